This is an optimization exercise on Yosys and OpenROAD, whose aim is small area, not a production implementation. Function was checked by simulation only, so behaviour that the tests miss may differ from the original. Order is by start time. A run may have started before the one above it ended, and the first run may already hold edits. Some runs may be left out. An edit can pass the tests and still lose a function that they never use. In runs 8 to 13 the design's own scripts or RTL, not TritonCTS, make the clock network. No driver is modelled on the clock port, so clock power and skew are understated where the tree is cut down; a real chip needs a root buffer or a tree. Power is estimated from default activity; no workload was simulated.

==> flow/design.v <==
module clock_generate(
	input clk,
	input rst_n,
	output reg clk_5_MHz,
	output ce_5_MHz
);
	reg [3:0] cnt;
	always @(posedge clk)
	begin
		if(!rst_n) begin
			cnt <= 4'b0;
			clk_5_MHz <= 1'b0;
		end
		else if(cnt > 3) begin
			cnt <= 0;
			clk_5_MHz <= ~clk_5_MHz;
		end
		else 
			cnt <= cnt + 4'b1;
	end
	assign ce_5_MHz = (cnt > 3) & ~clk_5_MHz;
endmodule 
module counter_mod
#(	parameter width_cnt = 9,
	parameter mod_cnt   = 10)(
	input clk,
	input en,
	input rst_n,
	output cout,
	output cout_rise
);
	reg [width_cnt-1:0] out;
	always @(posedge clk)
	begin
		if(!rst_n) 
			out <= 'd0;
		else if(en) begin
			if(out == (mod_cnt-1)) 
				out <= 'd0;
			else
				out <= out + 1'd1;
		end
	end
	assign cout = (out == (mod_cnt - 1));
	assign cout_rise = en & (out == (mod_cnt - 2));
endmodule
module fix_and_clear_ivi(
	input clk,
	input ce,
	input rst_n,
	input en,
	output reg fix,
	output fix_rise,
	output reg clrn
);
	reg en_delay;
	reg delay;
	reg clrn_reg;
	wire cout;
	wire tick;
	defparam cnt_mod_50.width_cnt = 9;
	defparam cnt_mod_50.mod_cnt   = 50;
	counter_mod cnt_mod_50(
		.clk(clk),
		.en(ce),
		.rst_n(rst_n),
		.cout(cout),
		.cout_rise(tick)
	);
	always @(posedge clk)
	begin
		if(!rst_n)
			en_delay <= 1'b0;
		else if(!clrn)
			en_delay <= 1'b0;
		else if(tick)
			en_delay <= en;  
	end
	always @(posedge clk)
	begin
		if(!rst_n) begin
			delay    <= 1'b0;
			fix      <= 1'b0;
			clrn_reg <= 1'b0;
			clrn     <= 1'b1;
		end
		else if(tick) begin
			delay    <= en_delay;
			fix      <= delay;
			clrn_reg <= fix;
			clrn     <= ~clrn_reg;
		end
	end
	assign fix_rise = tick & delay & ~fix;
endmodule
module jkff_trig( 
	input j,
	input k,
	input clk,
	input clrn,
	output reg q,
	output reg q_n
);
	always @ (posedge clk)
	begin
		if(!clrn) 
		begin
			q   <= 1'b0;
			q_n <= 1'b1;
		end
		else
		begin
			case({j,k})
				{1'b0, 1'b0}: begin q <= q;    q_n <= q_n;  end
				{1'b0, 1'b1}: begin q <= 1'b0; q_n <= 1'b1; end
				{1'b1, 1'b0}: begin q <= 1'b1; q_n <= 1'b0; end
				{1'b1, 1'b1}: begin q <= ~q;   q_n <= ~q_n; end
			endcase
		end
	end
endmodule
module async_counter
#(parameter width_cnt = 26)(
	input clk,
	input clrn,
	input cnt_en,
	input cnt_frw,
	output [width_cnt - 1:0] out
);
	reg [width_cnt - 1:0] q;
	always @(posedge clk)
	begin
		if(!clrn)
			q <= {width_cnt{1'b0}};
		else if(cnt_en)
			q <= q - 1'b1;
	end
	assign out = cnt_frw ? q : (1 + ~q);
endmodule
module lock_and_count(
   input in_a,
   input in_b,
   input clk,
   input rst_n,
   input clrn,
   output wire signed [25:0] result,
   output reg overflow,
   output reg stop,
   output reg cnt_en
);
	wire a;
	wire b;
	reg start;
	reg sign;
	wire q_sign;
	reg cnt_frw;
	wire signed [25:0] cnt;
	reg en;
	wire clr_n = clrn & rst_n;
	jkff_trig input_a (.j(in_a), .k(1'b0), .clk(clk), .clrn(clr_n), .q(a), .q_n());
	jkff_trig input_b (.j(in_b), .k(1'b0), .clk(clk), .clrn(clr_n), .q(b), .q_n());
	jkff_trig forward (.j(sign), .k(1'b0), .clk(clk), .clrn(clr_n), .q(q_sign), .q_n());
	always @(posedge clk)
	begin
		if(!rst_n) begin
			start    <= 1'b0;
			stop     <= 1'b0;
			sign     <= 1'b0;
			cnt_frw  <= 1'b0;
			en       <= 1'b0;
			overflow <= 1'b0;
			cnt_en   <= 1'b0;
		end
		else begin
			start <= a | b;
			stop  <= a & b;
			sign  <= a & ~b;
			cnt_frw <= ~q_sign;
			en <= (start & ~stop);
			overflow <= cnt_frw  ? (cnt < -24_999_999) : (cnt >  24_999_999);
			cnt_en <= (en & ~overflow);
		end
	end
	defparam acnt.width_cnt = 26;
	async_counter acnt(
		.clk(clk),
		.clrn(clr_n),
		.cnt_en(cnt_en),
		.cnt_frw(cnt_frw),
		.out(cnt)
	);
	assign result = cnt;
endmodule
module intervalometer(
   input clk,
   input ce_5,
   input rst_n,
   input in_a,
   input in_b,
   input [3:0] read_byte,
   output [7:0] out
);
	reg signed [31:0] interval;
	wire signed [25:0] cnt_1;
	wire overflow;
	wire ready;
	wire cnt_en;
	reg ready_all;
	reg overflow_all;
	reg count_stop;
	wire en_wr;
	wire fix_rise;
	wire clrn;
	lock_and_count lac_1(
		.in_a(in_a),
		.in_b(in_b),
		.clk(clk),
		.rst_n(rst_n),
		.clrn(clrn),
		.result(cnt_1),
		.overflow(overflow),
		.stop(ready),
		.cnt_en(cnt_en)
	);
	always @(posedge clk)
	begin
		if(!rst_n) begin
			overflow_all <= 1'b0;
			ready_all    <= 1'b0;
			count_stop   <= 1'b0;
		end
		else begin
			overflow_all <= overflow;
			ready_all    <= ready;  
			count_stop   <= ready_all | overflow_all;
		end
	end
	wire signed [31:0] summa = cnt_1;
	wire signed [31:0] result = overflow_all ? 32'h7FFFFFFF : summa;
	fix_and_clear_ivi f_n_clrn_ivi(
		.clk(clk),
		.ce(ce_5),
		.rst_n(rst_n),
		.en(count_stop),
		.fix(en_wr),
		.fix_rise(fix_rise),
		.clrn(clrn)
	);
	always @(posedge clk)
	begin
		if(!rst_n)
			interval <= 32'h00000000;
		else if(fix_rise)
			interval <= result;
	end
	assign out = ({8{read_byte[0]}} & interval[7:0])   |
	             ({8{read_byte[1]}} & interval[15:8])  |
	             ({8{read_byte[2]}} & interval[23:16]) |
	             ({8{read_byte[3]}} & interval[31:24]);
endmodule
module ivi_top(
	input        clk,
	input        rst_n,
	input        in_a,
	input        in_b,
	input  [3:0] read_byte,
	output [7:0] out
);
	wire clk_5;
	wire ce_5;
	clock_generate clk_5_MHz(
		.clk(clk),
		.rst_n(rst_n),
		.clk_5_MHz(clk_5),
		.ce_5_MHz(ce_5)
	);
	intervalometer ivi(
		.clk(clk),
		.ce_5(ce_5),
		.rst_n(rst_n),
		.in_a(in_a),
		.in_b(in_b),
		.read_byte(read_byte),
		.out(out)
	);
endmodule
==> flow/run.sh <==
#!/bin/bash
# synth_recipe.tcl (not shown) runs the flow's synth.tcl, then flattens the netlist and writes it again
# the make line also repeats each setting of config.mk as NAME=value (left out here)
make -C /OpenROAD-flow-scripts/flow DESIGN_CONFIG=/design/flow/config.mk WORK_HOME=/design/flow/orfs CLKGATE_MAP_FILE= SYNTH_SCRIPT=/design/flow/synth_recipe.tcl finish
==> flow/config.mk <==
export PLATFORM = sky130hd
export DESIGN_NAME = ivi_top
export DESIGN_NICKNAME = ivi_top
export VERILOG_FILES = /design/flow/design.v
export SDC_FILE = /design/flow/constraint.sdc
export NUM_CORES = 4
export LEC_CHECK = 0
export CAP_MARGIN = 20
export CORE_MARGIN = 2
export CORE_UTILIZATION = 40
export SLEW_MARGIN = 20
==> flow/constraint.sdc <==
create_clock -name core_clock -period 10.0 [get_ports {clk}]
set_input_delay 2.0000 -clock core_clock [delete_from_list [all_inputs] [get_ports {clk}]]
set_output_delay 2.0000 -clock core_clock [all_outputs]
set_load 0.01 [all_outputs]
==> metrics.md, run 1 <==
| Metric | Value |
|---|---|
| Cts repair resizes | 0 |
| CTS H-tree lvls | 3 |
| Slew headroom | 31.9% |
| Reg2Reg Setup Slack | 7.06 ns |
| Max-slew violation count | 0 |
| Die Y | 106 um |
| Most frequent cells in the layout | dfxtp_1, nor2_1, nand2_1 |
| Total gr overflow | 0 |
| Pwr dens | 166 mW/mm^2 |
| Internal power | 521 uW |
| I/O pin count | 16 |
| Clk slew on worst S/H paths | 0.08 ns |
| Final core occ | 44.3% |
| Status | finished clean |
| Cell count after synthesis | 499 |
| Crit-path most repeated cell | clkdlybuf4s50_1 |
| First-pass GRT wire length | 15.3 mm |
| Area taken by flip-flops and latches | 0.00170 mm^2 |
| FP Rows | 37 |
| Via count | 3,389 |
| Number of detailed-route iterations in the first pass | 4 |
| Die Width | 106 um |
| Worst-Margin Slew | 1.02 ns |
| Count of cell types in the netlist | 53 |
| CTS max path bufs | 2 |
| ANT nets after route | 0 |
| Area of the multi-input gates | 0.00228 mm^2 |
| Root Driver | clkbuf_8 |
| Post-CTS setup buffer count | 0 |
| Min Tclk post-route | 5.41 ns |
| RSZ-0062 raised after global routing | no |
| Worst Path Required | 8.00 ns |
| Share of cells above drive strength 1 | 5.85% |
| Synth-to-Final Area Change | 8.83% |
| Initial antenna violation count | 0 |
| Vias in the first global route | 3,097 |
| TritonCTS clock tree | built |
| Clk network pwr share | 32.4% |
| Cts bufs inserted | 9 |
| Remaining DRCs | 0 |
| Ant diodes | 0 |
| Max reg flops | 27 |
| Clk Latency, worst-skew pair | 0.36 ns |
| Vias per inst | 5.36 |
| Largest net degree at the start of global routing | 49 |
| CP peak stage delay | 0.63 ns |
| Core area | 0.0102 mm^2 |
| Setup violators final | 0 |
| Syn avg cell area | 8.35 um^2 |
| Met1 wire length | 4.40 mm |
| Sequential power share | 48.4% |
| Max-Cap Viols | 0 |
| Max IR drop VDD | 0.0607 mV |
| Initial core utilization | 40.7% |
| Metal3 WL | 444 um |
| Final Skew | 0.0103 ns |
| Fill cell count | 1,040 |
| GPL Wtd Cong | 0.826 |
| Worst Hold Class | reg2reg |
| Critical Path End Type | primary output |
| Post-synthesis sequential area ratio | 40.8% |
| Synthesized cell area | 0.00417 mm^2 |
| R2R Path End | ivi.lac_1.overflow |
| Switching fraction of total power | 30.8% |
| Top Metal Used | met4 |
| Final period util | 54.1% |
| Commonest register cell after synthesis | dfxtp_1 |
| Combinational power share | 19.2% |
| Worst-path cell chain | clkdlybuf4s50_1 -> a22oi_1 -> nand2_1 -> clkdlybuf4s50_1 |
| Fraction of registers with async set or reset after synthesis | 0% |
| Hold EP | ivi.lac_1.en |
| Crit Path Category | in2out |
| Worst reg2reg path depth | 7 |
| Worst path slowest cell | clkdlybuf4s50_1 |
| Hold depth | 1 |
| HP Start | ivi.lac_1.stop |
| Switching power of the nets | 232 uW |
| Port Buffers | 15 |
| Syn nets | 512 |
| Total track usage | 16.9% |
| Synth Warn # | 7 |
| Largest regs | ivi.interval (27), ivi.lac_1.acnt.q (26), ivi.f_n_clrn_ivi.cnt_mod_50.out (9) |
| Routed Wire Length | 8.93 mm |
| Met2 routed WL | 3.92 mm |
| Startpoint types | input pin |
| Post-DP HPWL | 6.23 mm |
| Flops & latches, synth | 85 |
| Fin nets | 504 |
| Worst flop-to-flop path startpoint | ivi.lac_1.cnt_frw |
| DR iter-0 viols | 204 |
| Fmax | 185 MHz |
| Wirelength per Cell | 14.1 um |
| Setup TNS | 0 ns |
| Clk sink count | 85 |
| Commonest non-fill, non-tap cell in the layout | dfxtp_1 |
| Die area | 0.0112 mm^2 |
| Final Hold Violating Endpoints | 0 |
| CP max FO | 8 |
| Hold buffers post-CTS | 0 |
| Leakage | 1.76 nW |
| Post-synth EDFFs | 0 |
| Top reg by flops | ivi.interval |
| Worst endpoint data arrival time | 3.41 ns |
## kinds of logic (layout without fill, tap and decap cells)
| group | Yosys count | in the layout | share of synthesized area, % |
|---|---|---|---|
| adders and majority gates | 5 | 5 | 1.50 |
| AOI/OAI and AO/OA | 96 | 96 | 14.8 |
| other | 1 | 1 | 0.0900 |
| DFF | 85 | 85 | 40.8 |
| muxes | 5 | 5 | 1.20 |
| xor gates and xnor gates | 56 | 56 | 11.8 |
| buffers and inverters | 43 | 40 | 4.59 |
| and+or+nand+nor | 208 | 208 | 25.2 |
## layout make-up
type / count / share of cell area (%)
Inverter: 7 / 0.579
Tap cell: 136 / 3.75
Clock inverter: 7 / 1.57
Sequential cell: 85 / 37.5
Timing Repair Buffer: 17 / 3.64
Clock buffer: 9 / 2.73
Multi-Input combinational cell: 371 / 50.2
## power groups by stage
stage	combinational, mW	sequential, mW	clock [mW]
detailed placement	0.143	0.373	0
finish	0.145	0.365	0.244
global placement	0.143	0.373	0
global route	0.163	0.367	0.265
CTS	0.144	0.365	0.251
floorplan	0.128	0.361	0
## synth_stat cells (all sizes together), types with 2 or more instances
library cell  instances  area [um^2]
mux2i                 5         50.1
nand2b                2         12.5
o211a                 4         40.0
and2                  5         31.3
nand3                21          105
a31oi                10         62.6
or3                   5         31.3
o41ai                 3         26.3
buf                  12         75.1
a22oi                10         75.1
or4                   5         41.3
o21ai                26          130
clkinv                2         7.51
ha                    5         62.6
nand4b                4         35.0
o211ai                5         37.5
inv                   5         18.8
nor2b                 4         25.0
nor2                 69          259
xnor2                26          228
xor2                 30          263
nor4                 12         96.3
a21boi                2         15.0
o21a                  2         15.0
dfxtp                85         1700
o31ai                 3         22.5
nand2                40          150
a21oi                23          115
clkbuf               24         90.1
nand4                 7         43.8
nor3                 18         90.1
and3                  6         37.5
nor3b                 5         42.5
or2                   2         12.5
## metrics by stage
step,hold WS (ns),cell area [um^2],power [mW],setup WS (ns),instances
floorplan,0.383,4170,0.490,5.53,499
global placement,0.389,4340,0.515,4.65,616
detailed placement,0.392,4340,0.516,4.60,616
CTS,0.405,4530,0.760,4.60,632
global route,0.420,4530,0.795,4.52,632
finish,0.402,4530,0.753,4.59,632
## routing by layer
layer | up-vias | global-route usage [%]
li1 | 1732 | -
met1 | 1578 | 23.9
met2 | 67 | 25.3
met3 | 12 | 3.37
met4 | 0 | 6.77
met5 | - | 0
## worst max-delay path, delay by kind of cell
family / cells / cell delay [ns]
buffers and inverters: 2 / 1.17
AOI/OAI and AO/OA: 1 / 0.14
and+or+nand+nor: 1 / 0.10
## how the worst max path moves through the flow
stage / start / endpoint / cells past startpoint
after CTS: read_byte[0] / out[1] / 4
after global routing: read_byte[0] / out[7] / 4
after floorplan: read_byte[0] / out[1] / 3
after global placement: read_byte[0] / out[1] / 4
after detailed placement: read_byte[2] / out[7] / 4
final: read_byte[2] / out[7] / 4
==> run 2, diff against run 1 <==
==> flow/design.v (replaced) <==
module ivi_top(
	input        clk,
	input        rst_n,
	input        in_a,
	input        in_b,
	input  [3:0] read_byte,
	output [7:0] out
);
	reg  [8:0] tb;
	wire       tb_top = &tb[8:4];             
	wire       tick   = tb_top &  tb[1] &  tb[0];    
	wire       etick  = tb_top & ~tb[1] & ~tb[0];    
	always @(posedge clk)
		if (!rst_n)
			tb <= 9'd15;
		else if (tick)
			tb <= 9'd0;
		else
			tb <= tb + 9'd1;
	reg  [3:0] st;
	wire       clr_st = st[3] | (st[2] & st[1]);    
	wire       cap    = tick & (st == 4'd3);
	wire       cs;
	always @(posedge clk)
		if (!rst_n)
			st <= 4'd0;
		else if (st == 4'd0) begin
			if (etick & cs)
				st <= 4'd1;
		end
		else if (tick)
			st <= (st == 4'd9) ? 4'd0 : st + 4'd1;
	reg        a, b, sb;
	reg [24:0] n;
	wire       clr = ~rst_n | clr_st;
	always @(posedge clk) begin
		a  <= ~clr & (a | in_a);
		b  <= ~clr & (b | in_b);
		sb <= b & (sb | ~a);
	end
	wire hi  = &{n[24], n[22], n[21], n[20], n[19], n[18], n[16],
	             n[14], n[13], n[12], n[11]};
	wire ov  = hi & (n[6] | (sb & (&n[5:0])));
	wire dn  = hi & n[6] & (sb ? (n[1] & n[0]) : n[2]);
	assign cs = (a & b) | dn;
	wire cnt_en = (a ^ b) & ~(b & in_a) & ~dn;
	always @(posedge clk)
		if (~a & ~b)
			n <= 25'd0;
		else if (cnt_en)
			n <= n + 25'd1;
	reg [24:0] m;
	reg        f, x;
	always @(posedge clk)
		if (cap)
			m <= n;
	always @(posedge clk)
		if (!rst_n) begin
			f <= 1'b1;
			x <= 1'b0;
		end
		else if (cap) begin
			f <= ov;
			x <= sb | ov;
		end
	wire [7:0] sel = ({8{read_byte[0]}} & m[7:0])   |
	                 ({8{read_byte[1]}} & m[15:8])  |
	                 ({8{read_byte[2]}} & m[23:16]) |
	                 ({8{read_byte[3]}} & {7'b0, m[24]});
	wire       rd_lo = read_byte[0] | read_byte[1] | read_byte[2];
	wire       inv   = x & (rd_lo | read_byte[3]);
	assign out[6:0] = (sel[6:0] & {7{~f}}) ^ {7{inv}};
	assign out[7]   = ((sel[7] & ~f) ^ (x & rd_lo)) | (read_byte[3] & x & ~f);
endmodule
==> run 2 against run 1 <==
  * Clock skew is essentially flat
  * Non-clock buffer count shrank 2
  * Wire length shrank 29%
  * Total power shrank 25%
  * Setup slack lost 0.78 ns
  * Final cell count shrank 32%
  * Sequential share of layout area grew 7.1 points
==> metrics.md, run 2 <==
| Metric | Value |
|---|---|
| Top cell type's share of synthesized area | 27.1% |
| Count of cell types in the netlist | 52 |
| Routed Wire Length | 6.33 mm |
| CTS max path bufs | 2 |
| Syn nets | 324 |
| Initial core utilization | 41.2% |
| Die area | 0.00868 mm^2 |
| Fin nets | 336 |
| I/O pin count | 16 |
| Yosys top cell by area | dfxtp_1 |
| First-pass GRT wire length | 10.8 mm |
| Setup TNS | 0 ns |
| CP max FO | 10 |
| Port Buffers | 15 |
| Dpl ws | 3.81 ns |
| Wirelength per Cell | 14.8 um |
| Post-synthesis sequential area ratio | 50.7% |
| Worst Path Required | 8.00 ns |
| Core area | 0.00773 mm^2 |
| Share of cells above drive strength 1 | 8.59% |
| Number of detailed-route iterations in the first pass | 6 |
| DR iter-0 viols | 148 |
| Max IR drop VDD | 0.0747 mV |
| Fraction of registers with async set or reset after synthesis | 0% |
| Status | finished clean |
| Top post-synthesis cells by area | dfxtp_1, edfxtp_1, xnor2_1 |
| Largest net degree at the start of global routing | 26 |
| Setup slack after layout | 3.81 ns |
| Syn avg cell area | 10.3 um^2 |
| R2R Path End | st[3] |
| Crit Path Category | in2out |
| HP Start | tb[0] |
| Clk Latency, worst-skew pair | 0.34 ns |
| Largest regs | m (25), n (25), tb (9) |
| Worst-Margin Slew | 1.02 ns |
| Hold buffers post-CTS | 0 |
| Ant diodes | 0 |
| Worst flop-to-flop path startpoint | n[0] |
| Pwr dens | 156 mW/mm^2 |
| Slew headroom | 31.6% |
| FP Rows | 32 |
| Min Tclk post-route | 6.19 ns |
| Cts repair resizes | 0 |
| Startpoint types | input pin |
| Flops & latches, synth | 68 |
| Max-slew violation count | 0 |
| Final period util | 61.9% |
| Critical Path End Type | primary output |
| Root Driver | clkbuf_8 |
| Initial antenna violation count | 0 |
| Hold depth | 1 |
| Post-DP HPWL | 4.43 mm |
| Commonest register cell after synthesis | dfxtp_1 |
| Reg2Reg Setup Slack | 7.44 ns |
| Synth-to-Final Area Change | 13.4% |
| Vias in the first global route | 2,137 |
| Total track usage | 16.0% |
| Cts bufs inserted | 9 |
| Final Hold Violating Endpoints | 0 |
| Setup violators final | 0 |
| Die Y | 93.2 um |
| GPL Wtd Cong | 0.804 |
| Post-synth EDFFs | 25 |
| Commonest non-fill, non-tap cell in the layout | nor2_1 |
| Fill cell count | 725 |
| Total gr overflow | 0 |
| Post-synth top cells | nor2_1, dfxtp_1, xnor2_1 |
| Final Skew | 0.0105 ns |
| ANT nets after route | 0 |
| TritonCTS clock tree | built |
| Remaining DRCs | 0 |
| Worst endpoint data arrival time | 4.19 ns |
| Via count | 2,266 |
| Die Width | 93.2 um |
| Synth Warn # | 1 |
| Worst Hold Class | reg2reg |
| Cell count after synthesis | 309 |
| Most numerous cell in the Yosys netlist | nor2_1 |
| Worst reg2reg path depth | 6 |
| Synthesized cell area | 0.00318 mm^2 |
| CTS H-tree lvls | 3 |
| Max-Cap Viols | 0 |
| Vias per inst | 5.29 |
| Leakage | 1.19 nW |
| Clk slew on worst S/H paths | 0.08 ns |
| Post-CTS setup buffer count | 0 |
| Hold EP | tb[0] |
| Most frequent cells in the layout | nor2_1, dfxtp_1, xnor2_1 |
| Fmax | 162 MHz |
| Final core occ | 46.7% |
| RSZ-0062 raised after global routing | no |
| Clk sink count | 68 |
==> run 2: cell count changes after synthesis, moves of 15 or more <==
| cell | delta |
|---|---|
| dfxtp_1 | -42 |
| xor2_1 | -27 |
| edfxtp_1 | +25 |
| o21ai_0 | -22 |
| nor2_1 | -20 |
| nand2_1 | -17 |
| a21oi_1 | -16 |
| clkbuf_1 | -15 |
==> run 2: worst max-delay path, cell delays in order <==
cell and delay [ns]:
clkdlybuf4s50_1 0.63, o41ai_4 0.79, xnor2_1 0.19, clkdlybuf4s50_1 0.57
==> run 2: metrics by stage <==
step	instances	instance area (um^2)	hold slack (ns)	power (mW)
after floorplan	309	3180	0.395	0.327
after global placement	412	3390	0.414	0.336
after detailed placement	412	3390	0.420	0.337
after CTS	428	3610	0.439	0.569
after global routing	428	3610	0.463	0.588
final	428	3610	0.438	0.564
==> run 2: worst max path at each step <==
stage | slack (ns) | to | cells past startpoint | from
floorplan | 4.95 | out[0] | 3 | read_byte[0]
global placement | 3.88 | out[2] | 4 | read_byte[0]
detailed placement | 3.81 | out[6] | 4 | read_byte[0]
CTS | 3.81 | out[6] | 4 | read_byte[0]
global route | 3.68 | out[6] | 4 | read_byte[0]
finish | 3.81 | out[6] | 4 | read_byte[0]
==> run 2: per-layer routing <==
layer	share of wire (%)	vias up	GRT usage, %
li1	-	1143	-
met1	50	1059	23.5
met2	44	52	22.8
met3	3.9	12	3.14
met4	1.9	0	6.99
met5	0	-	0
==> run 2: area by class of cell <==
type,instances,area (um^2),area share [%]
multi-input cells,217,1470,40.7
well taps,102,128,3.54
repair buffers,15,150,4.16
clock buffers,12,188,5.20
flip-flops and latches,68,1610,44.7
clock inverters,4,25.0,0.694
inverters,10,37.5,1.04
==> run 2: logic make-up (layout without fill, tap and decap cells) <==
| group | Yosys count | in the layout | share of synthesized area (%) |
|---|---|---|---|
| buffers and inverters | 24 | 41 | 3.19 |
| adders and majority gates | 7 | 7 | 2.75 |
| xor gates and xnor gates | 34 | 34 | 9.36 |
| DFF | 68 | 68 | 50.7 |
| and+or+nand+nor | 136 | 136 | 23.6 |
| AOI/OAI and AO/OA | 37 | 37 | 9.44 |
| muxes | 3 | 3 | 0.983 |
==> run 2: where the power goes <==
group          switching (mW)  internal [mW]
logic                  0.0176         0.0131
clock network           0.106          0.127
registers             0.00784          0.292
==> run 3, diff against run 2 <==
--- a/flow/design.v
+++ b/flow/design.v
@@ -8,14 +8,12 @@
 );
 	reg  [8:0] tb;
-	wire       tb_top = &tb[8:4];             
-	wire       tick   = tb_top &  tb[1] &  tb[0];    
-	wire       etick  = tb_top & ~tb[1] & ~tb[0];    
+	wire       tick  = (tb == 9'd434);
+	wire       etick = (tb == 9'd118);
+	wire [8:0] tb_sh = {tb[7:0], tb[8] ^ tb[3]};
 	always @(posedge clk)
 		if (!rst_n)
-			tb <= 9'd15;
-		else if (tick)
-			tb <= 9'd0;
+			tb <= 9'd313;
 		else
-			tb <= tb + 9'd1;
+			tb <= {tb_sh[8:3], tb_sh[2] & ~tick, tb_sh[1:0]};
 	reg  [3:0] st;
 	wire       clr_st = st[3] | (st[2] & st[1]);    
@@ -42,12 +40,17 @@
 	             n[14], n[13], n[12], n[11]};
 	wire ov  = hi & (n[6] | (sb & (&n[5:0])));
-	wire dn  = hi & n[6] & (sb ? (n[1] & n[0]) : n[2]);
+	wire dn  = hi & n[6] & n[1] & n[0];
 	assign cs = (a & b) | dn;
 	wire cnt_en = (a ^ b) & ~(b & in_a) & ~dn;
-	always @(posedge clk)
-		if (~a & ~b)
-			n <= 25'd0;
-		else if (cnt_en)
-			n <= n + 25'd1;
+	wire [25:0] nc;
+	assign nc[0] = cnt_en;
+	genvar i;
+	generate
+		for (i = 0; i < 25; i = i + 1) begin : g_cnt
+			assign nc[i+1] = nc[i] & n[i];
+			always @(posedge clk)
+				n[i] <= (a | b) & (n[i] ^ nc[i]);
+		end
+	endgenerate
 	reg [24:0] m;
 	reg        f, x;
==> run 3 against run 2 <==
  * Still clean on timing, DRC and antenna
  * Setup slack lost 0.84 ns
  * Utilization increased by 0.93 points
  * Sequential power about the same
  * Count of clock-buffer cells in the layout stayed put
  * Fmax down 12%
  * First-iteration DRC count rose by 20%
  * Non-clock buffer count rose by 1
  * Combinational power down 31%
  * Critical path depth increased by 25
==> metrics.md, run 3 <==
| Metric | Value |
|---|---|
| Largest regs | m (25), n (25), tb (9) |
| GPL Wtd Cong | 0.722 |
| Ant diodes | 0 |
| Share of cells above drive strength 1 | 9.43% |
| Crit Path Category | in2reg |
| Die Y | 88.0 um |
| Setup violators final | 0 |
| Placed cells | 324 |
| Vias per inst | 4.84 |
| Max-Cap Viols | 0 |
| Routed Wire Length | 4.83 mm |
| Top cell type's share of synthesized area | 30.5% |
| CP max FO | 2 |
| Slew headroom | 40.3% |
| Worst flop-to-flop path startpoint | n[14] |
| CP peak stage delay | 0.48 ns |
| Fin nets | 273 |
| Cell count after synthesis | 220 |
| Clk sink count | 68 |
| First-pass GRT wire length | 8.02 mm |
| Setup TNS | 0 ns |
| Leakage | 1.22 nW |
| Worst Hold Class | reg2reg |
| Largest net degree at the start of global routing | 30 |
| Initial antenna violation count | 0 |
| Total track usage | 14.1% |
| Clk slew on worst S/H paths | 0.07 ns |
| Most numerous cell in the Yosys netlist | dfxtp_1 |
| Post-synth top cells | dfxtp_1, ha_1, edfxtp_1, nor2b_1, nor2_1 |
| Total power | 532 uW |
| HP Start | n[8] |
| TritonCTS clock tree | built |
| Synthesized cell area | 0.00282 mm^2 |
| Worst path slowest cell | clkdlybuf4s50_1 |
| Initial core utilization | 41.5% |
| GR Util met1 | 20.9% |
| Total gr overflow | 0 |
| Final period util | 70.3% |
| Top post-synthesis cells by area | dfxtp_1, edfxtp_1, ha_1 |
| Post-DP HPWL | 3.43 mm |
| Hold WS | 0.449 ns |
| Syn nets | 254 |
| RSZ-0062 raised after global routing | no |
| Worst-Margin Slew | 0.895 ns |
| Fmax | 142 MHz |
| Fraction of registers with async set or reset after synthesis | 0% |
| Port Buffers | 15 |
| Flops & latches, synth | 68 |
| FP Rows | 30 |
| Synth Warn # | 1 |
| Root Driver | clkbuf_8 |
| Min Tclk post-route | 7.03 ns |
| Synth-to-Final Area Change | 14.7% |
| CTS H-tree lvls | 3 |
| CTS max path bufs | 2 |
| Cts bufs inserted | 9 |
| Count of cell types in the netlist | 42 |
| Vias in the first global route | 1,596 |
| Die area | 0.00774 mm^2 |
| Remaining DRCs | 0 |
| Die Width | 88.0 um |
| Setup crit start | in_a |
| GRT met3 Usage | 5.00% |
| Worst Path Required | 10.19 ns |
| DR iter-0 viols | 178 |
| Post-synth EDFFs | 25 |
| Post-synthesis sequential area ratio | 57.2% |
| Cell Count, Final, Fillers Out | 340 |
| Met2 usage in global routing | 17.9% |
| Commonest non-fill, non-tap cell in the layout | dfxtp_1 |
| Worst endpoint data arrival time | 7.22 ns |
| Critical Path End Type | flop |
| Commonest register cell after synthesis | dfxtp_1 |
| Yosys top cell by area | dfxtp_1 |
| Number of detailed-route iterations in the first pass | 4 |
| Status | finished clean |
| Hold buffers post-CTS | 0 |
| Core area | 0.00679 mm^2 |
| Startpoint types | input pin |
| Max-slew violation count | 0 |
| Wirelength per Cell | 14.2 um |
| GRT Max-Usage Layer | met1 |
| Final Hold Violating Endpoints | 0 |
| Max IR drop VDD | 0.0616 mV |
| ANT nets after route | 0 |
| Final Skew | 0.0103 ns |
| Crit-path most repeated cell | ha_1 |
| Post-CTS setup buffer count | 0 |
| I/O pin count | 16 |
| Clk Latency, worst-skew pair | 0.33 ns |
| Cts repair resizes | 0 |
| Syn avg cell area | 12.8 um^2 |
| Setup slack after layout | 2.97 ns |
| Dpl ws | 2.59 ns |
| Most frequent cells in the layout | dfxtp_1, ha_1, nor2b_1, edfxtp_1, clkdlybuf4s50_1 |
| Pwr dens | 165 mW/mm^2 |
| Via count | 1,645 |
run 3: area by class of cell:
type / count / area, um^2
timing repair buffer: 16 / 158
fill: 623 / 3560
sequential: 68 / 1610
multi-input combinational: 138 / 1140
clock inverter: 4 / 50.0
inverter: 6 / 22.5
clock buffer: 12 / 135
tap: 96 / 120
run 3: metrics by stage:
stage	cell area (um^2)	util [%]
2_1_floorplan	2820	-
3_3_place_gp	3050	44.9
3_5_place_dp	3050	44.9
4_1_cts	3230	47.6
5_1_grt	3230	47.6
6_report	3230	47.6
run 3: cells by family (layout without fill, tap and decap cells):
family          count (synthesis)  after routing  synth area share, %
xor+xnor                       10             10                 3.11
fa+ha+maj                      26             26                 11.5
buf+inv                        14             38                 2.49
flops                          68             68                 57.2
compound gates                 27             27                 7.86
mux                             2              2                0.710
simple gates                   73             73                 17.1
run 3: worst max-delay path: cells and delay by family:
family | cells | cell delay [ns]
AO/OA/AOI/OAI | 1 | 0.04
adder cells (fa/ha/maj) | 24 | 4.46
buffers and inverters | 1 | 0.48
AND/OR/NAND/NOR | 3 | 0.25
run 3: path summary, 6_finish.rpt:
check / end / slack, ns / depth (start not counted)
setup / recovery: n[23] / 2.97 / 29
hold / removal: m[8] / 0.45 / 0
setup reg to reg: n[23] / 4.12 / 28
hold reg to reg: m[8] / 0.45 / 0
run 3: metal layers:
metal / share of wire [%] / routed length (um)
met4: 1.1 / 53
met1: 52 / 2510
met2: 42 / 2050
met5: 0 / 0
met3: 4.3 / 210
run 3: power breakdown:
group          leakage (nW)  switching [mW]  internal [mW]
sequential            0.528         0.00642          0.291
combinational         0.606          0.0108         0.0104
clock                0.0866          0.0988          0.115
total                  1.22           0.116          0.416
==> run 4, diff against run 3 <==
==> flow/flow/run.sh (new file) <==
#!/bin/bash
# Standard layout with two changes: ports buffered with buf_1, and no CTS
# dummy loads. Each step's output goes to its own log here.
set -e
cp standard.sh standard_copy.sh.txt
export BUFFER_PORTS_ARGS="-buffer_cell sky130_fd_sc_hd__buf_1"
export CTS_ARGS="-sink_clustering_enable -repair_clock_nets -dont_use_dummy_load"
bash standard.sh synth > synth.log 2>&1
bash standard.sh finish > layout.log 2>&1
==> flow/standard.sh (new file) <==
#!/bin/bash
# synth_recipe.tcl (not shown) runs the flow's synth.tcl, then flattens the netlist and writes it again
# the make line also repeats each setting of config.mk as NAME=value (left out here)
make -C /OpenROAD-flow-scripts/flow DESIGN_CONFIG=/design/flow/config.mk WORK_HOME=/design/flow/orfs CLKGATE_MAP_FILE= SYNTH_SCRIPT=/design/flow/synth_recipe.tcl "${@:-finish}"
removed: flow/run.sh
==> run 4 against run 3 <==
  * Non-clock buffer count did not move
  * Clock skew rose by 0.023 ns
  * Setup slack improved by 0.42 ns
  * Critical endpoint is now n[24]
  * Still clean
==> metrics.md, run 4 <==
| Metric | Value |
|---|---|
| Cts repair resizes | 0 |
| I/O pin count | 16 |
| Final period util | 66.1% |
| Count of cell types in the netlist | 42 |
| Design area | 0.00308 mm^2 |
| Critical Path End Type | flop |
| Setup TNS | 0 ns |
| FP Rows | 30 |
| Fill cell count | 623 |
| Syn avg cell area | 12.8 um^2 |
| Share of cells above drive strength 1 | 8.02% |
| Cts bufs inserted | 9 |
| Hold buffers post-CTS | 0 |
| Worst path slowest cell | ha_1 |
| Slew headroom | 38.1% |
| Synth Warn # | 1 |
| Most numerous cell in the Yosys netlist | dfxtp_1 |
| Worst flop-to-flop path startpoint | n[14] |
| Max-slew violation count | 0 |
| Number of detailed-route iterations in the first pass | 4 |
| Largest net degree at the start of global routing | 30 |
| Synthesized cell area | 0.00282 mm^2 |
| Worst Path Required | 10.18 ns |
| TritonCTS clock tree | built |
| Delay-heaviest family, CP | adder cells |
| Final Hold Violating Endpoints | 0 |
| Syn nets | 254 |
| Area of the multi-input gates | 0.00114 mm^2 |
| HP Start | n[10] |
| Max IR drop VDD | 0.0692 mV |
| Remaining DRCs | 0 |
| CP max FO | 2 |
| Crit Path Category | in2reg |
| CTS max path bufs | 2 |
| Leakage | 1.16 nW |
| Status | finished clean |
| Routed Wire Length | 4.69 mm |
| Crit-path most repeated cell | ha_1 |
| Top post-synthesis cells by area | dfxtp_1, edfxtp_1, ha_1 |
| CP peak stage delay | 0.22 ns |
| Hold depth | 0 |
| DR iter-0 viols | 68 |
| Placed cell areas | 0.00296 mm^2 |
| Clk Latency, worst-skew pair | 0.33 ns |
| Startpoint types | input pin |
| Via count | 1,652 |
| Die Y | 88.0 um |
| Die Width | 88.0 um |
| Fin nets | 273 |
| Ant diodes | 0 |
| Yosys top cell by area | dfxtp_1 |
| Final Skew | 0.0329 ns |
| Fmax | 151 MHz |
| Pwr dens | 157 mW/mm^2 |
| Initial core utilization | 41.5% |
| Core area | 0.00679 mm^2 |
| Hold EP | m[10] |
| Cell count after synthesis | 220 |
| Post-CTS setup buffer count | 0 |
| Max-Cap Viols | 0 |
| Wirelength per Cell | 14.1 um |
| Top cell type's share of synthesized area | 30.5% |
| Commonest non-fill, non-tap cell in the layout | dfxtp_1 |
| Worst Hold Class | reg2reg |
| Min Tclk post-route | 6.61 ns |
| Fraction of registers with async set or reset after synthesis | 0% |
| First-pass GRT wire length | 7.82 mm |
| Worst-Margin Slew | 0.929 ns |
| Setup violators final | 0 |
| Commonest register cell after synthesis | dfxtp_1 |
| Most frequent cells in the layout | dfxtp_1, ha_1, nor2b_1, edfxtp_1, buf_1 |
| RSZ-0062 raised after global routing | no |
| Post-synth EDFFs | 25 |
| Post-synthesis sequential area ratio | 57.2% |
| ANT nets after route | 0 |
| Total gr overflow | 0 |
| Area taken by flip-flops and latches | 0.00161 mm^2 |
| Root Driver | clkbuf_8 |
| Clk sink count | 68 |
| Largest regs | m (25), n (25), tb (9) |
| Synth-to-Final Area Change | 9.23% |
| R2R Path End | n[24] |
| GPL Wtd Cong | 0.727 |
| Initial antenna violation count | 0 |
| Hold WS | 0.439 ns |
| Flops & latches, synth | 68 |
| Vias in the first global route | 1,562 |
| Die area | 0.00774 mm^2 |
| CTS H-tree lvls | 3 |
| Clk slew on worst S/H paths | 0.07 ns |
| Worst endpoint data arrival time | 6.78 ns |
| Vias per inst | 4.96 |
| Final core occ | 45.3% |
| Crit path buffers/inverters | 1 |
| Total track usage | 13.5% |
| Worst reg2reg path depth | 29 |
| Port Buffers | 15 |
| Reg2Reg Setup Slack | 4.15 ns |
| Post-DP HPWL | 3.36 mm |
| Post-synth top cells | dfxtp_1, ha_1, edfxtp_1, nor2b_1, nor2_1 |
-- run 4: kinds of logic (layout without fill, tap and decap cells) --
kind of cell / count (synthesis) / count (layout) / share of synthesized area (%)
AND/OR/NAND/NOR: 73 / 73 / 17.1
flip-flops: 68 / 68 / 57.2
AO/OA/AOI/OAI: 27 / 27 / 7.86
adder cells (fa/ha/maj): 26 / 26 / 11.5
buffers and inverters: 14 / 31 / 2.49
XOR/XNOR: 10 / 10 / 3.11
multiplexers: 2 / 2 / 0.710
-- run 4: area by class of cell --
class                      count  share of cell area (%)
multi-input combinational    138                    36.9
tap                           96                    3.90
inverter                       6                   0.731
timing repair buffer          16                    2.07
sequential                    68                    52.3
clock buffer                   9                    4.02
-- run 4: worst max-delay path by stage --
| stage | startpoint | to | slack [ns] | depth (start not counted) |
|---|---|---|---|---|
| finish | in_a | n[24] | 3.39 | 30 |
| global route | in_a | n[24] | 3.06 | 30 |
| CTS | in_a | n[24] | 3.35 | 30 |
| detailed placement | in_a | n[23] | 3.00 | 29 |
| global placement | in_a | n[23] | 3.05 | 29 |
| floorplan | in_a | n[23] | 3.41 | 28 |
-- run 4: report_power, final --
part	total (mW)	switching, mW	internal, mW
registers	0.297	0.00630	0.291
clock network	0.167	0.0868	0.0801
logic	0.0189	0.0105	0.00839
total	0.483	0.104	0.380
-- run 4: metrics by stage --
stage          std cells  setup slack [ns]  total power [mW]
2_1_floorplan        220              3.41             0.317
3_3_place_gp         324              3.05             0.322
3_5_place_dp         324              3.00             0.323
4_1_cts              333              3.35             0.490
5_1_grt              333              3.06             0.504
6_report             333              3.39             0.483
-- run 4: layer usage --
layer / vias to the layer above / share of wire [%] / track usage, % / routed length, um
li1: 830 / - / - / -
met3: 5 / 3.9 / 4.52 / 185
met5: - / 0 / 0 / 0
met4: 0 / 0.66 / 4.20 / 31
met1: 789 / 51 / 19.1 / 2390
met2: 28 / 45 / 19.4 / 2090
==> run 5, diff against run 4 <==
==> flow/flow/run.sh (replaced) <==
#!/bin/bash
# Layout flow: the standard flow (standard.sh) with
#  - synthesis: the standard flow's synthesis script, but yosys's abc call runs
#    flow/abc_area.script (area-oriented mapping, no up-sizing) in place of
#    ORFS's speed script; everything else (synth -nofsm -noshare, flatten,
#    renaming) is the same, so the registers are the standard ones
#  - ports buffered with buf_1
#  - CTS options: 
# Each step writes its full output to its own log in this folder.
set -euo pipefail
W=$(pwd)
export MY_ABC_SCRIPT=$W/flow/abc_area.script
export BUFFER_PORTS_ARGS="-buffer_cell sky130_fd_sc_hd__buf_1"
export CTS_ARGS="-sink_clustering_enable -repair_clock_nets -dont_use_dummy_load "
bash standard.sh SYNTH_SCRIPT=$W/flow/synth.tcl synth > synth.log 2>&1
bash standard.sh floorplan > floorplan.log 2>&1
bash standard.sh place > place.log 2>&1
bash standard.sh cts > cts.log 2>&1
bash standard.sh finish > finish.log 2>&1
==> flow/flow/abc_area.script (new file) <==
&get -n
&st
&dc2
&syn2
&dch -f
&nf -a -R 1000
&put
topo
dnsize -c
==> flow/flow/synth.tcl (new file) <==
proc synth {args} { yosys synth -nofsm -noshare {*}$args }
proc abc {args} {
  set i [lsearch -exact $args -script]
  if { $i >= 0 && [info exists ::env(MY_ABC_SCRIPT)] } { lset args [expr {$i+1}] $::env(MY_ABC_SCRIPT) }
  yosys abc {*}$args
}
source $::env(SCRIPTS_DIR)/synth.tcl
# left out here: clear keep_hierarchy, flatten, clean up, hide names made inside functions, write 1_2_yosys.v
==> run 5 against run 4 <==
  * Count of clock-buffer cells in the layout unchanged
  * Total power fell by 2.0%
  * Fmax rose by 0.39%
  * Largest cell class unchanged
  * Global-route usage grew 0.68 points
  * Area after synthesis down 5.3%
  * Critical endpoint is now n[23]
  * Die area fell by 5.1%
  * Synthesized cell count down 1.8%
==> metrics.md, run 5 <==
| Metric | Value |
|---|---|
| Port Buffers | 15 |
| I/O pin count | 16 |
| ANT nets after route | 0 |
| Crit Path Category | in2reg |
| Top post-synthesis cells by area | dfxtp_1, edfxtp_1, ha_1 |
| Crit path buffers/inverters | 1 |
| Ant diodes | 0 |
| Syn avg cell area | 12.4 um^2 |
| Syn nets | 250 |
| Largest regs | m (25), n (25), tb (9) |
| Dpl ws | 3.03 ns |
| CTS H-tree lvls | 3 |
| GPL Wtd Cong | 0.787 |
| Clk sink count | 68 |
| CP peak stage delay | 0.26 ns |
| FP Rows | 29 |
| Pwr dens | 160 mW/mm^2 |
| Flops & latches, synth | 68 |
| Setup slack after layout | 3.42 ns |
| Die area | 0.00734 mm^2 |
| Fmax | 152 MHz |
| Clk Latency, worst-skew pair | 0.32 ns |
| Vias in the first global route | 1,562 |
| Remaining DRCs | 0 |
| Delay-heaviest family, CP | adder cells |
| Setup TNS | 0 ns |
| Min Tclk post-route | 6.58 ns |
| Die Y | 85.7 um |
| Count of cell types in the netlist | 28 |
| Commonest register cell after synthesis | dfxtp_1 |
| Cts repair resizes | 0 |
| Worst reg2reg path depth | 29 |
| Vias per inst | 5.12 |
| Synth Warn # | 1 |
| Max-Cap Viols | 0 |
| Synthesized cell area | 0.00267 mm^2 |
| RSZ-0062 raised after global routing | no |
| CTS max path bufs | 2 |
| Most numerous cell in the Yosys netlist | dfxtp_1 |
| Top cell type's share of synthesized area | 32.2% |
| Post-synth top cells | dfxtp_1, ha_1, edfxtp_1 |
| Total gr overflow | 0 |
| Startpoint types | input pin |
| Hold depth | 0 |
| Worst path slowest cell | ha_1 |
| Cts bufs inserted | 9 |
| Largest net degree at the start of global routing | 30 |
| Initial antenna violation count | 0 |
| Critical Path End Type | flop |
| Wirelength per Cell | 14.0 um |
| Cell count after synthesis | 216 |
| Setup violators final | 0 |
| Worst flop-to-flop path startpoint | n[24] |
| Max IR drop VDD | 0.0802 mV |
| Slew headroom | 44.6% |
| Initial core utilization | 41.8% |
| Fin nets | 277 |
| Hold buffers post-CTS | 0 |
| Yosys top cell by area | dfxtp_1 |
| CP max FO | 2 |
| Root Driver | clkbuf_8 |
| Reg2Reg Setup Slack | 4.23 ns |
| Commonest non-fill, non-tap cell in the layout | dfxtp_1 |
| DR iter-0 viols | 164 |
| Max-slew violation count | 0 |
| Hold EP | m[8] |
| Status | finished clean |
| Worst-Margin Slew | 0.831 ns |
| Leakage | 1.15 nW |
| First-pass GRT wire length | 7.85 mm |
| TritonCTS clock tree | built |
| Number of detailed-route iterations in the first pass | 4 |
| Routed Wire Length | 4.47 mm |
| Post-CTS setup buffer count | 0 |
| Die Width | 85.7 um |
| Post-synthesis sequential area ratio | 60.4% |
| Share of cells above drive strength 1 | 4.56% |
| Total track usage | 14.1% |
| Synth-to-Final Area Change | 10.9% |
| Clk slew on worst S/H paths | 0.07 ns |
| Final period util | 65.8% |
| Crit-path most repeated cell | ha_1 |
| Via count | 1,628 |
| Worst Hold Class | reg2reg |
| Final Hold Violating Endpoints | 0 |
| Core area | 0.00639 mm^2 |
| Final Skew | 0.0194 ns |
| Post-synth EDFFs | 25 |
| HP Start | n[8] |
| Worst endpoint data arrival time | 6.77 ns |
| Post-DP HPWL | 3.24 mm |
| R2R Path End | n[23] |
| Fill cell count | 596 |
| Worst Path Required | 10.19 ns |
| Fraction of registers with async set or reset after synthesis | 0% |
| Most frequent cells in the layout | dfxtp_1, ha_1, edfxtp_1 |
==> run 5: changes by cell type after synthesis, sizes merged, moves of 4 or more <==
cell,delta
nand2,+4
inv,-6
buf,-4
clkinv,+5
clkbuf,-4
==> run 5: through the flow <==
stage | hold slack (ns) | total power, mW | cell area [um^2] | util [%] | cells
finish | 0.442 | 0.474 | 2960 | 46.4 | 318
detailed placement | 0.427 | 0.318 | 2840 | 44.4 | 309
floorplan | 0.410 | 0.310 | 2670 | - | 216
CTS | 0.443 | 0.481 | 2960 | 46.4 | 318
global placement | 0.426 | 0.318 | 2840 | 44.4 | 309
global route | 0.460 | 0.498 | 2960 | 46.4 | 318
==> run 5: per-layer routing <==
metal,part of all wire (%),GRT usage (%),vias to the layer above
met5,0,0,-
met4,1.8,8.66,0
met3,4.2,3.46,6
met2,45,19.5,32
met1,49,19.9,756
li1,-,-,834
==> run 5: final cells by class <==
type                       instances  area, um^2  share of cell area (%)
multi-input combinational        143        1050                    35.3
tap                               77        96.3                    3.25
inverter                           5        18.8                   0.634
timing repair buffer              16        63.8                    2.16
sequential                        68        1610                    54.4
clock buffer                       9         124                    4.18
==> run 5: where the power goes <==
| group | switching [mW] | internal (mW) |
|---|---|---|
| logic | 0.00938 | 0.00677 |
| clock network | 0.0821 | 0.0800 |
| registers | 0.00435 | 0.291 |
| total | 0.0958 | 0.378 |
==> run 5: kinds of logic after synthesis <==
| group | after synthesis | synth area share (%) |
|---|---|---|
| AND/OR/NAND/NOR | 78 | 15.7 |
| flip-flops | 68 | 60.4 |
| AO/OA/AOI/OAI | 28 | 7.45 |
| buffers and inverters | 5 | 0.703 |
| XOR/XNOR | 11 | 3.61 |
| adder cells (fa/ha/maj) | 26 | 12.2 |
==> run 5: worst max path at each step <==
stage	from	endpoint	slack, ns	cells past startpoint
after floorplan	in_a	n[23]	3.42	28
after global routing	in_a	n[23]	3.03	29
after CTS	in_a	n[23]	3.38	29
after detailed placement	in_a	n[23]	3.03	29
final	in_a	n[23]	3.42	29
after global placement	in_a	n[23]	3.08	29
==> run 6, diff against run 5 <==
--- a/flow/flow/run.sh
+++ b/flow/flow/run.sh
@@ -6,5 +6,5 @@
 #    renaming) is the same, so the registers are the standard ones
 #  - ports buffered with buf_1
-#  - CTS options: 
+#  - CTS options: -buf_list sky130_fd_sc_hd__clkbuf_4 -root_buf sky130_fd_sc_hd__clkbuf_4 -sink_clustering_size 25 -sink_clustering_max_diameter 200
 # Each step writes its full output to its own log in this folder.
 set -euo pipefail
@@ -12,5 +12,5 @@
 export MY_ABC_SCRIPT=$W/flow/abc_area.script
 export BUFFER_PORTS_ARGS="-buffer_cell sky130_fd_sc_hd__buf_1"
-export CTS_ARGS="-sink_clustering_enable -repair_clock_nets -dont_use_dummy_load "
+export CTS_ARGS="-sink_clustering_enable -repair_clock_nets -dont_use_dummy_load -buf_list sky130_fd_sc_hd__clkbuf_4 -root_buf sky130_fd_sc_hd__clkbuf_4 -sink_clustering_size 25 -sink_clustering_max_diameter 200"
 bash standard.sh SYNTH_SCRIPT=$W/flow/synth.tcl synth > synth.log 2>&1
 bash standard.sh floorplan > floorplan.log 2>&1
==> run 6 against run 5 <==
  * First-iteration DRC count down 29%
  * Setup slack improved by 0.047 ns
  * Area after synthesis unchanged
  * Clock power shrank 27%
  * Total power is 9.4% lower
  * Hold slack gained 0.0082 ns
  * Synthesized cell count unchanged
  * Sequential cell count stayed put
  * Critical path depth stayed put
  * Die area did not move
  * Utilization down 0.88 points
  * Still clean on timing, DRC and antenna
==> metrics.md, run 6 <==
| Metric | Value |
|---|---|
| Critical Path End Type | flop |
| Synth Warn # | 1 |
| Post-synthesis sequential area ratio | 60.4% |
| Worst Path Required | 10.25 ns |
| Commonest non-fill, non-tap cell in the layout | dfxtp_1 |
| Initial antenna violation count | 0 |
| Syn nets | 250 |
| Ant diodes | 0 |
| CP max FO | 2 |
| Initial core utilization | 41.8% |
| R2R Path End | n[23] |
| Total power | 429 uW |
| Port Buffers | 15 |
| GR Util met1 | 19.5% |
| CTS max path bufs | 2 |
| Final Hold Violating Endpoints | 0 |
| Hold buffers post-CTS | 0 |
| Commonest register cell after synthesis | dfxtp_1 |
| Crit path buffers/inverters | 1 |
| Count of cell types in the netlist | 28 |
| Vias in the first global route | 1,571 |
| Status | finished clean |
| Core area | 0.00639 mm^2 |
| Most frequent cells in the layout | dfxtp_1, ha_1, edfxtp_1 |
| Root Driver | clkbuf_4 |
| Share of cells above drive strength 1 | 4.56% |
| Max-slew violation count | 0 |
| Routed Wire Length | 4.47 mm |
| Wirelength per Cell | 14.1 um |
| Max IR drop VDD | 0.0815 mV |
| Largest regs | m (25), n (25), tb (9) |
| Fin nets | 277 |
| Syn avg cell area | 12.4 um^2 |
| Crit path capture | n[23] |
| Total track usage | 14.2% |
| Delay-heaviest family, CP | adder cells |
| Crit-path most repeated cell | ha_1 |
| Hold WS | 0.450 ns |
| Via count | 1,634 |
| Cell count after synthesis | 216 |
| Cts repair resizes | 0 |
| CP peak stage delay | 0.26 ns |
| Reg2Reg Setup Slack | 4.21 ns |
| Remaining DRCs | 0 |
| First-pass GRT wire length | 7.85 mm |
| Synthesized cell area | 0.00267 mm^2 |
| Vias per inst | 5.14 |
| Cts bufs inserted | 9 |
| Total gr overflow | 0 |
| Setup violators final | 0 |
| Post-synth EDFFs | 25 |
| Max-Cap Viols | 0 |
| Setup TNS | 0 ns |
| Top post-synthesis cells by area | dfxtp_1, edfxtp_1, ha_1 |
| Post-synth top cells | dfxtp_1, ha_1, edfxtp_1 |
| FP Rows | 29 |
| Crit Path Category | in2reg |
| Flops & latches, synth | 68 |
| RSZ-0062 raised after global routing | no |
| Min Tclk post-route | 6.53 ns |
| Leakage | 1.13 nW |
| Fraction of registers with async set or reset after synthesis | 0% |
| Met2 usage in global routing | 19.7% |
| Clk sink count | 68 |
| Die area | 0.00734 mm^2 |
| Crit path depth | 29 |
| Worst-Margin Slew | 0.829 ns |
| TritonCTS clock tree | built |
| Synth-to-Final Area Change | 8.76% |
| Die Y | 85.7 um |
| Worst reg2reg path depth | 29 |
| Clk Latency, worst-skew pair | 0.38 ns |
| I/O pin count | 16 |
| Die Width | 85.7 um |
| ANT nets after route | 0 |
| Worst path slowest cell | ha_1 |
| Post-DP HPWL | 3.24 mm |
| Clk slew on worst S/H paths | 0.10 ns |
| Number of detailed-route iterations in the first pass | 5 |
| Yosys top cell by area | dfxtp_1 |
| GRT Max-Usage Layer | met2 |
| Setup crit start | in_a |
| GPL Wtd Cong | 0.787 |
| Post-CTS setup buffer count | 0 |
| Startpoint types | input pin |
| Worst endpoint data arrival time | 6.78 ns |
| Fmax | 153 MHz |
| DR iter-0 viols | 117 |
| Final core occ | 45.5% |
| Worst flop-to-flop path startpoint | n[24] |
| Most numerous cell in the Yosys netlist | dfxtp_1 |
| Slew headroom | 44.7% |
| Largest net degree at the start of global routing | 30 |
| Worst Hold Class | reg2reg |
| Pwr dens | 148 mW/mm^2 |
| CTS H-tree lvls | 3 |
| GRT met3 Usage | 4.04% |
| Final period util | 65.3% |
| Top cell type's share of synthesized area | 32.2% |
| Final Skew | 0.0267 ns |
run 6: cell count changes in the layout (fill, tap and decap cells not counted):
cell / previous run / this run
clkbuf_8: 9 / 0
clkbuf_4: 0 / 9
run 6: cell families after synthesis:
group                      Yosys count  share of synthesized area (%)
and+or+nand+nor                     78                           15.7
DFF                                 68                           60.4
AOI/OAI and AO/OA                   28                           7.45
adders and majority gates           26                           12.2
xor gates and xnor gates            11                           3.61
buffers and inverters                5                          0.703
run 6: metal layers:
metal	part of all wire, %	wire [um]	vias to the layer above
li1	-	-	837
met1	48	2160	754
met2	45	2000	37
met3	4.9	217	6
met4	2.0	91	0
met5	0	0	-
run 6: worst min path at each step:
stage	from	endpoint	slack, ns	cells after the start
2_1_floorplan	tb[4]	tb[5]	0.41	1
3_3_place_gp	n[8]	m[8]	0.43	0
3_5_place_dp	n[8]	m[8]	0.43	0
4_1_cts	n[8]	m[8]	0.45	0
5_1_grt	n[23]	m[23]	0.47	0
6_report	n[8]	m[8]	0.45	0
run 6: final cells by class:
| class | instances | area (um^2) |
|---|---|---|
| Clock buffer | 9 | 67.6 |
| Fill cell | 602 | 3480 |
| Inverter | 5 | 18.8 |
| Multi-Input combinational cell | 143 | 1050 |
| Sequential cell | 68 | 1610 |
| Tap cell | 77 | 96.3 |
| Timing Repair Buffer | 16 | 63.8 |
run 6: power breakdown:
part / switching, mW / leakage (nW) / internal [mW] / total [mW]
registers: 0.00443 / 0.537 / 0.291 / 0.295
clock network: 0.0763 / 0.0414 / 0.0419 / 0.118
logic: 0.00936 / 0.550 / 0.00677 / 0.0161
run 6: stage by stage:
step | setup WS (ns) | cell area [um^2] | cells
2_1_floorplan | 3.42 | 2670 | 216
3_3_place_gp | 3.08 | 2840 | 309
3_5_place_dp | 3.03 | 2840 | 309
4_1_cts | 3.45 | 2900 | 318
5_1_grt | 3.10 | 2900 | 318
6_report | 3.47 | 2900 | 318
==> run 7, diff against run 6 <==
--- a/flow/flow/run.sh
+++ b/flow/flow/run.sh
@@ -2,5 +2,5 @@
 # Layout flow: the standard flow (standard.sh) with
 #  - synthesis: the standard flow's synthesis script, but yosys's abc call runs
-#    flow/abc_area.script (area-oriented mapping, no up-sizing) in place of
+#    flow/abc_area.script (deepsyn + area-oriented mapping, no up-sizing) in place of
 #    ORFS's speed script; everything else (synth -nofsm -noshare, flatten,
 #    renaming) is the same, so the registers are the standard ones
==> flow/flow/abc_area.script (replaced) <==
&get -n
&st
&deepsyn -T 60
&dch -f
&nf -a -R 1000
&put
topo
dnsize -c
--- a/flow/config.mk
+++ b/flow/config.mk
@@ -8,4 +8,4 @@
 export CAP_MARGIN = 20
 export CORE_MARGIN = 2
-export CORE_UTILIZATION = 40
+export CORE_UTILIZATION = 65
 export SLEW_MARGIN = 20
==> run 7 against run 6 <==
  * Critical path depth is 2 lower
  * Total power decreased by 0.13%
  * Design area shrank 2.1%
  * Synthesized cell count fell by 0.93%
  * Fmax rose by 0.42%
  * Critical path type unchanged
  * Critical endpoint unchanged
  * Highest routed layer unchanged
==> metrics.md, run 7 <==
| Metric | Value |
|---|---|
| Status | finished clean |
| Via count | 1,636 |
| Worst path slowest cell | ha_1 |
| Synth Warn # | 1 |
| Setup violators final | 0 |
| I/O pin count | 16 |
| Post-DP HPWL | 3.40 mm |
| Switching power of the nets | 90.0 uW |
| Worst-Margin Slew | 0.850 ns |
| Leakage | 1.11 nW |
| Core area | 0.00394 mm^2 |
| Post-synthesis sequential area ratio | 61.0% |
| Port Buffers | 15 |
| CTS max path bufs | 2 |
| Clk sink count | 68 |
| Worst Path Required | 10.23 ns |
| Post-synth EDFFs | 25 |
| Clk slew on worst S/H paths | 0.10 ns |
| Die area | 0.00459 mm^2 |
| CP peak stage delay | 0.26 ns |
| Final period util | 65.0% |
| Metal3 WL | 214 um |
| Commonest non-fill, non-tap cell in the layout | dfxtp_1 |
| Flops & latches, synth | 68 |
| CP max FO | 2 |
| Top post-synthesis cells by area | dfxtp_1, edfxtp_1, ha_1 |
| Setup TNS | 0 ns |
| Wirelength per Cell | 15.6 um |
| Switching fraction of total power | 21.0% |
| Top Metal Used | met4 |
| Combinational power share | 3.5% |
| Dpl ws | 3.09 ns |
| Worst Hold Class | reg2reg |
| FP Rows | 23 |
| Top cell type's share of synthesized area | 32.6% |
| TritonCTS clock tree | built |
| Worst endpoint data arrival time | 6.74 ns |
| Startpoint types | input pin |
| Fin nets | 275 |
| Final Hold Violating Endpoints | 0 |
| Total track usage | 22.9% |
| Hold buffers post-CTS | 0 |
| Crit-path most repeated cell | ha_1 |
| Cell count after synthesis | 214 |
| Post-synth top cells | dfxtp_1, nor2b_1, ha_1 |
| Clk network pwr share | 27.6% |
| Ant diodes | 0 |
| Most numerous cell in the Yosys netlist | dfxtp_1 |
| Die Y | 67.8 um |
| Cts bufs inserted | 9 |
| Vias in the first global route | 1,553 |
| Initial core utilization | 67.1% |
| Commonest register cell after synthesis | dfxtp_1 |
| Max IR drop VDD | 0.0871 mV |
| Root Driver | clkbuf_4 |
| Synthesized cell area | 0.00264 mm^2 |
| Most frequent cells in the layout | dfxtp_1, nor2b_1, ha_1 |
| Synth-to-Final Area Change | 7.52% |
| Post-CTS setup buffer count | 0 |
| Sequential power share | 68.9% |
| Internal power | 339 uW |
| Remaining DRCs | 0 |
| CTS H-tree lvls | 3 |
| Routed Wire Length | 4.50 mm |
| Count of cell types in the netlist | 28 |
| Worst flop-to-flop path startpoint | n[24] |
| RSZ-0062 raised after global routing | no |
| First-pass GRT wire length | 7.29 mm |
| Fraction of registers with async set or reset after synthesis | 0% |
| ANT nets after route | 0 |
| Slew headroom | 43.4% |
| Max-slew violation count | 0 |
| Largest net degree at the start of global routing | 29 |
| Total gr overflow | 0 |
| Final Skew | 0.0242 ns |
| Clk Latency, worst-skew pair | 0.39 ns |
| Crit Path Category | in2reg |
| Setup slack after layout | 3.50 ns |
| R2R Path End | n[23] |
| Yosys top cell by area | dfxtp_1 |
| Critical Path End Type | flop |
| DR iter-0 viols | 115 |
| Die Width | 67.8 um |
| Fmax | 154 MHz |
| Vias per inst | 5.66 |
| Initial antenna violation count | 0 |
| Worst reg2reg path depth | 30 |
| Syn nets | 248 |
| Met2 routed WL | 2.14 mm |
| Pwr dens | 151 mW/mm^2 |
| Reg2Reg Setup Slack | 4.08 ns |
| HP Start | tb[1] |
| Max-Cap Viols | 0 |
| Hold EP | tb[2] |
| Met1 wire length | 2.09 mm |
| Syn avg cell area | 12.4 um^2 |
| Min Tclk post-route | 6.50 ns |
| Share of cells above drive strength 1 | 4.60% |
| Cts repair resizes | 0 |
| Hold depth | 2 |
| Number of detailed-route iterations in the first pass | 4 |
| GPL Wtd Cong | 0.773 |
| Largest regs | m (25), n (25), tb (9) |
## run 7: power groups by stage
stage          Combinational, mW  Clock (mW)  Sequential [mW]
2_1_floorplan             0.0101           0            0.300
3_3_place_gp              0.0137           0            0.301
3_5_place_dp              0.0150           0            0.302
4_1_cts                   0.0152       0.121            0.295
5_1_grt                   0.0177       0.135            0.296
6_report                  0.0152       0.118            0.295
## run 7: how the worst max path moves through the flow
stage / depth (start not counted) / end / slack (ns) / start
6_report: 27 / n[23] / 3.50 / in_a
5_1_grt: 28 / n[24] / 3.23 / in_a
4_1_cts: 28 / n[24] / 3.48 / in_a
3_3_place_gp: 27 / n[23] / 3.16 / in_a
2_1_floorplan: 26 / n[23] / 3.49 / in_a
3_5_place_dp: 28 / n[24] / 3.09 / in_a
## run 7: critical path, delay by kind of cell
family          cells  cell delay, ns
simple gates        1            0.12
compound gates      1            0.07
buf+inv             1            0.09
fa+ha+maj          24            4.44
## run 7: kinds of logic after synthesis
group	synth area share (%)
compound gates	8.42
fa+ha+maj	12.3
flops	61.0
xor+xnor	2.98
buf+inv	0.994
simple gates	14.3
## run 7: stage by stage
stage	total power, mW	utilization (%)	hold slack [ns]	std cells	cell area [um^2]
floorplan	0.310	-	0.405	214	2640
global placement	0.315	70.4	0.417	280	2780
detailed placement	0.317	70.4	0.419	280	2780
CTS	0.432	72.1	0.433	289	2840
global route	0.449	72.1	0.451	289	2840
finish	0.429	72.1	0.434	289	2840
## run 7: layer usage
metal	up-vias	GRT usage, %
li1	823	-
met2	37	34.3
met5	-	0
met3	4	7.67
met4	0	10.0
met1	772	30.5
## run 7: final cells by class
class                      instances  area [um^2]
timing repair buffer              16         63.8
tap                               50         62.6
sequential                        68         1610
fill                             264         1100
clock buffer                       9         67.6
inverter                           7         26.3
multi-input combinational        139         1010
==> run 8, diff against run 7 <==
--- a/flow/flow/run.sh
+++ b/flow/flow/run.sh
@@ -6,5 +6,6 @@
 #    renaming) is the same, so the registers are the standard ones
 #  - ports buffered with buf_1
-#  - CTS options: -buf_list sky130_fd_sc_hd__clkbuf_4 -root_buf sky130_fd_sc_hd__clkbuf_4 -sink_clustering_size 25 -sink_clustering_max_diameter 200
+#  - clock tree: flow/manual_cts.tcl (root clkbuf_2, 4 clkbuf_8 leaves)
+#    instead of TritonCTS; old TritonCTS options, unused: -buf_list sky130_fd_sc_hd__clkbuf_4 -root_buf sky130_fd_sc_hd__clkbuf_4 -sink_clustering_size 25 -sink_clustering_max_diameter 200
 # Each step writes its full output to its own log in this folder.
 set -euo pipefail
@@ -12,4 +13,8 @@
 export MY_ABC_SCRIPT=$W/flow/abc_area.script
 export BUFFER_PORTS_ARGS="-buffer_cell sky130_fd_sc_hd__buf_1"
+export PRE_CTS_TCL=$W/flow/manual_cts.tcl
+export CTS_ROOT_BUF=sky130_fd_sc_hd__clkbuf_2
+export CTS_LEAF_BUF=sky130_fd_sc_hd__clkbuf_8
+export CTS_LEAVES=4
 export CTS_ARGS="-sink_clustering_enable -repair_clock_nets -dont_use_dummy_load -buf_list sky130_fd_sc_hd__clkbuf_4 -root_buf sky130_fd_sc_hd__clkbuf_4 -sink_clustering_size 25 -sink_clustering_max_diameter 200"
 bash standard.sh SYNTH_SCRIPT=$W/flow/synth.tcl synth > synth.log 2>&1
==> flow/flow/manual_cts.tcl (new file) <==
# Manual two-level clock tree, used in place of TritonCTS (sourced as PRE_CTS_TCL):
# clk -> one root buffer -> CTS_LEAVES leaf buffers -> the flip-flops, the
# flip-flops split into groups by k-means on their placed locations.
proc manual_clock_tree {root_master leaf_master K} {
  set db [ord::get_db]
  set block [ord::get_db_block]
  set clknet [[$block findBTerm clk] getNet]
  set sinks {}
  foreach it [$clknet getITerms] {
    set bb [[$it getInst] getBBox]
    lappend sinks [list $it [expr {([$bb xMin] + [$bb xMax]) / 2.0}] [expr {([$bb yMin] + [$bb yMax]) / 2.0}]]
  }
  set n [llength $sinks]
  # k-means, deterministic start: sinks sorted by x then spread
  set sorted [lsort -real -index 1 $sinks]
  set cents {}
  for {set k 0} {$k < $K} {incr k} {
    set s [lindex $sorted [expr {int(($k + 0.5) * $n / $K)}]]
    lappend cents [list [lindex $s 1] [lindex $s 2]]
  }
  for {set iter 0} {$iter < 50} {incr iter} {
    set assign {}
    foreach s $sinks {
      set best -1; set bd 1e30
      for {set k 0} {$k < $K} {incr k} {
        set c [lindex $cents $k]
        set d [expr {abs([lindex $s 1] - [lindex $c 0]) + abs([lindex $s 2] - [lindex $c 1])}]
        if {$d < $bd} { set bd $d; set best $k }
      }
      lappend assign $best
    }
    set newc {}
    for {set k 0} {$k < $K} {incr k} {
      set sx 0; set sy 0; set m 0
      foreach s $sinks a $assign { if {$a == $k} { set sx [expr {$sx + [lindex $s 1]}]; set sy [expr {$sy + [lindex $s 2]}]; incr m } }
      if {$m > 0} { lappend newc [list [expr {$sx / $m}] [expr {$sy / $m}]] } else { lappend newc [lindex $cents $k] }
    }
    set cents $newc
  }
  set rnet [odb::dbNet_create $block clknet_0_clk]
  $rnet setSigType CLOCK
  set root [odb::dbInst_create $block [$db findMaster $root_master] clkbuf_0_clk]
  [$root findITerm A] connect $clknet
  [$root findITerm X] connect $rnet
  set rx 0; set ry 0
  for {set k 0} {$k < $K} {incr k} {
    set lnet [odb::dbNet_create $block clknet_1_${k}_clk]
    $lnet setSigType CLOCK
    set leaf [odb::dbInst_create $block [$db findMaster $leaf_master] clkbuf_1_${k}_clk]
    [$leaf findITerm A] connect $rnet
    [$leaf findITerm X] connect $lnet
    set c [lindex $cents $k]
    $leaf setLocation [expr {int([lindex $c 0])}] [expr {int([lindex $c 1])}]
    $leaf setPlacementStatus PLACED
    set rx [expr {$rx + [lindex $c 0]}]; set ry [expr {$ry + [lindex $c 1]}]
    set m 0
    foreach s $sinks a $assign { if {$a == $k} { [lindex $s 0] disconnect; [lindex $s 0] connect $lnet; incr m } }
    puts "leaf $k: $m sinks"
  }
  $root setLocation [expr {int($rx / $K)}] [expr {int($ry / $K)}]
  $root setPlacementStatus PLACED
}
rename clock_tree_synthesis tritoncts_clock_tree_synthesis
proc clock_tree_synthesis {args} {
  manual_clock_tree $::env(CTS_ROOT_BUF) $::env(CTS_LEAF_BUF) $::env(CTS_LEAVES)
  set_propagated_clock [all_clocks]
}
--- a/flow/config.mk
+++ b/flow/config.mk
@@ -6,6 +6,7 @@
 export NUM_CORES = 4
 export LEC_CHECK = 0
-export CAP_MARGIN = 20
+export CAP_MARGIN = 0
 export CORE_MARGIN = 2
-export CORE_UTILIZATION = 65
-export SLEW_MARGIN = 20
+export CORE_UTILIZATION = 80
+export PLACE_DENSITY = 0.85
+export SLEW_MARGIN = 0
==> run 8 against run 7 <==
  * Fmax decreased by 2.4%
  * Clock skew rose by 0.011 ns
  * Register-to-register slack got worse by 0.18 ns
  * Total power fell by 0.57%
  * Area after synthesis unchanged
  * Die area decreased by 18%
  * Setup slack got worse by 0.16 ns
  * Largest cell class unchanged
  * Combinational power grew 7%
  * Utilization increased by 19 points
  * Sequential share of layout area rose by 0.30 points
  * Design area down 0.53%
  * Clock power is 3% lower
==> metrics.md, run 8 <==
| Metric | Value |
|---|---|
| Sequential power share | 69.5% |
| Switching fraction of total power | 21.2% |
| Pwr dens | 151 mW/mm^2 |
| HP Start | n[8] |
| Post-CTS setup buffer count | 0 |
| Fraction of registers with async set or reset after synthesis | 0% |
| Vias in the first global route | 1,675 |
| DR iter-0 viols | 196 |
| FP Rows | 20 |
| ANT nets after route | 0 |
| Min Tclk post-route | 6.66 ns |
| Worst reg2reg path depth | 31 |
| Crit Path Category | in2reg |
| Setup TNS | 0 ns |
| CP peak stage delay | 0.21 ns |
| Worst-Margin Slew | 1.19 ns |
| Initial core utilization | 85.2% |
| Total track usage | 29.4% |
| Startpoint types | input pin |
| Clk network pwr share | 26.7% |
| Clk slew on worst S/H paths | 0.12 ns |
| Top cell type's share of synthesized area | 32.6% |
| Wirelength per Cell | 18.7 um |
| CP max FO | 2 |
| Total gr overflow | 0 |
| Ant diodes | 0 |
| Vias per inst | 6.15 |
| Worst path slowest cell | ha_1 |
| Post-synth top cells | dfxtp_1, nor2b_1, ha_1 |
| Cts repair resizes | 0 |
| Worst Path Required | 10.26 ns |
| GPL Wtd Cong | 0.746 |
| I/O pin count | 16 |
| Clk Latency, worst-skew pair | 0.42 ns |
| Die area | 0.00378 mm^2 |
| Final Skew | 0.0350 ns |
| Post-synthesis sequential area ratio | 61.0% |
| Syn avg cell area | 12.4 um^2 |
| Die Y | 61.5 um |
| RSZ-0062 raised after global routing | no |
| Status | finished clean |
| Commonest non-fill, non-tap cell in the layout | dfxtp_1 |
| Worst Hold Class | reg2reg |
| Hold buffers post-CTS | 0 |
| Setup violators final | 0 |
| Post-DP HPWL | 3.88 mm |
| Most frequent cells in the layout | dfxtp_1, nor2b_1, ha_1 |
| Flops & latches, synth | 68 |
| Synth-to-Final Area Change | 6.96% |
| Placed cell areas | 0.00277 mm^2 |
| Design area | 0.00283 mm^2 |
| Core area | 0.00310 mm^2 |
| Synth Warn # | 1 |
| Fmax | 150 MHz |
| Fill cell count | 124 |
| Top post-synthesis cells by area | dfxtp_1, edfxtp_1, ha_1 |
| Hold EP | m[8] |
| First-pass GRT wire length | 7.94 mm |
| Commonest register cell after synthesis | dfxtp_1 |
| Max-Cap Viols | 0 |
| Cell count after synthesis | 214 |
| Hold depth | 0 |
| Final period util | 66.6% |
| Max-slew violation count | 0 |
| Internal power | 336 uW |
| Largest net degree at the start of global routing | 29 |
| Crit-path most repeated cell | ha_1 |
| R2R Path End | n[24] |
| Leakage | 1.11 nW |
| Number of detailed-route iterations in the first pass | 4 |
| Critical Path End Type | flop |
| Fin nets | 271 |
| Setup crit start | in_a |
| Via count | 1,715 |
| Most numerous cell in the Yosys netlist | dfxtp_1 |
| Worst flop-to-flop path startpoint | n[24] |
| Yosys top cell by area | dfxtp_1 |
| Switching power of the nets | 90.6 uW |
| Largest regs | m (25), n (25), tb (9) |
| Syn nets | 248 |
| Initial antenna violation count | 0 |
| Combinational power share | 3.8% |
| Port Buffers | 15 |
| Max IR drop VDD | 0.109 mV |
| Synthesized cell area | 0.00264 mm^2 |
| Share of cells above drive strength 1 | 2.98% |
| Remaining DRCs | 0 |
| Slew headroom | 20.0% |
| Reg2Reg Setup Slack | 3.90 ns |
| Die Width | 61.5 um |
| Post-synth EDFFs | 25 |
| Count of cell types in the netlist | 28 |
| Worst endpoint data arrival time | 6.93 ns |
| Routed Wire Length | 5.22 mm |
| Final Hold Violating Endpoints | 0 |
## run 8: cell count changes in the layout (fill, tap and decap cells not counted)
cell | before | now
clkbuf_4 | 9 | 0
clkbuf_8 | 0 | 4
a21boi_0 | 0 | 1
a21boi_1 | 1 | 0
clkbuf_2 | 0 | 1
## run 8: cell type report
class,instances,area (um^2),share of cell area (%)
repair buffers,16,63.8,2.26
multi-input cells,139,1010,35.8
well taps,44,55.1,1.95
plain buffers,5,60.1,2.12
flip-flops and latches,68,1610,57.0
inverters,7,26.3,0.929
## run 8: metal layers
layer | part of all wire [%] | track usage (%) | wire [um]
met1 | 41 | 38.1 | 2160
met2 | 50 | 53.5 | 2620
met3 | 5.6 | 2.52 | 293
met4 | 2.8 | 6.99 | 144
met5 | 0 | 0 | 0
## run 8: power by group through the flow
| stage | combinational, mW | sequential [mW] | clock, mW |
|---|---|---|---|
| 2_1_floorplan | 0.0101 | 0.300 | 0 |
| 3_3_place_gp | 0.0137 | 0.302 | 0 |
| 3_5_place_dp | 0.0161 | 0.302 | 0 |
| 4_1_cts | 0.0163 | 0.296 | 0.114 |
| 5_1_grt | 0.0180 | 0.297 | 0.122 |
| 6_report | 0.0162 | 0.296 | 0.114 |
## run 8: logic make-up (layout without fill, tap and decap cells)
| group | count (synthesis) | after routing | synth area share, % |
|---|---|---|---|
| and+or+nand+nor | 69 | 69 | 14.3 |
| DFF | 68 | 68 | 61.0 |
| AOI/OAI and AO/OA | 35 | 35 | 8.42 |
| adders and majority gates | 26 | 26 | 12.3 |
| xor gates and xnor gates | 9 | 9 | 2.98 |
| buffers and inverters | 7 | 28 | 0.994 |
## run 8: how the worst max path moves through the flow
stage,to,cells after the start
2_1_floorplan,n[23],26
3_3_place_gp,n[23],27
3_5_place_dp,n[23],27
4_1_cts,n[24],28
5_1_grt,n[24],28
6_report,n[24],28
## run 8: critical path, delay by kind of cell
family / cells / cell delay [ns]
AOI/OAI and AO/OA: 1 / 0.09
xor gates and xnor gates: 1 / 0.14
adders and majority gates: 24 / 4.52
buffers and inverters: 1 / 0.11
and+or+nand+nor: 1 / 0.05
## run 8: metrics by stage
step,utilization (%),setup WS (ns),cells,power [mW],hold slack (ns)
2_1_floorplan,-,3.49,214,0.310,0.405
3_3_place_gp,89.2,3.19,274,0.315,0.421
3_5_place_dp,89.2,2.92,274,0.318,0.441
4_1_cts,91.1,3.35,279,0.426,0.446
5_1_grt,91.1,3.06,279,0.437,0.458
6_report,91.1,3.34,279,0.426,0.440
==> run 9, diff against run 8 <==
--- a/flow/config.mk
+++ b/flow/config.mk
@@ -6,7 +6,6 @@
 export NUM_CORES = 4
 export LEC_CHECK = 0
-export CAP_MARGIN = 0
+export CAP_MARGIN = 20
 export CORE_MARGIN = 2
-export CORE_UTILIZATION = 80
-export PLACE_DENSITY = 0.85
-export SLEW_MARGIN = 0
+export CORE_UTILIZATION = 65
+export SLEW_MARGIN = 20
==> run 9 against run 8 <==
  * First-iteration DRC count decreased by 56%
  * Critical path depth shrank 1
  * Largest power group unchanged
  * Still clean on timing, DRC and antenna
  * Utilization decreased by 19 points
  * Sequential cell count unchanged
  * Setup slack improved by 0.21 ns
  * Combinational power shrank 7%
  * Design area increased by 0.27%
==> metrics.md, run 9 <==
| Metric | Value |
|---|---|
| Final Skew | 0.0235 ns |
| Most numerous cell in the Yosys netlist | dfxtp_1 |
| Area of the multi-input gates | 0.00101 mm^2 |
| Fin nets | 271 |
| Share of cells above drive strength 1 | 2.98% |
| Internal power | 335 uW |
| Via count | 1,621 |
| ANT nets after route | 0 |
| Routed Wire Length | 4.42 mm |
| Setup violators final | 0 |
| Delay-heaviest family, CP | adder cells |
| Vias in the first global route | 1,529 |
| CP max FO | 2 |
| Hold EP | tb[2] |
| Worst path slowest cell | ha_1 |
| Initial antenna violation count | 0 |
| Count of cell types in the netlist | 28 |
| Slew headroom | 44.0% |
| Post-synth EDFFs | 25 |
| Remaining DRCs | 0 |
| Crit Path Category | in2reg |
| Placed cell areas | 0.00278 mm^2 |
| RSZ-0062 raised after global routing | no |
| Worst flop-to-flop path startpoint | n[24] |
| Max-slew violation count | 0 |
| Port Buffers | 15 |
| Hold buffers post-CTS | 0 |
| DR iter-0 viols | 86 |
| HP Start | tb[1] |
| Worst reg2reg path depth | 30 |
| Commonest register cell after synthesis | dfxtp_1 |
| Metal3 WL | 140 um |
| Clk slew on worst S/H paths | 0.10 ns |
| Worst Path Required | 10.27 ns |
| Post-CTS setup buffer count | 0 |
| Largest regs | m (25), n (25), tb (9) |
| Die Width | 67.8 um |
| Syn avg cell area | 12.4 um^2 |
| Switching power of the nets | 87.7 uW |
| Leakage | 1.11 nW |
| Switching fraction of total power | 20.7% |
| Crit-path most repeated cell | ha_1 |
| Clk Latency, worst-skew pair | 0.41 ns |
| Synth-to-Final Area Change | 7.24% |
| Top Metal Used | met4 |
| Design area | 0.00284 mm^2 |
| Final Hold Violating Endpoints | 0 |
| Max IR drop VDD | 0.0953 mV |
| Die area | 0.00459 mm^2 |
| Top post-synthesis cells by area | dfxtp_1, edfxtp_1, ha_1 |
| R2R Path End | n[23] |
| Critical Path End Type | flop |
| Worst-Margin Slew | 0.841 ns |
| Worst endpoint data arrival time | 6.73 ns |
| Fraction of registers with async set or reset after synthesis | 0% |
| Die Y | 67.8 um |
| Vias per inst | 5.69 |
| I/O pin count | 16 |
| Final period util | 64.6% |
| Hold depth | 2 |
| Most frequent cells in the layout | dfxtp_1, nor2b_1, ha_1 |
| Startpoint types | input pin |
| Cell count after synthesis | 214 |
| Max-Cap Viols | 0 |
| Synthesized cell area | 0.00264 mm^2 |
| Wirelength per Cell | 15.5 um |
| Post-synthesis sequential area ratio | 61.0% |
| Fmax | 155 MHz |
| GPL Wtd Cong | 0.773 |
| Area taken by flip-flops and latches | 0.00161 mm^2 |
| Reg2Reg Setup Slack | 4.08 ns |
| Crit path depth | 27 |
| Met1 wire length | 2.07 mm |
| Dpl ws | 3.09 ns |
| Post-DP HPWL | 3.40 mm |
| Syn nets | 248 |
| Ant diodes | 0 |
| Crit path buffers/inverters | 1 |
| Met2 routed WL | 2.13 mm |
| Setup TNS | 0 ns |
| Setup slack after layout | 3.54 ns |
| Top cell type's share of synthesized area | 32.6% |
| Flops & latches, synth | 68 |
| Largest net degree at the start of global routing | 29 |
| Status | finished clean |
| Core area | 0.00394 mm^2 |
| Cts repair resizes | 0 |
| Commonest non-fill, non-tap cell in the layout | dfxtp_1 |
| Yosys top cell by area | dfxtp_1 |
| Clk network pwr share | 26.6% |
| CP peak stage delay | 0.26 ns |
| Total track usage | 20.9% |
| Combinational power share | 3.6% |
| Initial core utilization | 67.1% |
| Worst Hold Class | reg2reg |
| Fill cell count | 274 |
| Total gr overflow | 0 |
| Synth Warn # | 1 |
| Number of detailed-route iterations in the first pass | 4 |
| First-pass GRT wire length | 7.25 mm |
| Sequential power share | 69.8% |
| Pwr dens | 149 mW/mm^2 |
| Min Tclk post-route | 6.46 ns |
| FP Rows | 23 |
| Post-synth top cells | dfxtp_1, nor2b_1, ha_1 |
-- run 9: cell counts after synthesis --
Identical to the previous run, type by type.
-- run 9: cells by family after synthesis --
kind of cell / synth area share, %
DFF: 61.0
buffers and inverters: 0.994
AOI/OAI and AO/OA: 8.42
xor gates and xnor gates: 2.98
and+or+nand+nor: 14.3
adders and majority gates: 12.3
-- run 9: how the worst max path moves through the flow --
stage / endpoint / start / slack [ns]
4_1_cts: n[24] / in_a / 3.52
2_1_floorplan: n[23] / in_a / 3.49
5_1_grt: n[24] / in_a / 3.25
6_report: n[23] / in_a / 3.54
3_3_place_gp: n[23] / in_a / 3.16
3_5_place_dp: n[24] / in_a / 3.09
-- run 9: metal layers --
metal | global-route usage [%] | up-vias
met1 | 30.5 | 774
met2 | 34.8 | 31
met4 | 3.75 | 0
met3 | 1.50 | 7
li1 | - | 809
met5 | 0 | -
-- run 9: cell type report --
| class | instances | area share [%] |
|---|---|---|
| Sequential cell | 68 | 56.8 |
| Multi-Input combinational cell | 139 | 35.7 |
| Timing Repair Buffer | 16 | 2.25 |
| Tap cell | 50 | 2.21 |
| Buffer | 5 | 2.12 |
| Inverter | 7 | 0.927 |
-- run 9: tightest hold or removal path: stages (launching register included) --
cell,delay (ns)
dfxtp_1,0.32
nand2_1,0.05
nor2_1,0.03
-- run 9: power groups by stage --
stage	Combinational [mW]	Sequential [mW]	Clock [mW]
final	0.0151	0.295	0.113
after global routing	0.0176	0.296	0.126
after CTS	0.0152	0.295	0.114
after detailed placement	0.0150	0.302	0
after global placement	0.0137	0.301	0
after floorplan	0.0101	0.300	0
-- run 9: stage by stage --
step / power (mW) / utilization [%] / std cells / hold WS (ns)
final: 0.423 / 71.9 / 285 / 0.437
after global routing: 0.440 / 71.9 / 285 / 0.452
after CTS: 0.425 / 71.9 / 285 / 0.435
after detailed placement: 0.317 / 70.4 / 280 / 0.419
after global placement: 0.315 / 70.4 / 280 / 0.417
after floorplan: 0.310 / - / 214 / 0.405
==> run 10, diff against run 9 <==
--- a/flow/flow/run.sh
+++ b/flow/flow/run.sh
@@ -2,5 +2,5 @@
 # Layout flow: the standard flow (standard.sh) with
 #  - synthesis: the standard flow's synthesis script, but yosys's abc call runs
-#    flow/abc_area.script (deepsyn + area-oriented mapping, no up-sizing) in place of
+#    flow/abc_area.script (deepsyn + area-oriented &nf mapping, no up-sizing) in place of
 #    ORFS's speed script; everything else (synth -nofsm -noshare, flatten,
 #    renaming) is the same, so the registers are the standard ones
==> flow/flow/abc_area.script (replaced) <==
&get -n
&st
&deepsyn -T 60
&dch -f
&nf -a -C 32 -F 8 -A 8 -R 1000
&put
topo
dnsize -c
==> run 10 against run 9 <==
  * Final cell count shrank 3.5%
  * First-iteration DRC count up 27%
  * Synthesized cell count fell by 4.7%
  * Utilization decreased by 0.73 points
==> metrics.md, run 10 <==
| Metric | Value |
|---|---|
| Status | finished clean |
| Total gr overflow | 0 |
| Most frequent cells in the layout | dfxtp_1, nor2b_1, ha_1 |
| Fraction of registers with async set or reset after synthesis | 0% |
| Vias in the first global route | 1,487 |
| Leakage | 1.12 nW |
| Wirelength per Cell | 16.0 um |
| Worst Path Required | 10.25 ns |
| Largest net degree at the start of global routing | 29 |
| Fill cell count | 294 |
| Slew headroom | 39.4% |
| Post-synth top cells | dfxtp_1, nor2b_1, ha_1 |
| DR iter-0 viols | 109 |
| Vias per inst | 5.79 |
| Post-synth EDFFs | 25 |
| Syn avg cell area | 12.8 um^2 |
| Share of cells above drive strength 1 | 3.11% |
| Worst Hold Class | reg2reg |
| ANT nets after route | 0 |
| Post-CTS setup buffer count | 0 |
| CP max FO | 2 |
| Top cell type's share of synthesized area | 32.9% |
| Fin nets | 261 |
| Number of detailed-route iterations in the first pass | 6 |
| Area of the multi-input gates | 993 um^2 |
| Die area | 0.00455 mm^2 |
| Count of cell types in the netlist | 29 |
| Most numerous cell in the Yosys netlist | dfxtp_1 |
| Top post-synthesis cells by area | dfxtp_1, edfxtp_1, ha_1 |
| GPL Wtd Cong | 0.833 |
| Critical Path End Type | flop |
| Hold buffers post-CTS | 0 |
| Initial core utilization | 66.3% |
| Worst endpoint data arrival time | 6.82 ns |
| Startpoint types | input pin |
| Clk slew on worst S/H paths | 0.09 ns |
| Setup TNS | 0 ns |
| Cts repair resizes | 0 |
| Synth Warn # | 1 |
| Pwr dens | 150 mW/mm^2 |
| Area taken by flip-flops and latches | 0.00161 mm^2 |
| Commonest register cell after synthesis | dfxtp_1 |
| Cell count after synthesis | 204 |
| Core area | 0.00394 mm^2 |
| Flops & latches, synth | 68 |
| Total track usage | 20.7% |
| Final Skew | 0.0258 ns |
| I/O pin count | 16 |
| Die Y | 67.4 um |
| Syn nets | 238 |
| Clk Latency, worst-skew pair | 0.42 ns |
| Final period util | 65.7% |
| RSZ-0062 raised after global routing | no |
| Min Tclk post-route | 6.57 ns |
| Port Buffers | 15 |
| Setup slack after layout | 3.43 ns |
| Max-Cap Viols | 0 |
| FP Rows | 23 |
| Largest regs | m (25), n (25), tb (9) |
| Synthesized cell area | 0.00262 mm^2 |
| Commonest non-fill, non-tap cell in the layout | dfxtp_1 |
| Post-DP HPWL | 3.34 mm |
| Max IR drop VDD | 0.123 mV |
| Fmax | 152 MHz |
| Synth-to-Final Area Change | 7.32% |
| Via count | 1,591 |
| Worst-Margin Slew | 0.908 ns |
| Post-synthesis sequential area ratio | 61.6% |
| Max-slew violation count | 0 |
| Crit Path Category | in2reg |
| Yosys top cell by area | dfxtp_1 |
| Ant diodes | 0 |
| First-pass GRT wire length | 7.09 mm |
| Final Hold Violating Endpoints | 0 |
| Dpl ws | 3.01 ns |
| Setup violators final | 0 |
| Remaining DRCs | 0 |
| Initial antenna violation count | 0 |
| Die Width | 67.4 um |
| Routed Wire Length | 4.41 mm |
==> run 10: area by class of cell <==
class | count | share of cell area [%]
sequential | 68 | 57.4
multi-input combinational | 132 | 35.4
timing repair buffer | 16 | 2.27
tap | 50 | 2.23
buffer | 5 | 2.14
inverter | 4 | 0.535
==> run 10: path summary, 6_finish.rpt <==
| kind | slack (ns) | start | endpoint | cells after the start |
|---|---|---|---|---|
| min | 0.44 | tb[1] | tb[2] | 2 |
| min reg2reg | 0.44 | tb[1] | tb[2] | 2 |
| max | 3.43 | in_a | n[23] | 27 |
| max reg2reg | 4.08 | n[14] | n[23] | 30 |
==> run 10: cell families (layout without fill, tap and decap cells) <==
kind of cell	count (synthesis)	in the layout	share of synthesized area [%]
DFF	68	68	61.6
adders and majority gates	26	26	12.4
and+or+nand+nor	69	69	14.5
xor gates and xnor gates	9	9	3.01
buffers and inverters	4	25	0.574
AOI/OAI and AO/OA	28	28	7.89
==> run 10: per-stage QoR <==
stage          hold WS (ns)  power (mW)  instance area (um^2)  util, %  instances
3_5_place_dp          0.422       0.317                  2750     69.7        270
2_1_floorplan         0.405       0.310                  2620        -        204
3_3_place_gp          0.417       0.315                  2750     69.7        270
4_1_cts               0.435       0.424                  2810     71.2        275
5_1_grt               0.456       0.436                  2810     71.2        275
6_report              0.438       0.421                  2810     71.2        275
==> run 10: power breakdown <==
part	total (mW)	internal, mW	switching, mW
Clock	0.111	0.0385	0.0727
Combinational	0.0151	0.00631	0.00880
Sequential	0.295	0.291	0.00452
Total	0.421	0.335	0.0860
==> run 10: metal layers <==
layer | vias to the layer above | share of wire (%) | global-route usage, %
li1 | 792 | - | -
met1 | 756 | 46 | 29.8
met2 | 36 | 48 | 35.5
met3 | 7 | 5.1 | 1.50
met4 | 0 | 1.5 | 2.81
met5 | - | 0 | 0
==> run 10: critical path: stages <==
cell and delay (ns):
buf_1 0.11, a21oi_1 0.09, ha_1 0.20, ha_1 0.21
ha_1 0.19, ha_1 0.18, ha_1 0.19, ha_1 0.18
ha_1 0.18, ha_1 0.18, ha_1 0.18, ha_1 0.19
ha_1 0.18, ha_1 0.18, ha_1 0.19, ha_1 0.19
ha_1 0.18, ha_1 0.18, ha_1 0.18, ha_1 0.18
ha_1 0.18, ha_1 0.17, ha_1 0.18, ha_1 0.17
ha_1 0.18, ha_1 0.26, nor2b_1 0.13
==> run 11, diff against run 10 <==
--- a/flow/flow/run.sh
+++ b/flow/flow/run.sh
@@ -6,5 +6,6 @@
 #    renaming) is the same, so the registers are the standard ones
 #  - ports buffered with buf_1
-#  - clock tree: flow/manual_cts.tcl (root clkbuf_2, 4 clkbuf_8 leaves)
+#  - clock tree: flow/manual_cts.tcl (4 clkbuf_8 leaves on the clock port,
+#    no root buffer)
 #    instead of TritonCTS; old TritonCTS options, unused: -buf_list sky130_fd_sc_hd__clkbuf_4 -root_buf sky130_fd_sc_hd__clkbuf_4 -sink_clustering_size 25 -sink_clustering_max_diameter 200
 # Each step writes its full output to its own log in this folder.
@@ -14,5 +15,5 @@
 export BUFFER_PORTS_ARGS="-buffer_cell sky130_fd_sc_hd__buf_1"
 export PRE_CTS_TCL=$W/flow/manual_cts.tcl
-export CTS_ROOT_BUF=sky130_fd_sc_hd__clkbuf_2
+export CTS_ROOT_BUF=none
 export CTS_LEAF_BUF=sky130_fd_sc_hd__clkbuf_8
 export CTS_LEAVES=4
--- a/flow/flow/manual_cts.tcl
+++ b/flow/flow/manual_cts.tcl
@@ -1,4 +1,4 @@
 # Manual two-level clock tree, used in place of TritonCTS (sourced as PRE_CTS_TCL):
-# clk -> one root buffer -> CTS_LEAVES leaf buffers -> the flip-flops, the
+# clk -> one root buffer (or none) -> CTS_LEAVES leaf buffers -> the flip-flops, the
 # flip-flops split into groups by k-means on their placed locations.
 proc manual_clock_tree {root_master leaf_master K} {
@@ -38,9 +38,13 @@
     set cents $newc
   }
-  set rnet [odb::dbNet_create $block clknet_0_clk]
-  $rnet setSigType CLOCK
-  set root [odb::dbInst_create $block [$db findMaster $root_master] clkbuf_0_clk]
-  [$root findITerm A] connect $clknet
-  [$root findITerm X] connect $rnet
+  if {$root_master eq "none"} {
+    set rnet $clknet
+  } else {
+    set rnet [odb::dbNet_create $block clknet_0_clk]
+    $rnet setSigType CLOCK
+    set root [odb::dbInst_create $block [$db findMaster $root_master] clkbuf_0_clk]
+    [$root findITerm A] connect $clknet
+    [$root findITerm X] connect $rnet
+  }
   set rx 0; set ry 0
   for {set k 0} {$k < $K} {incr k} {
@@ -58,6 +62,8 @@
     puts "leaf $k: $m sinks"
   }
-  $root setLocation [expr {int($rx / $K)}] [expr {int($ry / $K)}]
-  $root setPlacementStatus PLACED
+  if {$root_master ne "none"} {
+    $root setLocation [expr {int($rx / $K)}] [expr {int($ry / $K)}]
+    $root setPlacementStatus PLACED
+  }
 }
 rename clock_tree_synthesis tritoncts_clock_tree_synthesis
==> run 11 against run 10 <==
  * Still clean
  * Die area unchanged
  * Critical path depth is the same
  * Via count fell by 1.6%
  * Clock power decreased by 11%
  * First-iteration DRC count decreased by 2.8%
  * Sequential cell count did not move
  * Design area fell by 0.18%
  * Largest cell class unchanged
==> metrics.md, run 11 <==
| Metric | Value |
|---|---|
| Status | finished clean |
| Fin nets | 260 |
| Post-synthesis sequential area ratio | 61.6% |
| Hold buffers post-CTS | 0 |
| Syn nets | 238 |
| Share of cells above drive strength 1 | 2.68% |
| Total gr overflow | 0 |
| FP Rows | 23 |
| Crit Path Category | in2reg |
| Most frequent cells in the layout | dfxtp_1, nor2b_1, ha_1 |
| Worst Hold Class | reg2reg |
| Post-synth top cells | dfxtp_1, nor2b_1, ha_1 |
| Critical Path End Type | flop |
| Final period util | 68.2% |
| Crit-path most repeated cell | ha_1 |
| First-pass GRT wire length | 7.04 mm |
| CP max FO | 2 |
| Most numerous cell in the Yosys netlist | dfxtp_1 |
| Multiplexer share of the synthesized area | 0% |
| Post-DP HPWL | 3.34 mm |
| ANT nets after route | 0 |
| Synth Warn # | 1 |
| Vias in the first global route | 1,475 |
| Total power | 409 uW |
| Largest regs | m (25), n (25), tb (9) |
| DR iter-0 viols | 106 |
| Slew headroom | 39.1% |
| Top post-synthesis cells by area | dfxtp_1, edfxtp_1, ha_1 |
| Initial core utilization | 66.3% |
| Top cell type's share of synthesized area | 32.9% |
| Commonest register cell after synthesis | dfxtp_1 |
| Setup violators final | 0 |
| Core area | 0.00394 mm^2 |
| Leakage | 1.11 nW |
| Fraction of registers with async set or reset after synthesis | 0% |
| CP peak stage delay | 0.26 ns |
| Clk Latency, worst-skew pair | 0.16 ns |
| Synthesized cell area | 0.00262 mm^2 |
| Synth Area in Simple Gates | 14.4% |
| Max-slew violation count | 0 |
| Fmax | 147 MHz |
| Count of cell types in the netlist | 29 |
| Post-Synth XOR/XNOR Area | 3.01% |
| Die Y | 67.4 um |
| Startpoint types | input pin |
| Worst path slowest cell | ha_1 |
| Post-Synth Adder-Cell Area | 12.4% |
| Syn avg cell area | 12.8 um^2 |
| Min Tclk post-route | 6.82 ns |
| Largest net degree at the start of global routing | 29 |
| I/O pin count | 16 |
| Setup TNS | 0 ns |
| Synth-to-Final Area Change | 7.13% |
| Clk slew on worst S/H paths | 0.09 ns |
| Initial antenna violation count | 0 |
| Post-synthesis compound-gate area fraction | 7.89% |
| Max IR drop VDD | 0.124 mV |
| Worst endpoint data arrival time | 6.82 ns |
| Die area | 0.00455 mm^2 |
| GPL Wtd Cong | 0.833 |
| Final Hold Violating Endpoints | 0 |
| Main combinational cell family by area after synthesis | simple AND/OR/NAND/NOR gates |
| Worst-Margin Slew | 0.913 ns |
| Port Buffers | 15 |
| Post-CTS setup buffer count | 0 |
| Via count | 1,566 |
| Remaining DRCs | 0 |
| Routed Wire Length | 4.34 mm |
| Commonest non-fill, non-tap cell in the layout | dfxtp_1 |
| Vias per inst | 5.72 |
| Yosys top cell by area | dfxtp_1 |
| Pwr dens | 146 mW/mm^2 |
| Cell count after synthesis | 204 |
| Die Width | 67.4 um |
| Final Skew | 0.0252 ns |
| Total track usage | 20.6% |
| Max-Cap Viols | 0 |
| Post-synth EDFFs | 25 |
| Wirelength per Cell | 15.8 um |
| Cts repair resizes | 0 |
| RSZ-0062 raised after global routing | no |
| Flops & latches, synth | 68 |
| Ant diodes | 0 |
| Fill cell count | 294 |
| Worst Path Required | 9.99 ns |
| Number of detailed-route iterations in the first pass | 7 |
run 11: changes by cell type in the layout (fill, tap and decap cells not counted):
cell	before	now
clkbuf_2	1	0
run 11: critical path, delay by kind of cell:
kind,cells,cell delay [ns]
AOI/OAI and AO/OA,1,0.09
adders and majority gates,24,4.48
buffers and inverters,1,0.11
and+or+nand+nor,1,0.13
run 11: worst paths after layout:
| kind | start | to | slack, ns | cells past startpoint |
|---|---|---|---|---|
| max | in_a | n[23] | 3.18 | 27 |
| min reg2reg | tb[1] | tb[2] | 0.44 | 2 |
| max reg2reg | n[14] | n[23] | 4.09 | 30 |
| min | tb[1] | tb[2] | 0.44 | 2 |
run 11: power breakdown:
part | switching, mW | total, mW | internal, mW
Clock | 0.0617 | 0.0988 | 0.0370
Combinational | 0.00877 | 0.0151 | 0.00631
Sequential | 0.00450 | 0.295 | 0.291
Total | 0.0750 | 0.409 | 0.334
run 11: per-stage QoR:
| stage | hold WS [ns] | setup slack, ns | util (%) | area [um^2] | cells |
|---|---|---|---|---|---|
| 5_1_grt | 0.456 | 2.91 | 71.1 | 2800 | 274 |
| 3_3_place_gp | 0.417 | 3.18 | 69.7 | 2750 | 270 |
| 3_5_place_dp | 0.422 | 3.01 | 69.7 | 2750 | 270 |
| 4_1_cts | 0.435 | 3.14 | 71.1 | 2800 | 274 |
| 2_1_floorplan | 0.405 | 3.49 | - | 2620 | 204 |
| 6_report | 0.438 | 3.18 | 71.1 | 2800 | 274 |
run 11: cell families after synthesis:
family	after synthesis
AO/OA/AOI/OAI	28
XOR/XNOR	9
adder cells (fa/ha/maj)	26
buffers and inverters	4
AND/OR/NAND/NOR	69
flip-flops	68
run 11: metal layers:
layer / part of all wire [%] / GRT usage (%) / vias to the layer above
met5: 0 / 0 / -
met4: 1.2 / 2.55 / 0
met3: 4.5 / 1.17 / 4
met2: 49 / 35.5 / 31
met1: 46 / 29.8 / 742
li1: - / - / 789
run 11: final cells by class:
type	count	area (um^2)	area share (%)
buffer	4	55.1	1.97
inverter	4	15.0	0.536
multi-input combinational	132	993	35.5
sequential	68	1610	57.5
tap	50	62.6	2.23
timing repair buffer	16	63.8	2.28
==> run 12, diff against run 11 <==
--- a/flow/flow/run.sh
+++ b/flow/flow/run.sh
@@ -3,5 +3,6 @@
 #  - synthesis: the standard flow's synthesis script, but yosys's abc call runs
 #    flow/abc_area.script (deepsyn + area-oriented &nf mapping, no up-sizing) in place of
-#    ORFS's speed script; everything else (synth -nofsm -noshare, flatten,
+#    ORFS's speed script, and no adder extraction (extract_fa) before it;
+#    everything else (synth -nofsm -noshare, flatten,
 #    renaming) is the same, so the registers are the standard ones
 #  - ports buffered with buf_1
--- a/flow/flow/synth.tcl
+++ b/flow/flow/synth.tcl
@@ -5,4 +5,6 @@
   yosys abc {*}$args
 }
+# no half/full-adder extraction: the counter's xor/and logic goes to abc
+proc extract_fa {args} { puts "extract_fa skipped" }
 source $::env(SCRIPTS_DIR)/synth.tcl
 # left out here: clear keep_hierarchy, flatten, clean up, hide names made inside functions, write 1_2_yosys.v
==> run 12 against run 11 <==
  * Still clean on timing, DRC and antenna
  * Synthesized cell count rose by 7.4%
  * Sequential power about the same
  * Design area down 5.5%
  * Combinational power barely moved
  * First-iteration DRC count up 97%
  * Area after synthesis down 5.8%
  * Utilization increased by 1.3 points
  * Global-route usage grew 2.4 points
  * Register-to-register slack improved by 1.4 ns
  * Sequential share of layout area rose by 3.3 points
==> metrics.md, run 12 <==
| Metric | Value |
|---|---|
| Worst Path Required | 10.10 ns |
| Critical Path End Type | flop |
| Worst endpoint data arrival time | 5.93 ns |
| Fmax | 172 MHz |
| Slew headroom | 47.2% |
| Final period util | 58.3% |
| Switching fraction of total power | 19.0% |
| CP max FO | 5 |
| Crit Path Category | in2reg |
| Delay-heaviest family, CP | simple AND/OR/NAND/NOR gates |
| Sequential power share | 72.2% |
| Startpoint types | input pin |
| Worst-path cell chain | buf_1 -> o21ai_0 -> nand2_1 -> nor2_1 -> and3_1 -> and2_0 -> and3_1 -> and3_1 -> and3_1 -> and2_0 -> and3_1 -> and2_0 -> and3_1 -> and2_0 -> and3_1 -> and3_1 -> and3_1 -> o21ai_0 -> a21oi_1 |
| Worst reg2reg path depth | 19 |
| I/O pin count | 16 |
| GPL Wtd Cong | 0.855 |
| Setup TNS | 0 ns |
| Final Skew | 0.0216 ns |
| Vias per inst | 6.05 |
| Port Buffers | 15 |
| CP peak stage delay | 0.26 ns |
| Routed Wire Length | 4.65 mm |
| Most numerous cell in the Yosys netlist | dfxtp_1 |
| Commonest non-fill, non-tap cell in the layout | dfxtp_1 |
| Worst Hold Class | reg2reg |
| Combinational power share | 3.6% |
| Clk network pwr share | 24.3% |
| Crit-path most repeated cell | and3_1 |
| Min Tclk post-route | 5.83 ns |
| Initial core utilization | 67.3% |
| RSZ-0062 raised after global routing | no |
| R2R Path End | n[24] |
| Hold buffers post-CTS | 0 |
| Synthesized cell area | 0.00246 mm^2 |
| Count of cell types in the netlist | 26 |
| Wirelength per Cell | 16.2 um |
| Synth-to-Final Area Change | 7.47% |
| Total track usage | 23.0% |
| Top post-synthesis cells by area | dfxtp_1, edfxtp_1, a21oi_1 |
| Share of cells above drive strength 1 | 2.51% |
| Cts repair resizes | 0 |
| Vias in the first global route | 1,652 |
| Status | finished clean |
| Switching power of the nets | 78.0 uW |
| Internal power | 333 uW |
| Initial antenna violation count | 0 |
| Syn nets | 227 |
| FP Rows | 22 |
| Syn avg cell area | 11.2 um^2 |
| Commonest register cell after synthesis | dfxtp_1 |
| Post-CTS setup buffer count | 0 |
| Post-synthesis sequential area ratio | 65.4% |
| Yosys top cell by area | dfxtp_1 |
| Synth Warn # | 1 |
| Fin nets | 249 |
| HP Start | tb[1] |
| Area of the multi-input gates | 853 um^2 |
| Leakage | 0.957 nW |
| Flops & latches, synth | 68 |
| Fraction of registers with async set or reset after synthesis | 0% |
| Reg2Reg Setup Slack | 5.52 ns |
| Final core occ | 72.3% |
| Remaining DRCs | 0 |
| Largest regs | m (25), n (25), tb (9) |
| DR iter-0 viols | 209 |
| Most frequent cells in the layout | dfxtp_1, a21oi_1, edfxtp_1 |
| Worst-Margin Slew | 0.790 ns |
| Core area | 0.00366 mm^2 |
| Via count | 1,736 |
| Clk slew on worst S/H paths | 0.10 ns |
| Final Hold Violating Endpoints | 0 |
| Cell count after synthesis | 219 |
| Max IR drop VDD | 0.112 mV |
| Total gr overflow | 0 |
| Pwr dens | 155 mW/mm^2 |
| Hold EP | tb[2] |
| Die area | 0.00430 mm^2 |
| Ant diodes | 0 |
| Area taken by flip-flops and latches | 0.00161 mm^2 |
| Max-Cap Viols | 0 |
| Top cell type's share of synthesized area | 34.9% |
| Hold depth | 2 |
| Post-synth top cells | dfxtp_1, a21oi_1, edfxtp_1 |
| Number of detailed-route iterations in the first pass | 5 |
| Worst path slowest cell | and3_1 |
| Clk Latency, worst-skew pair | 0.16 ns |
| Post-synth EDFFs | 25 |
| Worst flop-to-flop path startpoint | n[14] |
| ANT nets after route | 0 |
| Crit path buffers/inverters | 1 |
| Die Y | 65.6 um |
| First-pass GRT wire length | 7.78 mm |
| Post-DP HPWL | 3.45 mm |
| Max-slew violation count | 0 |
| Setup violators final | 0 |
| Largest net degree at the start of global routing | 29 |
| Fill cell count | 272 |
| Die Width | 65.6 um |
[run 12: cell types whose count changed after synthesis, sizes merged, moves of 4 or more]
| cell | delta |
|---|---|
| ha | -26 |
| nor2b | -26 |
| a21oi | +19 |
| o21ai | +16 |
| nor2 | +14 |
| nor3 | +11 |
| and3 | +9 |
| xor2 | -6 |
| xnor2 | +5 |
| and2 | +4 |
[run 12: how the worst max path moves through the flow]
stage	from	end	slack [ns]	cells past startpoint
after floorplan	in_a	n[23]	4.59	18
after global placement	read_byte[0]	out[1]	4.12	5
after detailed placement	read_byte[1]	out[2]	4.08	5
after CTS	read_byte[1]	out[2]	4.08	5
after global routing	in_a	n[23]	3.69	19
final	in_a	n[23]	4.17	19
[run 12: cell families after synthesis]
group / Yosys count / synth area share (%)
and+or+nand+nor: 79 / 16.3
xor gates and xnor gates: 8 / 2.84
AOI/OAI and AO/OA: 63 / 15.3
buffers and inverters: 1 / 0.152
DFF: 68 / 65.4
[run 12: final cells by class]
cell class	count	area share [%]
repair buffers	16	2.41
well taps	48	2.27
flip-flops and latches	68	60.9
multi-input cells	150	32.2
inverters	1	0.142
plain buffers	4	2.08
[run 12: through the flow]
stage                     hold slack (ns)  std cells  area (um^2)  power [mW]  setup slack [ns]
after floorplan                     0.405        219         2460       0.310              4.59
after global placement              0.425        283         2590       0.317              4.12
after detailed placement            0.421        283         2590       0.318              4.08
after CTS                           0.419        287         2650       0.413              4.08
after global routing                0.424        287         2650       0.427              3.69
final                               0.417        287         2650       0.411              4.17
[run 12: power by group through the flow]
stage,Combinational [mW],Sequential (mW),Clock [mW]
finish,0.0148,0.297,0.0997
global route,0.0169,0.298,0.112
CTS,0.0148,0.297,0.102
detailed placement,0.0147,0.303,0
global placement,0.0140,0.303,0
floorplan,0.00911,0.301,0
[run 12: worst reg2reg max path, delay by kind of cell, from the launching register on]
family | cells | cell delay, ns
compound gates | 1 | 0.19
simple gates | 18 | 3.71
flops | 1 | 0.45
[run 12: metal layers]
metal | part of all wire, % | vias up | GRT usage (%)
li1 | - | 858 | -
met1 | 44 | 827 | 32.6
met2 | 50 | 46 | 39.0
met3 | 4.5 | 5 | 2.05
met4 | 1.5 | 0 | 4.95
met5 | 0 | - | 0
==> run 13, diff against run 12 <==
--- a/flow/flow/run.sh
+++ b/flow/flow/run.sh
@@ -7,5 +7,5 @@
 #    renaming) is the same, so the registers are the standard ones
 #  - ports buffered with buf_1
-#  - clock tree: flow/manual_cts.tcl (4 clkbuf_8 leaves on the clock port,
+#  - clock tree: flow/manual_cts.tcl (2 clkbuf_16 leaves on the clock port,
 #    no root buffer)
 #    instead of TritonCTS; old TritonCTS options, unused: -buf_list sky130_fd_sc_hd__clkbuf_4 -root_buf sky130_fd_sc_hd__clkbuf_4 -sink_clustering_size 25 -sink_clustering_max_diameter 200
@@ -17,6 +17,6 @@
 export PRE_CTS_TCL=$W/flow/manual_cts.tcl
 export CTS_ROOT_BUF=none
-export CTS_LEAF_BUF=sky130_fd_sc_hd__clkbuf_8
-export CTS_LEAVES=4
+export CTS_LEAF_BUF=sky130_fd_sc_hd__clkbuf_16
+export CTS_LEAVES=2
 export CTS_ARGS="-sink_clustering_enable -repair_clock_nets -dont_use_dummy_load -buf_list sky130_fd_sc_hd__clkbuf_4 -root_buf sky130_fd_sc_hd__clkbuf_4 -sink_clustering_size 25 -sink_clustering_max_diameter 200"
 bash standard.sh SYNTH_SCRIPT=$W/flow/synth.tcl synth > synth.log 2>&1
==> run 13 against run 12 <==
  * Still clean
  * First-iteration DRC count decreased by 17%
  * Via count fell by 1.8%
  * Die area is the same
  * Sequential power is essentially flat
  * Critical path type unchanged
  * Critical endpoint unchanged
  * Highest routed layer unchanged
==> metrics.md, run 13 <==
| Metric | Value |
|---|---|
| Fmax | 172 MHz |
| Total gr overflow | 0 |
| Startpoint types | input pin |
| Setup TNS | 0 ns |
| Worst path slowest cell | and3_1 |
| Syn nets | 227 |
| Max IR drop VDD | 0.144 mV |
| Leakage | 0.953 nW |
| Clk Latency, worst-skew pair | 0.18 ns |
| Port Buffers | 15 |
| Synthesized cell area | 0.00246 mm^2 |
| Most frequent cells in the layout | dfxtp_1, a21oi_1, edfxtp_1 |
| Setup crit start | in_a |
| Most numerous cell in the Yosys netlist | dfxtp_1 |
| Final Skew | 0.0156 ns |
| Initial antenna violation count | 0 |
| Count of cell types in the netlist | 26 |
| Hold buffers post-CTS | 0 |
| Dpl ws | 4.08 ns |
| Post-DP HPWL | 3.45 mm |
| Worst-path cell chain | buf_1 -> o21ai_0 -> nand2_1 -> nor2_1 -> and3_1 -> and2_0 -> and3_1 -> and3_1 -> and3_1 -> and2_0 -> and3_1 -> and2_0 -> and3_1 -> and2_0 -> and3_1 -> and3_1 -> and3_1 -> o21ai_0 -> a21oi_1 |
| DR iter-0 viols | 173 |
| Placed cells | 283 |
| Min Tclk post-route | 5.82 ns |
| Worst flop-to-flop path startpoint | n[21] |
| Die Y | 65.6 um |
| Largest regs | m (25), n (25), tb (9) |
| Cell count after synthesis | 219 |
| RSZ-0062 raised after global routing | no |
| FP Rows | 22 |
| Post-synth top cells | dfxtp_1, a21oi_1, edfxtp_1 |
| Status | finished clean |
| Wirelength per Cell | 16.3 um |
| Crit path depth | 19 |
| Fin nets | 247 |
| Ant diodes | 0 |
| ANT nets after route | 0 |
| Vias per inst | 5.98 |
| Die area | 0.00430 mm^2 |
| Worst-Margin Slew | 0.791 ns |
| Crit-path most repeated cell | and3_1 |
| Design area | 0.00264 mm^2 |
| Crit Path Category | in2reg |
| Initial core utilization | 67.3% |
| Die Width | 65.6 um |
| Area taken by flip-flops and latches | 0.00161 mm^2 |
| Largest net degree at the start of global routing | 38 |
| Critical Path End Type | flop |
| GPL Wtd Cong | 0.855 |
| Commonest register cell after synthesis | dfxtp_1 |
| Max-slew violation count | 0 |
| Final period util | 58.2% |
| Synth-to-Final Area Change | 7.26% |
| Final Hold Violating Endpoints | 0 |
| First-pass GRT wire length | 7.67 mm |
| Via count | 1,705 |
| Setup violators final | 0 |
| Max-Cap Viols | 0 |
| Commonest non-fill, non-tap cell in the layout | dfxtp_1 |
| Syn avg cell area | 11.2 um^2 |
| Cts repair resizes | 0 |
| CP max FO | 5 |
| Worst endpoint data arrival time | 5.94 ns |
| Top cell type's share of synthesized area | 34.9% |
| Fill cell count | 273 |
| Reg2Reg Setup Slack | 5.51 ns |
| Total track usage | 22.7% |
| Share of cells above drive strength 1 | 1.69% |
| Remaining DRCs | 0 |
| Crit path capture | n[23] |
| Worst Hold Class | reg2reg |
| Clk slew on worst S/H paths | 0.12 ns |
| Delay-heaviest family, CP | simple AND/OR/NAND/NOR gates |
| Number of detailed-route iterations in the first pass | 4 |
| I/O pin count | 16 |
| Pwr dens | 156 mW/mm^2 |
| Cell Count, Final, Fillers Out | 285 |
| Vias in the first global route | 1,633 |
| Flops & latches, synth | 68 |
| R2R Path End | n[24] |
| Routed Wire Length | 4.64 mm |
| Hold depth | 2 |
| Post-CTS setup buffer count | 0 |
| Post-synth EDFFs | 25 |
| Area of the multi-input gates | 853 um^2 |
| Synth Warn # | 1 |
| Worst Path Required | 10.12 ns |
| Core area | 0.00366 mm^2 |
| Yosys top cell by area | dfxtp_1 |
| Placed cell areas | 0.00259 mm^2 |
| Crit path buffers/inverters | 1 |
| Post-synthesis sequential area ratio | 65.4% |
| Top post-synthesis cells by area | dfxtp_1, edfxtp_1, a21oi_1 |
| Setup slack after layout | 4.18 ns |
| Hold WS | 0.444 ns |
| CP peak stage delay | 0.26 ns |
| Worst reg2reg path depth | 19 |
| Fraction of registers with async set or reset after synthesis | 0% |
| Slew headroom | 47.2% |
[run 13: how the worst min path moves through the flow]
stage               endpoint  slack (ns)   from
finish                 tb[2]        0.44  tb[1]
detailed placement     tb[5]        0.42  tb[4]
global placement       tb[5]        0.42  tb[4]
global route           tb[2]        0.46  tb[1]
floorplan              tb[2]        0.40  tb[1]
CTS                    tb[5]        0.45  tb[4]
[run 13: cell type report]
cell class / instances / share of cell area, %
well taps: 48 / 2.27
repair buffers: 16 / 2.41
flip-flops and latches: 68 / 61.0
plain buffers: 2 / 1.89
multi-input cells: 150 / 32.3
inverters: 1 / 0.142
[run 13: cells by family after synthesis]
kind of cell | after synthesis | synth area share (%)
compound gates | 63 | 15.3
xor+xnor | 8 | 2.84
buf+inv | 1 | 0.152
flops | 68 | 65.4
simple gates | 79 | 16.3
[run 13: power breakdown]
group	switching, mW	internal [mW]
clock	0.0622	0.0374
sequential	0.00577	0.291
combinational	0.00957	0.00522
[run 13: worst min-delay path, delay by kind of cell, from the launching register on]
family,cells,cell delay (ns)
AND/OR/NAND/NOR,2,0.09
flip-flops,1,0.33
[run 13: stage by stage]
step           power, mW  utilization [%]
6_report           0.411             72.2
5_1_grt            0.426             72.2
4_1_cts            0.414             72.2
3_5_place_dp       0.318             70.8
3_3_place_gp       0.317             70.8
2_1_floorplan      0.310                -
[run 13: routing by layer]
metal  vias to the layer above  track usage [%]  routed length [um]
met5                         -                0                   0
met1                       802             32.1                2060
li1                        858                -                   -
met3                         6             1.88                 180
met4                         0             4.17                  84
met2                        39             39.0                2310

==> separate check: timing with driven ports <==
In the flow no input, the clock included, has a driving cell. The finished layouts below were timed again as built, in two steps. Step 1 sets driving cells, clkbuf_16 on the clock port and buf_2 on the other inputs (assumed; they add their load-dependent delay and slew). Step 2, shift: input delay + t, output delay - t, t = (earliest + latest rising clock arrival at the registers) / 2. This alone moves slack from input paths to output paths. a / b / c = no drivers / after step 1 / after step 2; a / b = the first two.
| run | t, ns | setup slack, ns | slew at the worst register clock pin (ns) | worst data-port slew with drivers (ns) |
|---|---|---|---|---|
| run 1 | 0.393 | 4.594 / 4.568 / 4.568 | 0.09 / 0.09 | 0.03 |
| run 2 | 0.366 | 3.812 / 3.789 / 3.789 | 0.08 / 0.08 | 0.04 |
| run 3 | 0.357 | 2.970 / 2.969 / 2.611 | 0.08 / 0.08 | 0.03 |
| run 4 | 0.344 | 3.394 / 3.393 / 3.049 | 0.08 / 0.08 | 0.03 |
| run 5 | 0.342 | 3.420 / 3.427 / 3.085 | 0.07 / 0.07 | 0.03 |
| run 6 | 0.390 | 3.467 / 3.475 / 3.085 | 0.10 / 0.10 | 0.03 |
| run 7 | 0.399 | 3.495 / 3.487 / 3.088 | 0.10 / 0.10 | 0.04 |
| run 8 | 0.428 | 3.338 / 3.339 / 2.911 | 0.12 / 0.12 | 0.03 |
| run 9 | 0.420 | 3.543 / 3.534 / 3.114 | 0.11 / 0.11 | 0.03 |
| run 10 | 0.430 | 3.429 / 3.427 / 2.997 | 0.11 / 0.11 | 0.03 |
| run 11 | 0.209 | 3.176 / 3.204 / 2.996 | 0.11 / 0.11 | 0.03 |
| run 12 | 0.200 | 4.171 / 4.200 / 4.000 | 0.10 / 0.10 | 0.03 |
| run 13 | 0.214 | 4.184 / 4.207 / 3.993 | 0.12 / 0.12 | 0.04 |
After both steps every run listed still meets setup and hold. The setup slack of run 10, which loses most, moves by -0.002 ns with the drivers and by -0.432 ns with both steps.
